From an optimization exercise on the open Yosys and OpenROAD flow, aimed at small area; shortcuts taken in it are not production practice. RTL that was checked went through simulation tests only; none was proved equivalent to the original. The runs stand in the order in which they began. Some may have run side by side, so a run need not build on the results above it, and the first need not be the original design. Not every run is shown, and edits may drop behaviour that the tests do not exercise. For runs 3 and 12, only the layout was checked, not whether the RTL still works. The clock cells of runs 8, 9 and 11 to 13 come from the design's own scripts or RTL, not from TritonCTS. The flow treats the clock pin as an ideal source. Dropping or thinning the clock tree relies on that and would not hold on a real chip.

### design.v
module counter #(
    parameter END=15,
    parameter WIDTH=4
)(
    input clk, 
    input reset, 
    input cnt_inc, 
    output cnt_end, 
    output reg[WIDTH-1:0] cnt
);
assign cnt_end = (cnt == END);
always @(posedge clk, posedge reset) begin
	if (reset) cnt <= 0;
	else if (cnt_end) cnt <= 0;
	else if (cnt_inc) cnt <= cnt + 1;
end
endmodule
module keyboard #(
    parameter CNT_THRESHOLD=1000-1
)(
    input  wire       clk,
    input  wire       reset,
    input  wire [3:0] row,            
    output reg  [3:0] col,            
    output reg        keyboard_en,    
    output reg  [3:0] keyboard_num,   
    output reg [15:0] keyboard_led    
);
wire cnt_end;
counter #(CNT_THRESHOLD, 10) u_counter(
    .clk(clk), 
    .reset(reset), 
    .cnt_inc(1'b1),
    .cnt_end(cnt_end)
);
reg[15:0] key;
reg[15:0] key_r;
wire[15:0] key_posedge = (~key_r) & key;  
always @(posedge clk, posedge reset) begin
    if (reset == 1) begin
        keyboard_num <= 0;   
    end else if (key_posedge) begin
		if (key_posedge[0]) keyboard_num <= 'hd;
		else if (key_posedge[1]) keyboard_num <= 'hc;
		else if (key_posedge[2]) keyboard_num <= 'hb;
		else if (key_posedge[3]) keyboard_num <= 'ha;
		else if (key_posedge[4]) keyboard_num <= 'hf;
		else if (key_posedge[5]) keyboard_num <= 'h9;
		else if (key_posedge[6]) keyboard_num <= 'h6;
		else if (key_posedge[7]) keyboard_num <= 'h3;
		else if (key_posedge[8]) keyboard_num <= 'h0;
		else if (key_posedge[9]) keyboard_num <= 'h8;
		else if (key_posedge[10]) keyboard_num <= 'h5;
		else if (key_posedge[11]) keyboard_num <= 'h2;
		else if (key_posedge[12]) keyboard_num <= 'he;
		else if (key_posedge[13]) keyboard_num <= 'h7;
		else if (key_posedge[14]) keyboard_num <= 'h4;
		else if (key_posedge[15]) keyboard_num <= 'h1;
	end else begin
		keyboard_num <= 0;
	end
end
always @(posedge clk, posedge reset) begin
    if (reset == 1) begin
        keyboard_en <= 0;
    end else if (key_posedge) begin
		keyboard_en <= 1;
	end else begin
		keyboard_en <= 0;
	end
end
always @(posedge clk, posedge reset) begin
    if (reset == 1)
        keyboard_led <= 0;
    else 
        keyboard_led <= key;
end
always @(posedge clk, posedge reset) begin
    if (reset == 1)           col <= 4'b1111;
    else if (col ==  4'b1111) col <= 4'b1110;
    else if (cnt_end)         col <= {col[2:0], col[3]};
end
always @(posedge clk, posedge reset) begin
    if (reset == 1) key_r <= 0;
    else key_r <= key;
end
always @(posedge clk, posedge reset) begin
    if (reset == 1) key <= 0;
    else if (cnt_end) begin
        if (col[0] == 0) key[3:0]   <= ~row;
        if (col[1] == 0) key[7:4]   <= ~row;
        if (col[2] == 0) key[11:8]  <= ~row;
        if (col[3] == 0) key[15:12] <= ~row;
    end
end
endmodule
module state_machine(
    input wire clk,set,rst,sure,check,
    input wire[3:0] keyboard_num,
    input wire keyboard_en,
    output reg[7:0] led_en,
    output reg[6:0] led,
    output reg led0,led1,led2,led3
    );
parameter IDLE =4'b0000;
parameter s0 =4'b0001;
parameter s1 =4'b0010;
parameter s2 =4'b0011;
parameter s3 =4'b0100;
parameter s4 =4'b0101;
parameter s5 =4'b0110;
parameter s6 =4'b0111;
parameter s7 =4'b1000;
parameter s8 =4'b1001;
parameter IDLE1 =3'b000;
parameter a0 =3'b001;
parameter a1 =3'b010;
parameter a2 =3'b011;
parameter a3 =3'b100;
parameter a4 =3'b101;
wire cnt_end;
reg[3:0] current_state;
reg[3:0] next_state;
reg[2:0] current_state1;
reg[2:0] next_state1;
reg[5:0] mi;
reg[5:0] temp;
reg[1:0] n;
always @(posedge clk or posedge rst)                   
begin
if(rst) n<=2'b10;
else if(sure)n<=2'b10;
else if(((current_state==s2)|(current_state==s6)|(current_state==s4)|(current_state==s0))&keyboard_en) n<=n-2'b01;
end 
always @(posedge clk or posedge rst)
begin
if(rst) temp<=6'd0;
else if((current_state==s2)|(current_state==s6)|(current_state==s4))
     begin
     if((n==2'b10)&keyboard_en)
     begin
     case(keyboard_num)
     4'd1:temp[5:4]<=2'b01;
     4'd2:temp[5:4]<=2'b10;
     4'd3:temp[5:4]<=2'b11;
     default:temp[5:4]<=2'b00;
     endcase
     end
     else if((n==2'b01)&keyboard_en)
     begin
     case(keyboard_num)
     4'd1:temp[3:2]<=2'b01;
     4'd2:temp[3:2]<=2'b10;
     4'd3:temp[3:2]<=2'b11;
     default:temp[3:2]<=2'b00;
     endcase
     end
     else if((n==2'b00)&keyboard_en)
     begin
     case(keyboard_num)
     4'd1:temp[1:0]<=2'b01;
     4'd2:temp[1:0]<=2'b10;
     4'd3:temp[1:0]<=2'b11;
     default:temp[1:0]<=2'b00;
     endcase
     end
     end
else if(!((current_state==s2)|(current_state==s6)|(current_state==s4))) temp<=6'd0;
end
always @(*)
begin
    if(rst) next_state1=IDLE1;
    else
    begin
    case(current_state1)
    IDLE1:if(check) next_state1=a0;
            else next_state1=IDLE1;
    a0:if((temp[5:4]==mi[5:4])&&(temp[5:4]!=2'b00)) next_state1=a1;
        else if((temp[5:4]!=mi[5:4])&&(temp[5:4]!=2'b00)) next_state1=a4;
        else next_state1=a0;
    a1:if((temp[3:2]==mi[3:2])&&(temp[3:2]!=2'b00)) next_state1=a2;
        else if((temp[3:2]!=mi[3:2])&&(temp[3:2]!=2'b00))next_state1=a4;
        else next_state1=a1;
    a2:if((temp[1:0]==mi[1:0])&&(temp[1:0]!=2'b00)) next_state1=a3;
        else if((temp[1:0]!=mi[1:0])&&(temp[1:0]!=2'b00))next_state1=a4;
        else next_state1=a2;
    a3:if(sure)next_state1=IDLE1;
        else next_state1=a3;
    a4:if(sure)next_state1=IDLE1;
        else next_state1=a4;
    default:next_state1=IDLE1;
    endcase
    end
end
always @(posedge clk or posedge rst)
begin
if(rst) mi<=6'd0;
else if(current_state==s0)
     begin
     if((n==2'b10)&keyboard_en)
     begin
     case(keyboard_num)
     4'd1:mi[5:4]<=2'b01;
     4'd2:mi[5:4]<=2'b10;
     4'd3:mi[5:4]<=2'b11;
     default:mi[5:4]<=2'b00;
     endcase
     end
     else if((n==2'b01)&keyboard_en)
     begin
     case(keyboard_num)
     4'd1:mi[3:2]<=2'b01;
     4'd2:mi[3:2]<=2'b10;
     4'd3:mi[3:2]<=2'b11;
     default:mi[3:2]<=2'b00;
     endcase
     end
     else if((n==2'b00)&keyboard_en)
     begin
     case(keyboard_num)
     4'd1:mi[1:0]<=2'b01;
     4'd2:mi[1:0]<=2'b10;
     4'd3:mi[1:0]<=2'b11;
     default:mi[1:0]<=2'b00;
     endcase
     end
     end
else if(current_state==IDLE)mi<=6'd0;
end
counter #(200-1, 8) u_counter(   
    .clk(clk), 
    .reset(rst), 
    .cnt_inc(1'b1),
    .cnt_end(cnt_end)
);
always @(posedge clk or posedge rst)
begin
if(rst) current_state<=IDLE;
else current_state<=next_state;
end
always @(posedge clk or posedge rst)
begin
if(rst) current_state1<=IDLE1;
else current_state1<=next_state1;
end
always @(*)
begin
case(current_state)
    IDLE:if(set) next_state=s0;
         else next_state=IDLE;
    s0:if(sure) next_state=s1;
        else next_state=s0;
    s1:if(check)next_state=s2;
        else next_state=s1;
    s2:if(sure&(current_state1==a3)) next_state=IDLE;
        else if(sure) next_state=s3;
        else next_state=s2;
    s3:if(check)next_state=s4;
        else next_state=s3;
    s4:if(sure&(current_state1==a3)) next_state=IDLE;
        else if(sure) next_state=s5;
        else next_state=s4;
    s5:if(check)next_state=s6;
        else next_state=s5;
    s6:if(sure&(current_state1==a3)) next_state=IDLE;
        else if(sure) next_state=s7;
        else next_state=s6;
    default:next_state=s7;
endcase
end
always @(posedge clk or posedge rst)
begin
if(rst) led_en <= 8'b11111110;
else if(cnt_end) led_en<={led_en[6:0],led_en[7]};
end
always@(*)
begin
case(current_state)
    IDLE:led=7'b0000001;
    s0:case(led_en)
        8'b11011111:case(mi[1:0])
                    2'b01:led=7'b1001111;
                    2'b10:led=7'b0010010;
                    2'b11:led=7'b0000110;
                    default:led=7'b1111111;
                    endcase
        8'b10111111:case(mi[3:2])
                    2'b01:led=7'b1001111;
                    2'b10:led=7'b0010010;
                    2'b11:led=7'b0000110;
                    default:led=7'b1111111;
                    endcase
        8'b01111111:case(mi[5:4])
                    2'b01:led=7'b1001111;
                    2'b10:led=7'b0010010;
                    2'b11:led=7'b0000110;
                    default:led=7'b1111111;
                    endcase
        default:led=7'b1111111;
        endcase
    s1:led=7'b1111111;
    s5:led=7'b1111111;
    s3:led=7'b1111111;
    s7:led=7'b0111000;
    default:case(led_en)
            8'b11011111:case(temp[1:0])
                    2'b01:led=7'b1001111;
                    2'b10:led=7'b0010010;
                    2'b11:led=7'b0000110;
                    default:led=7'b1111111;
                    endcase
            8'b10111111:case(temp[3:2])
                    2'b01:led=7'b1001111;
                    2'b10:led=7'b0010010;
                    2'b11:led=7'b0000110;
                    default:led=7'b1111111;
                    endcase
            8'b01111111:case(temp[5:4])
                    2'b01:led=7'b1001111;
                    2'b10:led=7'b0010010;
                    2'b11:led=7'b0000110;
                    default:led=7'b1111111;
                    endcase
            default:led=7'b1111111;
            endcase
endcase
end
always@(posedge clk or posedge rst)
begin
if(rst) led0<=1'b0;
else if(current_state==s1) led0<=1'b1;
else if(current_state==IDLE) led0<=1'b0;
else led0<=led0;
end
always@(posedge clk or posedge rst)
begin
if(rst) led1<=1'b0;
else if(current_state==s3) led1<=1'b1;
else if(current_state==IDLE) led1<=1'b0;
else led1<=led1;
end
always@(posedge clk or posedge rst)
begin
if(rst) led2<=1'b0;
else if(current_state==s5) led2<=1'b1;
else if(current_state==IDLE) led2<=1'b0;
else led2<=led2;
end
always@(posedge clk or posedge rst)
begin
if(rst) led3<=1'b0;
else if(current_state==s7) led3<=1'b1;
else if(current_state==IDLE) led3<=1'b0;
else led3<=led3;
end
endmodule
module lock #(
    parameter CNT_THRESHOLD=1000-1
)(
    input wire clk,set1,rst,sure,check,
    input  wire [3:0] row,
    output wire  [3:0] col,
    output wire[7:0] led_en,
    output wire[6:0] led,
    output wire led0,led1,led2,led3
    );
wire[3:0] keyboard_num;
wire keyboard_en;
keyboard #(CNT_THRESHOLD
)u_keyboard(
.clk(clk),.reset(rst),.row(row),.col(col),.keyboard_num(keyboard_num),.keyboard_en(keyboard_en)
);
state_machine u_state_machine(
.clk(clk),.rst(rst),.sure(sure),.check(check),.set(set1),.keyboard_num(keyboard_num),.keyboard_en(keyboard_en),.led_en(led_en),.led(led),.led0(led0),.led1(led1),.led2(led2),.led3(led3)
);
endmodule
### run.sh
#!/bin/bash
# synth_recipe.tcl (not shown) runs the flow's synth.tcl, then flattens the netlist and writes it again
# the make line also repeats each setting of config.mk as NAME=value (left out here)
make -C /OpenROAD-flow-scripts/flow DESIGN_CONFIG=/design/flow/config.mk WORK_HOME=/design/flow/orfs CLKGATE_MAP_FILE= SYNTH_SCRIPT=/design/flow/synth_recipe.tcl finish
### config.mk
export PLATFORM = sky130hd
export DESIGN_NAME = lock
export DESIGN_NICKNAME = lock
export VERILOG_FILES = /design/flow/design.v
export SDC_FILE = /design/flow/constraint.sdc
export NUM_CORES = 4
export LEC_CHECK = 0
export CAP_MARGIN = 20
export CORE_MARGIN = 2
export CORE_UTILIZATION = 40
export SLEW_MARGIN = 20
### constraint.sdc
create_clock -name core_clock -period 10.0 [get_ports {clk}]
set_input_delay 2.0000 -clock core_clock [delete_from_list [all_inputs] [get_ports {clk}]]
set_output_delay 2.0000 -clock core_clock [all_outputs]
set_load 0.01 [all_outputs]
==> results.txt, run 1 <==
Syn Nets=469; final slew viol count=0; Max-slew headroom=0.369; layout cells sized above 1=0.0986; Netlist cell types=60; top cells by area, synth=dfrtp_1 45%, dfstp_2 7.0%, nor2_1 3.8%, nand2_1 3.6%, a21oi_1 3.3%; Seq/Total Area, Yosys=0.515; Fill cells=approximately 1100; CP max FO=11; Worst Max-Slew Pin Slew=942 ps; setup TNS=0 ps; Die Y=110 µm; element type at the critical path end=output pin; Clock Pin Slew Worst Setup and Hold Paths=~90 ps; core area=roughly 11000 µm²; maxcap violations=0; RSZ-0062 raised after global routing=no; Setup Skew=around 6.3 ps; post-cts sizing count=0; DRT iter0 DRCs=128; WS Path Type=reg2out; clock sink count=92; postcts setup bufs=0; antenna cells=0; WL per Instance=14.3 µm; hold path start=u_keyboard.key[3]; CTS tree=done; Final min period=around 4700 ps; Hold Path Class=reg2reg; Vias=between 3000 and 4000; ys flop type=dfrtp_1; Die Width=110 µm; Storage cell area=approximately 2300 µm²; status=finished clean; synthesized cell area=4500 µm²; EDFF count, synth=0; Fmax=213 MHz; ys async rst share=1.00; footprint of the multi-input gates=2020 µm²; #FFs+latches synth=92; Synth top cells by count=80 x dfrtp_1, 46 x nor2_1, 43 x nand2_1, 30 x a21oi_1, 28 x o21ai_0; hold buffers post-CTS=0; Fin. Hold Viols=0; total routed wirelength=9000 µm; WP data arrival=2700 ps; die area=12100 µm²; Rows=38; # IOs=32; CTS Buf Count=9; Root Driver=clkbuf_8; clk latency of the worst-skew pair=~360 ps; I/O Buffers=31; WP data required=8000 ps; Worst R2R Start=u_state_machine.n[1]; crit path from=u_state_machine.led_en[5]; Syn Area/Cell=between 9 and 10 µm²; starting density of the core=0.413; ANT nets after route=0; synthesized instance count=about 460; r2r setup slk=7800 ps; Area Growth Syn to Fin=14.7%; Tcrit/Tclk final=0.470; fin nets=slightly below 500; CTS HTree Levels=3; global-route wire length before repair=15400 µm; Yosys warning total=4; Synth top area share=0.445; Via density=5.43; startpoint types=register; initial antenna violation count=0; Final Setup Violations=0; Congestion Overflow GR=0; gp weighted congestion=0.919; vias in the first global route=roughly 3200; post-placement cell count=611; Finished Layout Cells=627; area leader, netlist=dfrtp_1; Detailed Place HPWL=6390 µm; GRT Total Usage=0.164; DRC=0; Initial DRT Pass Iterations=4; clk buf depth=2; most common cell in the netlist=dfrtp_1; pin count of the biggest net entering global routing=64
## per-layer routing
metal | GRT usage | vias to the layer above | routed length, µm
li1 | - | 1665 | -
met2 | 0.271 | 70 | 4360
met5 | 0 | - | 0
met3 | 0.0464 | 9 | 407
met4 | 0.0470 | 0 | 83
met1 | 0.209 | 1658 | 4150
## cells in the final DEF (no fill, tap or decap), types with 3 or more instances in the layout
master and n:
and2_1 3, nand4_1 6, nand2b_1 18, xnor2_1 6, o31ai_1 4, dfrtp_1 80
nand3_1 12, nor2b_1 12, nor3_1 8, bufinv_16 3, nand2_1 43, xor2_1 6
o22ai_1 9, a2111oi_0 5, and3_1 5, nor2_1 46, a211oi_1 7, nand3b_1 4
dfstp_2 12, o21ai_0 28, a21oi_1 30, a22o_1 5, ha_1 5, o21ai_1 4
a31oi_1 9, clkdlybuf4s50_1 31, inv_1 18, clkbuf_8 9, mux2_4 7
## through the flow
stage          utilization  area [µm²]  hold slack (ps)  worst slack [ps]
3_3_place_gp         0.451        4910              377              5720
5_1_grt              0.474        5160              420              5050
6_report             0.474        5160              398              5300
2_1_floorplan            -        4500              367              5610
3_5_place_dp         0.451        4910              383              5730
4_1_cts              0.474        5160              404              5290
## state kept, by name, summed over array words and instances (netlist names)
register and flops:
u_state_machine.current_state 4, u_state_machine.led2 1, u_state_machine.led_en 8, u_state_machine.n 2, u_keyboard.u_counter.cnt 10, u_keyboard.key_r 16, u_state_machine.led3 1, u_keyboard.keyboard_en 1
u_keyboard.key 16, u_state_machine.led1 1, u_keyboard.col 4, u_state_machine.mi 6, u_state_machine.temp 6, u_state_machine.current_state1 3, u_state_machine.led0 1, u_keyboard.keyboard_num 4
u_state_machine.u_counter.cnt 8
## logic make-up after synthesis
| group | share of synthesized area |
|---|---|
| multiplexers | 0.0331 |
| buffers and inverters | 0.0362 |
| AND/OR/NAND/NOR | 0.203 |
| flip-flops | 0.515 |
| AO/OA/AOI/OAI | 0.175 |
| XOR/XNOR | 0.0234 |
| adder cells (fa/ha/maj) | 0.0139 |
## critical path, stage by stage (launching register included)
cell and delay [ps]:
dfstp_2 630, nor2b_1 400, o21ai_0 170, a21o_1 210
a2111oi_0 300, o22ai_1 120, clkdlybuf4s50_1 510
## worst paths after layout
path,cells past startpoint,endpoint
worst max-delay path,6,led[5]
worst min-delay path,0,u_keyboard.key_r[3]
worst max register to register,5,u_state_machine.mi[1]
worst min register to register,0,u_keyboard.key_r[3]
max in group asynchronous,3,u_state_machine.mi[4]
min in group asynchronous,2,u_state_machine.current_state[0]
## cell type report
cell class              instances  area share
inverters                      20      0.0148
well taps                     140      0.0340
multi-input cells             326       0.391
repair buffers                 33      0.0631
clock inverters                 7      0.0238
flip-flops and latches         92       0.449
clock buffers                   9      0.0240
Power of run 1 is not shown: the default activity estimate is doubtful for this run.
==> run 2, diff against run 1 <==
==> design.v (replaced) <==
module keyboard(
    input  wire       clk,
    input  wire       reset,
    input  wire [3:0] row,
    output wire [3:0] col,
    output wire [7:0] led_en,
    output wire       kb_en,     
    output wire [1:0] kb_cls     
);
reg [7:0] c200;
reg [2:0] m5;
reg [2:0] dpos;
reg [1:0] cpos;
reg       ninit;
reg [15:0] key;
reg ev1, dg1, ev2, dg2;
wire disp_end = (c200 == 8'd199);
wire kb_end   = disp_end & (m5 == 3'd4);
always @(posedge clk, posedge reset) begin
    if (reset) begin
        c200 <= 0; m5 <= 0; dpos <= 0; cpos <= 0; ninit <= 0;
        ev1 <= 0; dg1 <= 0; ev2 <= 0; dg2 <= 0;
    end else begin
        ninit <= 1'b1;
        c200 <= disp_end ? 8'd0 : c200 + 8'd1;
        if (disp_end) begin
            m5 <= (m5 == 3'd4) ? 3'd0 : m5 + 3'd1;
            dpos <= dpos + 3'd1;
        end
        if (kb_end) cpos <= cpos + 2'd1;
        ev1 <= kb_end & (|p);
        dg1 <= kb_end & p[3] & ~p[2] & ~p[1] & ~p[0] & (cpos != 2'd0);
        ev2 <= ev1;
        dg2 <= dg1;
    end
end
wire [3:0] sel = (cpos == 2'd0) ? key[3:0] : (cpos == 2'd1) ? key[7:4] :
                 (cpos == 2'd2) ? key[11:8] : key[15:12];
wire [3:0] p = ~row & ~sel;
always @(posedge clk, posedge reset) begin
    if (reset) key <= 0;
    else if (kb_end) begin
        if (cpos == 2'd0) key[3:0]   <= ~row;
        if (cpos == 2'd1) key[7:4]   <= ~row;
        if (cpos == 2'd2) key[11:8]  <= ~row;
        if (cpos == 2'd3) key[15:12] <= ~row;
    end
end
assign col    = ninit ? ~(4'b0001 << cpos) : 4'b1111;
assign led_en = ~(8'b00000001 << dpos);
assign kb_en  = ev2;
assign kb_cls = {dg2 & cpos[1], dg2 & ~(cpos[1] & cpos[0])};
endmodule
module state_machine(
    input wire clk,set,rst,sure,check,
    input wire [1:0] kb_cls,
    input wire kb_en,
    input wire [7:0] led_en,
    output reg [6:0] led,
    output reg led0,led1,led2,led3
    );
localparam IDLE=4'd0, s0=4'd1, s1=4'd2, s2=4'd3, s3=4'd4, s4=4'd5, s5=4'd6, s6=4'd7, s7=4'd8;
localparam IDLE1=3'd0, a0=3'd1, a1=3'd2, a2=3'd3, a3=3'd4, a4=3'd5;
reg [3:0] st, nst;
reg [2:0] st1, nst1;
reg [5:0] mi, temp;
reg [1:0] n;
wire att = (st == s2) | (st == s4) | (st == s6);
wire wr0 = kb_en & (n == 2'b10);
wire wr1 = kb_en & (n == 2'b01);
wire wr2 = kb_en & (n == 2'b00);
always @(posedge clk or posedge rst) begin
    if (rst) n <= 2'b10;
    else if (sure) n <= 2'b10;
    else if ((att | (st == s0)) & kb_en) n <= n - 2'b01;
end
always @(posedge clk or posedge rst) begin
    if (rst) temp <= 6'd0;
    else if (att) begin
        if (wr0) temp[5:4] <= kb_cls;
        if (wr1) temp[3:2] <= kb_cls;
        if (wr2) temp[1:0] <= kb_cls;
    end else temp <= 6'd0;
end
always @(posedge clk or posedge rst) begin
    if (rst) mi <= 6'd0;
    else if (st == s0) begin
        if (wr0) mi[5:4] <= kb_cls;
        if (wr1) mi[3:2] <= kb_cls;
        if (wr2) mi[1:0] <= kb_cls;
    end else if (st == IDLE) mi <= 6'd0;
end
always @(*) begin
    case (st1)
    IDLE1: nst1 = check ? a0 : IDLE1;
    a0: nst1 = (temp[5:4] == 2'b00) ? a0 : (temp[5:4] == mi[5:4]) ? a1 : a4;
    a1: nst1 = (temp[3:2] == 2'b00) ? a1 : (temp[3:2] == mi[3:2]) ? a2 : a4;
    a2: nst1 = (temp[1:0] == 2'b00) ? a2 : (temp[1:0] == mi[1:0]) ? a3 : a4;
    a3: nst1 = sure ? IDLE1 : a3;
    a4: nst1 = sure ? IDLE1 : a4;
    default: nst1 = IDLE1;
    endcase
end
always @(*) begin
    case (st)
    IDLE: nst = set ? s0 : IDLE;
    s0: nst = sure ? s1 : s0;
    s1: nst = check ? s2 : s1;
    s2: nst = (sure & (st1 == a3)) ? IDLE : sure ? s3 : s2;
    s3: nst = check ? s4 : s3;
    s4: nst = (sure & (st1 == a3)) ? IDLE : sure ? s5 : s4;
    s5: nst = check ? s6 : s5;
    s6: nst = (sure & (st1 == a3)) ? IDLE : sure ? s7 : s6;
    default: nst = s7;
    endcase
end
always @(posedge clk or posedge rst) begin
    if (rst) begin st <= IDLE; st1 <= IDLE1; led0 <= 0; led1 <= 0; led2 <= 0; led3 <= 0; end
    else begin
        st <= nst; st1 <= nst1;
        led0 <= (st != IDLE) & (st != s0);
        led1 <= (st >= s3);
        led2 <= (st >= s5);
        led3 <= (st == s7);
    end
end
reg [1:0] dig;
always @(*) begin
    case (led_en)
    8'b11011111: dig = (st == s0) ? mi[1:0] : temp[1:0];
    8'b10111111: dig = (st == s0) ? mi[3:2] : temp[3:2];
    8'b01111111: dig = (st == s0) ? mi[5:4] : temp[5:4];
    default: dig = 2'b00;
    endcase
    case (st)
    IDLE: led = 7'b0000001;
    s1, s3, s5: led = 7'b1111111;
    s7: led = 7'b0111000;
    default: case (dig)
        2'b01: led = 7'b1001111;
        2'b10: led = 7'b0010010;
        2'b11: led = 7'b0000110;
        default: led = 7'b1111111;
        endcase
    endcase
end
endmodule
module lock(
    input wire clk,set1,rst,sure,check,
    input  wire [3:0] row,
    output wire  [3:0] col,
    output wire[7:0] led_en,
    output wire[6:0] led,
    output wire led0,led1,led2,led3
    );
wire kb_en;
wire [1:0] kb_cls;
keyboard u_keyboard(
.clk(clk),.reset(rst),.row(row),.col(col),.led_en(led_en),.kb_en(kb_en),.kb_cls(kb_cls)
);
state_machine u_state_machine(
.clk(clk),.rst(rst),.sure(sure),.check(check),.set(set1),.kb_cls(kb_cls),.kb_en(kb_en),.led_en(led_en),.led(led),.led0(led0),.led1(led1),.led2(led2),.led3(led3)
);
endmodule
==> results.txt, run 2 <==
postcts setup bufs=0; Tcrit/Tclk final=0.498; Syn Nets=approximately 380; Synth top cells by count=61 x dfrtp_1, 52 x nand2_1, 44 x nor2_1, 30 x a21oi_1; DRC=0; GRT Total Usage=0.163; Root Driver=clkbuf_8; Endpoint, Worst Hold=u_keyboard.dg2; slowest stage delay, CP=620 ps; maxcap violations=0; biggest regs=u_keyboard.key (16), u_keyboard.c200 (8); Syn Area/Cell=9.24 µm²; Via density=5.11; Congestion Overflow GR=0; Fill cells=763; CTS tree=done; clk latency of the worst-skew pair=approximately 340 ps; CP top delay family=simple AND/OR/NAND/NOR gates; final slew viol count=0; synthesized cell area=3240 µm²; post-placement cell count=475; setup TNS=0 ps; largest reg by FF count=u_keyboard.key; gp weighted congestion=0.858; CP cell instances=ha_1, ha_1, nor2_1, or4b_2, o22ai_1, o21ai_0, nand2_1, clkdlybuf4s50_1; Worst path slowest cell=or4b_2; total routed wirelength=6430 µm; Fin. Hold Viols=0; global-route wire length before repair=around 11000 µm; WP data required=8000 ps; I/O Buffers=31; Synth top area share=0.471; ANT nets after route=0; die area=8840 µm²; EDFF count, synth=0; synthesized instance count=351; Setup Skew=3.98 ps; #FFs+latches synth=62; most frequent cells in the layout=61 x dfrtp_1, 52 x nand2_1, 44 x nor2_1; WP data arrival=around 3000 ps; Rows=32; Fmax=201 MHz; fin nets=410; Worst Max-Slew Pin Slew=roughly 770 ps; Initial DRT Pass Iterations=5; CP max FO=3; Vias=~2500; r2r setup slk=7900 ps; WS Path Type=reg2out; flip-flop count of the largest register after layout=16; leading cell type in the layout, fill and taps excluded=dfrtp_1; clock sink count=62; pin count of the biggest net entering global routing=63; # IOs=32; Detailed Place HPWL=4660 µm; layout cells sized above 1=0.0771; most common cell in the netlist=dfrtp_1; DRT iter0 DRCs=117; WL per Instance=13.1 µm; Area Growth Syn to Fin=18.0%; hold buffers post-CTS=0; status=finished clean; element type at the critical path end=output pin; initial antenna violation count=0; RSZ-0062 raised after global routing=no; startpoint types=register; Seq/Total Area, Yosys=0.479; post-cts sizing count=0; vias in the first global route=2440; hold path start=u_keyboard.dg1; Netlist cell types=51; Die Width=94.0 µm; CTS Buf Count=9; Hold Path Class=reg2reg; Yosys warning total=2; Worst R2R Start=u_keyboard.c200[0]; ys async rst share=1.00; antenna cells=0; Finished Core Util=0.490; WP buf/inv=1; Clock Pin Slew Worst Setup and Hold Paths=70 ps; clk buf depth=2; starting density of the core=0.415; top cells by area, synth=dfrtp_1 47%, ha_1 6.6%, nand2_1 6.0%, nor2_1 5.1%, a21oi_1 4.6%; Final min period=4980 ps; Max-slew headroom=0.484; CTS HTree Levels=3; WHS Path Cells=0; Worst R2R Path Depth=7; cell mode on critical path=ha_1; Reg2Reg Capture Point=u_keyboard.m5[2]; Fin Hold WS=351 ps; Finished Layout Cells=between 400 and 500; Die Y=94.0 µm; ys flop type=dfrtp_1; Final Setup Violations=0; area leader, netlist=dfrtp_1; core area=approximately 7800 µm²
run 2: cell types whose count changed after synthesis, moves of 8 or more:
| cell | before | now |
|---|---|---|
| a31oi_1 | 9 | 1 |
| dfrtp_1 | 80 | 61 |
| dfstp_2 | 12 | 1 |
| ha_1 | 5 | 17 |
| mux2i_1 | 1 | 11 |
| nand2_1 | 43 | 52 |
| nand2b_1 | 18 | 4 |
run 2: routing by layer:
layer,GRT usage,up-vias,share of wire
met1,0.220,1199,0.49
met3,0.0353,10,0.034
met2,0.256,37,0.47
met5,0,-,0
li1,-,1262,-
met4,0.0616,0,0.013
run 2: kinds of logic (layout without fill, tap and decap cells):
family	count (synthesis)	after routing	synth area share
fa+ha+maj	17	17	0.0656
mux	13	13	0.0409
compound gates	75	75	0.136
xor+xnor	10	10	0.0270
flops	62	62	0.479
simple gates	139	139	0.206
buf+inv	34	72	0.0444
other cells	1	1	0.00116
run 2: how the worst max path moves through the flow:
stage / start / depth (start not counted) / end
6_report: u_keyboard.dpos[0] / 8 / led[2]
5_1_grt: u_keyboard.dpos[2] / 8 / led[2]
4_1_cts: u_keyboard.dpos[0] / 8 / led[2]
3_5_place_dp: u_keyboard.dpos[0] / 8 / led[2]
3_3_place_gp: u_keyboard.dpos[0] / 8 / led[2]
2_1_floorplan: u_keyboard.dpos[0] / 7 / led[4]
run 2: cell type report:
class                   instances  area, µm²  area share
inverters                      23       86.3      0.0226
flip-flops and latches         62       1550       0.406
clock buffers                   9        124      0.0324
well taps                     102        128      0.0334
clock inverters                 7       65.1      0.0170
multi-input cells             255       1550       0.404
repair buffers                 33        325      0.0850
run 2: metrics by stage:
stage | cell area (µm²) | setup slack (ps)
5_1_grt | 3830 | 4760
4_1_cts | 3830 | 4980
3_5_place_dp | 3640 | 5360
6_report | 3830 | 5020
3_3_place_gp | 3640 | 5400
2_1_floorplan | 3240 | 5950
Power of run 2 is not shown: the default activity estimate is doubtful for this run.
==> run 3, diff against run 2 <==
==> design.v (replaced) <==
module keyboard(
    input  wire       clk,
    input  wire       reset,
    input  wire [3:0] row,
    output wire [3:0] col,
    output wire [2:0] dpos,
    output wire       kb_en,     
    output wire [1:0] kb_cls     
);
reg [7:0] c200;
reg [2:0] m5;
reg [2:0] dp;
reg       ninit;
reg [15:0] key;      
reg ev1, ev2;
reg dg1, dg2;
wire disp_end = c200[1] & ~c200[2] & ~c200[4] & ~c200[5] & ~c200[6] & ~c200[7];
wire kb_end   = disp_end & m5[2];
wire [3:0] p  = ~row & ~key[3:0];
always @(posedge clk, posedge reset) begin
    if (reset) begin
        c200 <= 8'b00000110;
        m5 <= 0; dp <= 0; ninit <= 0; ev1 <= 0; ev2 <= 0;
        key <= 0;
    end else begin
        ninit <= 1'b1;
        c200 <= {c200[6:0], c200[7] ^ c200[5] ^ (c200[3] & ~c200[4])};
        if (disp_end) begin
            m5 <= {m5[1] & m5[0], m5[1] ^ m5[0], ~m5[0] & ~m5[2]};
            dp <= dp + 3'd1;
        end
        if (kb_end) key <= {~row, key[15:4]};
        ev1 <= kb_end & (|p);
        ev2 <= ev1;
    end
end
always @(posedge clk) begin
    dg1 <= p[3] & ~p[2] & ~p[1] & ~p[0] & (dp[1:0] != 2'd0);
    dg2 <= dg1;
end
wire [1:0] cpos = dp[1:0] - m5[1:0];
assign col    = ninit ? ~(4'b0001 << cpos) : 4'b1111;
assign dpos   = dp;
assign kb_en  = ev2;
assign kb_cls = {dg2 & dp[1], dg2 & ~(dp[1] & dp[0])};
endmodule
module state_machine(
    input wire clk,set,rst,sure,check,
    input wire [1:0] kb_cls,
    input wire kb_en,
    input wire [2:0] dpos,
    output reg [6:0] led,
    output reg led0,led1,led2,led3
    );
localparam W=2'd0, E=2'd1, ADV=2'd2, RET=2'd3;
localparam IDLE1=3'd0, a0=3'd1, a1=3'd2, a2=3'd3, a3=3'd4, a4=3'd5;
reg [1:0] ph;
reg [2:0] st1, nst1;
reg [5:0] mi, temp;
reg [1:0] n;
wire l0 = ~led0;                        
wire is_idle = (ph == RET) | ((ph == W) & l0);
wire is_s0   = (ph == E) & l0;
wire att     = (ph == E) & led0;
wire is_s7   = ((ph == W) & led3) | ((ph == ADV) & led2);
wire wr0 = kb_en & (n == 2'b10);
wire wr1 = kb_en & (n == 2'b01);
wire wr2 = kb_en & (n == 2'b00);
always @(posedge clk or posedge rst) begin
    if (rst) n <= 2'b10;
    else if (sure) n <= 2'b10;
    else if ((ph == E) & kb_en) n <= n - 2'b01;
end
always @(posedge clk or posedge rst) begin
    if (rst) temp <= 6'd0;
    else if (att) begin
        if (wr0) temp[5:4] <= kb_cls;
        if (wr1) temp[3:2] <= kb_cls;
        if (wr2) temp[1:0] <= kb_cls;
    end else temp <= 6'd0;
end
always @(posedge clk or posedge rst) begin
    if (rst) mi <= 6'd0;
    else if (is_s0) begin
        if (wr0) mi[5:4] <= kb_cls;
        if (wr1) mi[3:2] <= kb_cls;
        if (wr2) mi[1:0] <= kb_cls;
    end else if (is_idle) mi <= 6'd0;
end
always @(*) begin
    case (st1)
    IDLE1: nst1 = check ? a0 : IDLE1;
    a0: nst1 = (temp[5:4] == 2'b00) ? a0 : (temp[5:4] == mi[5:4]) ? a1 : a4;
    a1: nst1 = (temp[3:2] == 2'b00) ? a1 : (temp[3:2] == mi[3:2]) ? a2 : a4;
    a2: nst1 = (temp[1:0] == 2'b00) ? a2 : (temp[1:0] == mi[1:0]) ? a3 : a4;
    a3: nst1 = sure ? IDLE1 : a3;
    a4: nst1 = sure ? IDLE1 : a4;
    default: nst1 = IDLE1;
    endcase
end
always @(posedge clk or posedge rst) begin
    if (rst) begin
        ph <= W; st1 <= IDLE1; led0 <= 0; led1 <= 0; led2 <= 0; led3 <= 0;
    end else begin
        st1 <= nst1;
        case (ph)
        W:   if (l0 ? set : (check & ~led3)) ph <= E;
        E:   if (sure) ph <= (led0 & (st1 == a3)) ? RET : ADV;
        ADV: ph <= (check & ~led2) ? E : W;
        RET: ph <= set ? E : W;
        endcase
        if (ph == ADV) {led3, led2, led1, led0} <= {led2, led1, led0, 1'b1};
        if (ph == RET) {led3, led2, led1, led0} <= 4'b0000;
    end
end
reg [1:0] dig;
wire [5:0] x = temp | (mi & {6{is_s0}});    
always @(*) begin
    case (dpos)
    3'd5: dig = x[1:0];
    3'd6: dig = x[3:2];
    3'd7: dig = x[5:4];
    default: dig = 2'b00;
    endcase
    if (is_idle) led = 7'b0000001;
    else if (is_s7) led = 7'b0111000;
    else if (ph != E) led = 7'b1111111;
    else case (dig)
        2'b01: led = 7'b1001111;
        2'b10: led = 7'b0010010;
        2'b11: led = 7'b0000110;
        default: led = 7'b1111111;
        endcase
end
endmodule
module lock(
    input wire clk,set1,rst,sure,check,
    input  wire [3:0] row,
    output wire  [3:0] col,
    output wire[7:0] led_en,
    output wire[6:0] led,
    output wire led0,led1,led2,led3
    );
wire kb_en;
wire [1:0] kb_cls;
wire [2:0] dpos;
keyboard u_keyboard(
.clk(clk),.reset(rst),.row(row),.col(col),.dpos(dpos),.kb_en(kb_en),.kb_cls(kb_cls)
);
assign led_en = ~(8'b00000001 << dpos);
state_machine u_state_machine(
.clk(clk),.rst(rst),.sure(sure),.check(check),.set(set1),.kb_cls(kb_cls),.kb_en(kb_en),.dpos(dpos),.led(led),.led0(led0),.led1(led1),.led2(led2),.led3(led3)
);
endmodule
==> flow/run.sh (new file) <==
#!/bin/bash
# Own layout flow: the standard ORFS flow with three changes:
#  - synthesis maps with an area-oriented ABC script and leaves half/full
#    adders to ABC (no adder cell extraction); registers are untouched;
#  - ports are buffered with buf_1;
# Each step's full output goes to ORFS's own logs; make's output to make.log.
set -euo pipefail
here=$(pwd)
export MY_ABC_SCRIPT="$here/flow/area.abc"
bash standard.sh SYNTH_SCRIPT="$here/flow/synth.tcl" ADDER_MAP_FILE= \
  "BUFFER_PORTS_ARGS=-buffer_cell sky130_fd_sc_hd__buf_1" finish > "$here/make.log" 2>&1
==> flow/area.abc (new file) <==
strash
&get -n
&st
&dch
&nf -R 1000
&put
==> flow/synth.tcl (new file) <==
proc synth {args} { yosys synth -nofsm -noshare {*}$args }
proc abc {args} {
  set i [lsearch -exact $args -script]
  if {$i >= 0} { set args [lreplace $args [expr {$i+1}] [expr {$i+1}] $::env(MY_ABC_SCRIPT)] }
  yosys abc {*}$args
}
source $::env(SCRIPTS_DIR)/synth.tcl
# left out here: clear keep_hierarchy, flatten, clean up, hide names made inside functions, write 1_2_yosys.v
==> standard.sh (new file) <==
#!/bin/bash
# synth_recipe.tcl (not shown) runs the flow's synth.tcl, then flattens the netlist and writes it again
# the make line also repeats each setting of config.mk as NAME=value (left out here)
make -C /OpenROAD-flow-scripts/flow DESIGN_CONFIG=/design/flow/config.mk WORK_HOME=/design/flow/orfs CLKGATE_MAP_FILE= SYNTH_SCRIPT=/design/flow/synth_recipe.tcl "${@:-finish}"
--- a/config.mk
+++ b/config.mk
@@ -9,3 +9,5 @@
 export CORE_MARGIN = 2
 export CORE_UTILIZATION = 40
+export CTS_BUF_LIST = sky130_fd_sc_hd__clkbuf_4
+export CTS_CLUSTER_SIZE = 30
 export SLEW_MARGIN = 20
removed: run.sh
==> results.txt, run 3 <==
Initial DRT Pass Iterations=4; I/O Buffers=31; hold buffers post-CTS=0; top cells by area, synth=dfrtp_1 52%, mux2_1 7.5%, o21ai_0 4.3%, nand2_1 3.8%, dfstp_2 3.1%; synthesized cell area=2550 µm²; core area=approximately 6200 µm²; gp weighted congestion=0.873; CTS Buf Count=9; Rows=29; post-placement cell count=347; Worst path slowest cell=dfrtp_1; hold path start=u_keyboard.dg1; Yosys warning total=2; GRT Total Usage=0.151; Via density=5.16; Endpoint, Worst Hold=u_keyboard.dg2; Syn Nets=around 250; clk latency of the worst-skew pair=390 ps; maxcap violations=0; WS Path Type=reg2out; Fill cells=around 610; Tcrit/Tclk final=0.434; leading cell type in the layout, fill and taps excluded=dfrtp_1; CP max FO=10; Netlist cell types=37; Fin. Hold Viols=0; starting density of the core=0.408; post-cts sizing count=0; Synth top cells by count=53 x dfrtp_1, 26 x nand2_1, 22 x o21ai_0, 18 x nor2_1, 17 x mux2_1; WHS Path Cells=0; clk buf depth=2; Final min period=4340 ps; Reg2Reg Capture Point=u_keyboard.key[0]; ys flop type=dfrtp_1; global-route wire length before repair=8250 µm; Worst R2R Start=u_keyboard.c200[1]; ys async rst share=0.966; flip-flop count of the largest register after layout=16; Clock Pin Slew Worst Setup and Hold Paths=100 ps; r2r setup slk=about 7600 ps; Worst Max-Slew Pin Slew=829 ps; synthesized instance count=237; Synth top area share=0.521; RSZ-0062 raised after global routing=no; Die Y=83.8 µm; Detailed Place HPWL=around 3500 µm; # IOs=32; Seq/Total Area, Yosys=0.567; post-route setup slack=roughly 5700 ps; Area Growth Syn to Fin=14.1%; total routed wirelength=4930 µm; Hold Path Class=reg2reg; vias in the first global route=1821; largest reg by FF count=u_keyboard.key; CTS HTree Levels=3; #FFs+latches synth=58; WP data required=8000 ps; Fmax=230 MHz; postcts setup bufs=0; element type at the critical path end=output pin; Die Width=83.8 µm; fin nets=290; cell mode on critical path=a21oi_1; most frequent cells in the layout=53 x dfrtp_1, 31 x buf_1, 26 x nand2_1; startpoint types=register; Final Setup Violations=0; Max-slew headroom=0.446; CP cell instances=clkinv_1, nand2_1, nor2_1, a21oi_1, o22a_1, o21ai_0, a21oi_1, and2_0, buf_1; Finished Layout Cells=363; most common cell in the netlist=dfrtp_1; ANT nets after route=0; Worst R2R Path Depth=5; Congestion Overflow GR=0; Syn Area/Cell=10.7 µm²; Vias=1874; status=finished clean; CTS tree=done; die area=approximately 7000 µm²; pin count of the biggest net entering global routing=57; DRC=0; biggest regs=u_keyboard.key (16), u_keyboard.c200 (8); post-place setup slack=between 6000 and 7000 ps; EDFF count, synth=0; Root Driver=clkbuf_4; WP data arrival=2340 ps; setup TNS=0 ps; slowest stage delay, CP=between 400 and 500 ps; antenna cells=0; final slew viol count=0; DRT iter0 DRCs=103; layout cells sized above 1=0.0734; clock sink count=58; WL per Instance=approximately 14 µm; Setup Skew=10.5 ps; initial antenna violation count=0; area leader, netlist=dfrtp_1
==> run 3: changes by cell type after synthesis, sizes merged, moves of 4 or more <==
cell and change:
clkbuf -5, xor2 +4, ha -17, nand2 -26
nor2 -26, dfrtp -8, mux2 +15, a21oi -16
inv -23, clkinv +7, buf -6, mux2i -11
==> run 3: layout make-up <==
class | count | area, µm² | area share
sequential | 58 | 1450 | 0.497
inverter | 7 | 26.3 | 0.00904
clock buffer | 10 | 75.1 | 0.0258
multi-input combinational | 172 | 1080 | 0.370
clock inverter | 6 | 57.6 | 0.0198
timing repair buffer | 33 | 131 | 0.0452
tap | 77 | 96.3 | 0.0331
==> run 3: cell families (layout without fill, tap and decap cells) <==
group	count (synthesis)	count (layout)	share of synthesized area
XOR/XNOR	12	12	0.0413
multiplexers	17	17	0.0751
buffers and inverters	7	56	0.0103
flip-flops	58	58	0.567
AND/OR/NAND/NOR	87	87	0.176
AO/OA/AOI/OAI	55	55	0.129
other	1	1	0.00147
==> run 3: how the worst max path moves through the flow <==
stage | start | endpoint | slack [ps]
floorplan | u_state_machine.ph[1] | led[5] | 6310
detailed placement | u_state_machine.ph[1] | led[5] | 6050
finish | u_state_machine.ph[1] | led[5] | 5660
global route | u_state_machine.ph[1] | led[2] | 5350
CTS | u_state_machine.ph[1] | led[5] | 5620
global placement | u_state_machine.ph[1] | led[5] | 6150
==> run 3: critical path, delay by kind of cell (launching register included) <==
family / cells / cell delay (ps)
flip-flops: 1 / 430
buffers and inverters: 2 / 230
AO/OA/AOI/OAI: 4 / 570
AND/OR/NAND/NOR: 3 / 740
==> run 3: routing by layer <==
layer / track usage / up-vias / routed length, µm
met4: 0.0616 / 0 / 95
met3: 0.0673 / 6 / 212
met1: 0.177 / 889 / 2270
met2: 0.244 / 43 / 2350
li1: - / 936 / -
met5: 0 / - / 0
==> run 3: stage by stage <==
step           hold WS, ps  utilization  area [µm²]
2_1_floorplan          310            -        2550
3_3_place_gp           310        0.445        2780
3_5_place_dp           317        0.445        2780
4_1_cts                341        0.466        2910
5_1_grt                354        0.466        2910
6_report               343        0.466        2910
Power of run 3 is not shown: the default activity estimate is doubtful for this run.
==> run 4, diff against run 3 <==
--- a/design.v
+++ b/design.v
@@ -53,26 +53,36 @@
     output reg led0,led1,led2,led3
     );
-localparam W=2'd0, E=2'd1, ADV=2'd2, RET=2'd3;
+localparam W=2'b00, E=2'b01, ADV=2'b11, RET=2'b10;
 localparam IDLE1=3'd0, a0=3'd1, a1=3'd2, a2=3'd3, a3=3'd4, a4=3'd5;
+localparam N0=2'b10, N1=2'b01, N2=2'b00, N3=2'b11;
 reg [1:0] ph;
 reg [2:0] st1, nst1;
-reg [5:0] mi, temp;
-reg [1:0] n;
-wire l0 = ~led0;                        
+reg [5:0] temp;
+reg [5:0] mi;
+reg [1:0] n, nn;
+wire l0 = ~led0;
+wire is_e    = (ph == E);
 wire is_idle = (ph == RET) | ((ph == W) & l0);
-wire is_s0   = (ph == E) & l0;
-wire att     = (ph == E) & led0;
 wire is_s7   = ((ph == W) & led3) | ((ph == ADV) & led2);
-wire wr0 = kb_en & (n == 2'b10);
-wire wr1 = kb_en & (n == 2'b01);
-wire wr2 = kb_en & (n == 2'b00);
+wire cmp_off = l0 & ((ph == E) | (ph == ADV));
+wire wr0 = kb_en & (n == N0);
+wire wr1 = kb_en & (n == N1);
+wire wr2 = kb_en & (n == N2);
+always @(*) begin
+    case (n)
+    N0: nn = N1;
+    N1: nn = N2;
+    N2: nn = N3;
+    default: nn = N0;
+    endcase
+end
 always @(posedge clk or posedge rst) begin
-    if (rst) n <= 2'b10;
-    else if (sure) n <= 2'b10;
-    else if ((ph == E) & kb_en) n <= n - 2'b01;
+    if (rst) n <= N0;
+    else if (sure) n <= N0;
+    else if (is_e & kb_en) n <= nn;
 end
 always @(posedge clk or posedge rst) begin
     if (rst) temp <= 6'd0;
-    else if (att) begin
+    else if (is_e) begin
         if (wr0) temp[5:4] <= kb_cls;
         if (wr1) temp[3:2] <= kb_cls;
@@ -80,18 +90,16 @@
     end else temp <= 6'd0;
 end
-always @(posedge clk or posedge rst) begin
-    if (rst) mi <= 6'd0;
-    else if (is_s0) begin
-        if (wr0) mi[5:4] <= kb_cls;
-        if (wr1) mi[3:2] <= kb_cls;
-        if (wr2) mi[1:0] <= kb_cls;
-    end else if (is_idle) mi <= 6'd0;
+always @(posedge clk) begin
+    if ((ph == ADV) & l0) mi <= temp;
 end
+wire [1:0] t0 = cmp_off ? 2'b00 : temp[5:4];
+wire [1:0] t1 = cmp_off ? 2'b00 : temp[3:2];
+wire [1:0] t2 = cmp_off ? 2'b00 : temp[1:0];
 always @(*) begin
     case (st1)
     IDLE1: nst1 = check ? a0 : IDLE1;
-    a0: nst1 = (temp[5:4] == 2'b00) ? a0 : (temp[5:4] == mi[5:4]) ? a1 : a4;
-    a1: nst1 = (temp[3:2] == 2'b00) ? a1 : (temp[3:2] == mi[3:2]) ? a2 : a4;
-    a2: nst1 = (temp[1:0] == 2'b00) ? a2 : (temp[1:0] == mi[1:0]) ? a3 : a4;
+    a0: nst1 = (t0 == 2'b00) ? a0 : (t0 == mi[5:4]) ? a1 : a4;
+    a1: nst1 = (t1 == 2'b00) ? a1 : (t1 == mi[3:2]) ? a2 : a4;
+    a2: nst1 = (t2 == 2'b00) ? a2 : (t2 == mi[1:0]) ? a3 : a4;
     a3: nst1 = sure ? IDLE1 : a3;
     a4: nst1 = sure ? IDLE1 : a4;
@@ -115,15 +123,13 @@
 end
 reg [1:0] dig;
-wire [5:0] x = temp | (mi & {6{is_s0}});    
 always @(*) begin
-    case (dpos)
-    3'd5: dig = x[1:0];
-    3'd6: dig = x[3:2];
-    3'd7: dig = x[5:4];
+    case ({is_e, dpos})
+    4'b1101: dig = temp[1:0];
+    4'b1110: dig = temp[3:2];
+    4'b1111: dig = temp[5:4];
     default: dig = 2'b00;
     endcase
     if (is_idle) led = 7'b0000001;
     else if (is_s7) led = 7'b0111000;
-    else if (ph != E) led = 7'b1111111;
     else case (dig)
         2'b01: led = 7'b1001111;
==> results.txt, run 4 <==
WL per Instance=13.7 µm; Fin. Hold Viols=0; DRC=0; ys async rst share=0.862; setup TNS=0 ps; CTS HTree Levels=3; starting density of the core=0.417; DRT iter0 DRCs=26; Fmax=~240 MHz; initial antenna violation count=0; Root Driver=clkbuf_4; WS Path Type=reg2out; die area=6860 µm²; Syn Area/Cell=~11 µm²; WP data required=roughly 8000 ps; WP data arrival=between 2000 and 2500 ps; leading cell type in the layout, fill and taps excluded=dfrtp_1; Synth top area share=0.474; area leader, netlist=dfrtp_1; layout cells sized above 1=0.0659; biggest regs=u_keyboard.key (16), u_keyboard.c200 (8); # IOs=32; flip-flop count of the largest register after layout=16; GRT Total Usage=0.166; antenna cells=0; RSZ-0062 raised after global routing=no; Max-slew headroom=0.436; most frequent cells in the layout=47 x dfrtp_1, 33 x nand2_1, 31 x buf_1; Synth top cells by count=47 x dfrtp_1, 33 x nand2_1, 19 x nor2_1, 18 x mux2_1; Tcrit/Tclk final=0.423; Area Growth Syn to Fin=14.9%; Detailed Place HPWL=3430 µm; top cells by area, synth=dfrtp_1 47%, mux2_1 8.2%, edfxtp_1 7.3%, nand2_1 5.0%, dfstp_2 3.2%; Die Y=82.8 µm; Setup Skew=12.2 ps; CTS Buf Count=9; most common cell in the netlist=dfrtp_1; Die Width=82.8 µm; Congestion Overflow GR=0; fin nets=277; I/O Buffers=31; GRT met2 Usage=0.284; global-route wire length before repair=about 8000 µm; #FFs+latches synth=58; clock sink count=58; Via density=5.03; Clock Pin Slew Worst Setup and Hold Paths=100 ps; hold buffers post-CTS=0; vias in the first global route=1820; Vias=1752; largest reg by FF count=u_keyboard.key; synthesized cell area=between 2000 and 2500 µm²; Initial DRT Pass Iterations=4; synthesized instance count=around 230; total routed wirelength=about 4800 µm; Yosys warning total=2; Final min period=roughly 4200 ps; ANT nets after route=0; clk latency of the worst-skew pair=390 ps; startpoint types=register; clk buf depth=2; postcts setup bufs=0; Final Setup Violations=0; maxcap violations=0; element type at the critical path end=output pin; post-cts sizing count=0; core area=5960 µm²; status=finished clean; ys flop type=dfrtp_1; CP max FO=9; pin count of the biggest net entering global routing=51; CTS tree=done; busiest grt layer=met2; Rows=28; Hold Path Class=reg2reg; GRT met1 Usage=0.186; Syn Nets=234; EDFF count, synth=6; GRT met3 Usage=0.0682; Worst Max-Slew Pin Slew=between 800 and 900 ps; Seq/Total Area, Yosys=0.594; Netlist cell types=36; final slew viol count=0; gp weighted congestion=0.801
run 4: cell count changes after synthesis, sizes merged, moves of 3 or more:
cell	previous run	this run
edfxtp	0	6
a22o	3	0
nand4	4	0
nor2b	7	3
o21ai	22	12
nand2	26	33
dfrtp	53	47
run 4: path summary, 6_finish.rpt:
| check | startpoint | endpoint | slack (ps) | cells past startpoint |
|---|---|---|---|---|
| worst min register to register | u_keyboard.dg1 | u_keyboard.dg2 | 330 | 0 |
| min in group asynchronous | rst | u_keyboard.key[4] | 1720 | 2 |
| worst min-delay path | u_keyboard.dg1 | u_keyboard.dg2 | 330 | 0 |
| worst max register to register | u_keyboard.c200[1] | u_keyboard.key[3] | 7800 | 4 |
| max in group asynchronous | rst | u_state_machine.temp[0] | 7770 | 2 |
| worst max-delay path | u_state_machine.ph[1] | led[2] | 5770 | 8 |
run 4: area by class of cell:
cell class | instances | area (µm²)
inverters | 8 | 31.3
well taps | 75 | 93.8
clock inverters | 7 | 82.6
multi-input cells | 159 | 978
clock buffers | 9 | 67.6
repair buffers | 32 | 124
flip-flops and latches | 58 | 1480
fillers | 564 | 3100
run 4: kinds of logic (layout without fill, tap and decap cells):
logic type / Yosys count / after routing / share of synthesized area
AOI/OAI and AO/OA: 38 / 38 / 0.0907
xor gates and xnor gates: 12 / 12 / 0.0423
buffers and inverters: 8 / 56 / 0.0121
DFF: 58 / 58 / 0.594
muxes: 18 / 18 / 0.0816
other: 1 / 1 / 0.00151
and+or+nand+nor: 90 / 90 / 0.178
run 4: metal layers:
metal  vias to the layer above  wire length (µm)  part of all wire
met1                       840              2080              0.44
li1                        875                 -                 -
met5                         -                 0                 0
met3                         7               244             0.051
met2                        30              2370              0.50
met4                         0                66             0.014
run 4: through the flow:
step	worst slack (ps)	std cells	util	area, µm²	hold slack [ps]
2_1_floorplan	6360	225	-	2480	310
3_3_place_gp	6280	332	0.454	2700	311
3_5_place_dp	6210	332	0.454	2700	318
4_1_cts	5760	348	0.479	2850	328
5_1_grt	5570	348	0.479	2850	352
6_report	5770	348	0.479	2850	328
run 4: critical path, stage by stage, from the launching register on:
cell and delay, ps:
dfrtp_1 490, clkinv_1 160, nand2_1 210, nor2_1 100, a22oi_1 200, nand2_1 130
nor3_1 220, or2_0 160, buf_1 170
Power of run 4 is not shown: the default activity estimate is doubtful for this run.
==> run 5, diff against run 4 <==
--- a/design.v
+++ b/design.v
@@ -13,14 +13,15 @@
 reg       ninit;
 reg [15:0] key;      
+reg       first;     
 reg ev1, ev2;
 reg dg1, dg2;
 wire disp_end = c200[1] & ~c200[2] & ~c200[4] & ~c200[5] & ~c200[6] & ~c200[7];
 wire kb_end   = disp_end & m5[2];
-wire [3:0] p  = ~row & ~key[3:0];
+wire [3:0] p  = ~row & ~(key[3:0] & {4{~first}});
 always @(posedge clk, posedge reset) begin
     if (reset) begin
         c200 <= 8'b00000110;
         m5 <= 0; dp <= 0; ninit <= 0; ev1 <= 0; ev2 <= 0;
-        key <= 0;
+        first <= 1'b1;
     end else begin
         ninit <= 1'b1;
@@ -30,5 +31,5 @@
             dp <= dp + 3'd1;
         end
-        if (kb_end) key <= {~row, key[15:4]};
+        if (kb_end & dp[1] & dp[0]) first <= 1'b0;
         ev1 <= kb_end & (|p);
         ev2 <= ev1;
@@ -36,4 +37,5 @@
 end
 always @(posedge clk) begin
+    if (kb_end) key <= {~row, key[15:4]};
     dg1 <= p[3] & ~p[2] & ~p[1] & ~p[0] & (dp[1:0] != 2'd0);
     dg2 <= dg1;
@@ -82,7 +84,6 @@
     else if (is_e & kb_en) n <= nn;
 end
-always @(posedge clk or posedge rst) begin
-    if (rst) temp <= 6'd0;
-    else if (is_e) begin
+always @(posedge clk) begin
+    if (is_e) begin
         if (wr0) temp[5:4] <= kb_cls;
         if (wr1) temp[3:2] <= kb_cls;
==> flow/run.sh (replaced) <==
#!/bin/bash
# Own layout flow: the standard ORFS flow with these changes:
#  - synthesis maps with an area-oriented ABC script and leaves half/full
#    adders to ABC (no adder cell extraction); registers are untouched;
#  - ports are buffered with buf_1;
#  - clock tree synthesis inserts no dummy load cells.
# Each step's full output goes to ORFS's own logs under orfs/logs; make's
# output goes to make.log here.
set -euo pipefail
here=$(pwd)
export MY_ABC_SCRIPT="$here/flow/area.abc"
bash standard.sh SYNTH_SCRIPT="$here/flow/synth.tcl" ADDER_MAP_FILE= \
  "BUFFER_PORTS_ARGS=-buffer_cell sky130_fd_sc_hd__buf_1" \
  "CTS_ARGS=-sink_clustering_enable -repair_clock_nets -dont_use_dummy_load -buf_list sky130_fd_sc_hd__clkbuf_4" \
  finish > "$here/make.log" 2>&1
--- a/config.mk
+++ b/config.mk
@@ -10,4 +10,3 @@
 export CORE_UTILIZATION = 40
 export CTS_BUF_LIST = sky130_fd_sc_hd__clkbuf_4
-export CTS_CLUSTER_SIZE = 30
 export SLEW_MARGIN = 20
==> results.txt, run 5 <==
status=finished clean; gp weighted congestion=0.780; EDFF count, synth=22; core area=5920 µm²; most common cell in the netlist=nand2_1; most frequent cells in the layout=31 x buf_1, 30 x nand2_1, 25 x dfrtp_1; Area Growth Syn to Fin=11.6%; top cells by area, synth=edfxtp_1 27%, dfrtp_1 26%, dfxtp_1 6.5%, nand2_1 4.6%, dfstp_2 4.3%; Synth top cells by count=30 x nand2_1, 25 x dfrtp_1, 22 x edfxtp_1, 21 x nor2_1, 18 x clkinv_1; Worst R2R Path Depth=5; starting density of the core=0.414; Finished Core Util=0.462; initial antenna violation count=0; total routed wirelength=approximately 4600 µm; Clock Pin Slew Worst Setup and Hold Paths=90 ps; WHS Path Cells=0; Hold Path Class=reg2reg; ys async rst share=0.492; ys flop type=dfrtp_1; Worst Max-Slew Pin Slew=613 ps; WS Path Type=reg2out; Die Width=82.3 µm; Tcrit/Tclk final=0.418; clk buf depth=2; RSZ-0062 raised after global routing=no; Final Setup Violations=0; largest reg by FF count=u_keyboard.key; setup TNS=0 ps; Via density=5.05; die area=6770 µm²; element type at the critical path end=output pin; startpoint types=register; Synth top area share=0.269; final slew viol count=0; post-cts sizing count=0; I/O Buffers=31; CTS Buf Count=9; Max-slew headroom=0.590; r2r setup slk=7910 ps; WP data arrival=2180 ps; WL per Instance=13.5 µm; Fmax=239 MHz; DRT iter0 DRCs=111; clock sink count=59; synthesized instance count=approximately 230; Syn Nets=237; DRC=0; # IOs=32; synthesized cell area=2450 µm²; global-route wire length before repair=7500 µm; Netlist cell types=35; Rows=28; leading cell type in the layout, fill and taps excluded=buf_1; biggest regs=u_keyboard.key (16), u_keyboard.c200 (8); Fin. Hold Viols=0; clk latency of the worst-skew pair=380 ps; area leader, netlist=edfxtp_1; Seq/Total Area, Yosys=0.633; Die Y=slightly above 80 µm; post-placement cell count=335; CTS HTree Levels=3; #FFs+latches synth=59; vias in the first global route=1646; ANT nets after route=0; Root Driver=clkbuf_4; layout cells sized above 1=0.0558; Vias=1736; maxcap violations=0; Finished Layout Cells=~340; postcts setup bufs=0; GRT Total Usage=0.155; Congestion Overflow GR=0; CP max FO=9; pin count of the biggest net entering global routing=30; Final min period=4180 ps; Syn Area/Cell=10.8 µm²; Detailed Place HPWL=between 3000 and 4000 µm; Yosys warning total=2; antenna cells=0; hold buffers post-CTS=0; Initial DRT Pass Iterations=4; Setup Skew=33.5 ps; WP data required=around 8000 ps; flip-flop count of the largest register after layout=16; CTS tree=done; fin nets=280
[run 5: cell count changes after synthesis, moves of 3 or more]
cell      change
dfrtp_1      -22
a21oi_1       +5
mux2_1       -18
edfxtp_1     +16
nand2_1       -3
dfxtp_1       +6
nor3_1        +4
clkinv_1     +10
[run 5: stage by stage]
step	worst slack, ps	cell area [µm²]	hold WS [ps]
finish	5820	2740	332
global route	5590	2740	352
CTS	5790	2740	336
detailed placement	6230	2670	318
global placement	6320	2670	311
floorplan	6360	2450	310
[run 5: critical path: stages, from the launching register on]
cell and delay, ps:
dfrtp_1 480, clkinv_1 170, nand2_1 200, nor2_1 90
a22oi_1 190, nand2_1 140, nor3_1 240, or2_0 140
buf_1 150
[run 5: cell type report]
class	count	area (µm²)
Timing Repair Buffer	32	124
Multi-Input combinational cell	151	833
Sequential cell	59	1550
Inverter	18	67.6
Fill cell	580	3180
Tap cell	75	93.8
Clock buffer	9	67.6
[run 5: path summary, 6_finish.rpt]
| path | start | to |
|---|---|---|
| max | u_state_machine.ph[1] | led[2] |
| min | u_keyboard.dg1 | u_keyboard.dg2 |
| max in group asynchronous | rst | u_keyboard.ev2 |
| min reg2reg | u_keyboard.dg1 | u_keyboard.dg2 |
| max reg2reg | u_keyboard.c200[1] | u_keyboard.key[10] |
| min in group asynchronous | rst | u_keyboard.ev1 |
[run 5: routing by layer]
layer | global-route usage | up-vias | share of wire
li1 | - | 887 | -
met1 | 0.183 | 812 | 0.47
met2 | 0.259 | 33 | 0.49
met3 | 0.0359 | 4 | 0.033
met4 | 0.0850 | 0 | 0.010
met5 | 0 | - | 0
[run 5: logic make-up after synthesis]
logic type                share of synthesized area
and+or+nand+nor                               0.184
DFF                                           0.633
AOI/OAI and AO/OA                             0.112
buffers and inverters                        0.0275
other                                       0.00153
xor gates and xnor gates                     0.0429
Power of run 5 is not shown: the default activity estimate is doubtful for this run.
==> run 6, diff against run 5 <==
--- a/config.mk
+++ b/config.mk
@@ -8,5 +8,5 @@
 export CAP_MARGIN = 20
 export CORE_MARGIN = 2
-export CORE_UTILIZATION = 40
+export CORE_UTILIZATION = 65
 export CTS_BUF_LIST = sky130_fd_sc_hd__clkbuf_4
 export SLEW_MARGIN = 20
==> results.txt, run 6 <==
ys flop type=dfrtp_1; Tcrit/Tclk final=0.427; Seq/Total Area, Yosys=0.633; Final Setup Violations=0; synthesized cell area=2450 µm²; r2r setup slk=7870 ps; Fin. Hold Viols=0; element type at the critical path end=output pin; largest reg by FF count=u_keyboard.key; Final min period=4270 ps; CTS Buf Count=9; DRT iter0 DRCs=166; global-route wire length before repair=7390 µm; flip-flop count of the largest register after layout=16; Vias=1763; cell mode on critical path=nand2_1; ANT nets after route=0; RSZ-0062 raised after global routing=no; Syn Nets=roughly 240; initial antenna violation count=0; maxcap violations=0; most common cell in the netlist=nand2_1; Area Growth Syn to Fin=10.3%; Setup Skew=22.1 ps; Reg2Reg Capture Point=u_keyboard.key[7]; area leader, netlist=edfxtp_1; CTS tree=done; #FFs+latches synth=59; WL per Instance=14.4 µm; WP buf/inv=2; synthesized instance count=228; clk buf depth=2; Clock Pin Slew Worst Setup and Hold Paths=70 ps; DRC=0; startpoint types=register; setup TNS=0 ps; die area=around 4300 µm²; Synth top cells by count=30 x nand2_1, 25 x dfrtp_1, 22 x edfxtp_1, 21 x nor2_1, 18 x clkinv_1; CP max FO=9; Via density=5.56; WHS Path Cells=0; GRT Total Usage=0.240; Worst R2R Start=u_keyboard.c200[1]; Hold Path Class=reg2reg; ys async rst share=0.492; Rows=22; final slew viol count=0; Max-slew headroom=0.591; fin nets=between 200 and 300; starting density of the core=0.675; Congestion Overflow GR=0; Syn Area/Cell=10.8 µm²; WP data arrival=approximately 2300 ps; hold path start=u_keyboard.dg1; clock sink count=59; WS Path Type=reg2out; total routed wirelength=around 4600 µm; leading cell type in the layout, fill and taps excluded=buf_1; clk latency of the worst-skew pair=about 390 ps; Endpoint, Worst Hold=u_keyboard.dg2; post-cts sizing count=0; Synth top area share=0.269; Initial DRT Pass Iterations=4; CP cell instances=clkinv_1, nand2_1, nor2_1, a22oi_1, nand2_1, nor3_1, or2_0, buf_1; top cells by area, synth=edfxtp_1 27%, dfrtp_1 26%, dfxtp_1 6.5%, nand2_1 4.6%, dfstp_2 4.3%; Worst path slowest cell=dfrtp_1; Fmax=between 200 and 250 MHz; Die Y=65.4 µm; EDFF count, synth=22; Netlist cell types=35; status=finished clean; Detailed Place HPWL=3120 µm; # IOs=32; CP top delay family=simple AND/OR/NAND/NOR gates; vias in the first global route=1562; Die Width=65.4 µm; Yosys warning total=2; slowest stage delay, CP=approximately 500 ps; I/O Buffers=31; Worst Max-Slew Pin Slew=612 ps; core area=3630 µm²; Worst R2R Path Depth=5; pin count of the biggest net entering global routing=30; hold buffers post-CTS=0; biggest regs=u_keyboard.key (16), u_keyboard.c200 (8); layout cells sized above 1=0.0558; antenna cells=0; most frequent cells in the layout=31 x buf_1, 30 x nand2_1, 25 x dfrtp_1; postcts setup bufs=0; WP data required=8000 ps; CTS HTree Levels=3; gp weighted congestion=0.855; Root Driver=clkbuf_4
[run 6: cell counts after synthesis]
Identical to the previous run, type by type.
[run 6: per-layer routing]
metal | vias to the layer above | share of wire | global-route usage
met2 | 35 | 0.48 | 0.371
met3 | 9 | 0.044 | 0.0634
li1 | 880 | - | -
met4 | 0 | 0.018 | 0.125
met1 | 839 | 0.46 | 0.314
met5 | - | 0 | 0
[run 6: metrics by stage]
step	instances	hold slack, ps	worst slack, ps	area, µm²	util
6_report	317	335	5730	2700	0.744
5_1_grt	317	342	5460	2700	0.744
4_1_cts	317	334	5750	2700	0.744
3_5_place_dp	308	319	6220	2640	0.726
3_3_place_gp	308	319	6330	2640	0.726
2_1_floorplan	228	310	6360	2450	-
[run 6: worst max-delay path by stage]
stage | startpoint | endpoint | slack [ps] | cells past startpoint
2_1_floorplan | u_state_machine.ph[1] | led[2] | 6360 | 7
3_3_place_gp | u_state_machine.ph[1] | led[2] | 6330 | 8
3_5_place_dp | u_state_machine.ph[1] | led[2] | 6220 | 8
4_1_cts | u_state_machine.ph[1] | led[2] | 5750 | 8
5_1_grt | u_state_machine.ph[1] | led[2] | 5460 | 8
6_report | u_state_machine.ph[1] | led[2] | 5730 | 8
[run 6: cell families after synthesis]
| logic type | Yosys count | share of synthesized area |
|---|---|---|
| and+or+nand+nor | 92 | 0.184 |
| DFF | 59 | 0.633 |
| AOI/OAI and AO/OA | 46 | 0.112 |
| buffers and inverters | 18 | 0.0275 |
| xor gates and xnor gates | 12 | 0.0429 |
| other | 1 | 0.00153 |
[run 6: layout make-up]
class,instances,area (µm²)
Sequential cell,59,1550
Timing Repair Buffer,32,124
Clock buffer,9,67.6
Multi-Input combinational cell,151,833
Inverter,18,67.6
Fill cell,285,930
Tap cell,48,60.1
Power of run 6 is not shown: the default activity estimate is doubtful for this run.
==> run 7, diff against run 6 <==
--- a/design.v
+++ b/design.v
@@ -53,10 +53,15 @@
     input wire [2:0] dpos,
     output reg [6:0] led,
-    output reg led0,led1,led2,led3
+    output wire led0,led1,led2,led3
     );
 localparam W=2'b00, E=2'b01, ADV=2'b11, RET=2'b10;
-localparam IDLE1=3'd0, a0=3'd1, a1=3'd2, a2=3'd3, a3=3'd4, a4=3'd5;
+localparam IDLE1=3'b000, a0=3'b010, a1=3'b011, a2=3'b001, a3=3'b100, a4=3'b110;
 localparam N0=2'b10, N1=2'b01, N2=2'b00, N3=2'b11;
 reg [1:0] ph;
+reg [2:0] lv;    
+assign led0 = lv[0] | lv[2];
+assign led1 = lv[1];
+assign led2 = lv[2];
+assign led3 = lv[2] & ~lv[0];
 reg [2:0] st1, nst1;
 reg [5:0] temp;
@@ -94,13 +99,21 @@
     if ((ph == ADV) & l0) mi <= temp;
 end
-wire [1:0] t0 = cmp_off ? 2'b00 : temp[5:4];
-wire [1:0] t1 = cmp_off ? 2'b00 : temp[3:2];
-wire [1:0] t2 = cmp_off ? 2'b00 : temp[1:0];
+reg [1:0] ts, ms;
+always @(*) begin
+    case (st1)
+    a0: begin ts = temp[5:4]; ms = mi[5:4]; end
+    a1: begin ts = temp[3:2]; ms = mi[3:2]; end
+    a2: begin ts = temp[1:0]; ms = mi[1:0]; end
+    default: begin ts = 2'b00; ms = 2'b00; end
+    endcase
+end
+wire go = (|ts) & ~cmp_off;
+wire eq = (ts == ms);
 always @(*) begin
     case (st1)
     IDLE1: nst1 = check ? a0 : IDLE1;
-    a0: nst1 = (t0 == 2'b00) ? a0 : (t0 == mi[5:4]) ? a1 : a4;
-    a1: nst1 = (t1 == 2'b00) ? a1 : (t1 == mi[3:2]) ? a2 : a4;
-    a2: nst1 = (t2 == 2'b00) ? a2 : (t2 == mi[1:0]) ? a3 : a4;
+    a0: nst1 = ~go ? a0 : eq ? a1 : a4;
+    a1: nst1 = ~go ? a1 : eq ? a2 : a4;
+    a2: nst1 = ~go ? a2 : eq ? a3 : a4;
     a3: nst1 = sure ? IDLE1 : a3;
     a4: nst1 = sure ? IDLE1 : a4;
@@ -110,5 +123,5 @@
 always @(posedge clk or posedge rst) begin
     if (rst) begin
-        ph <= W; st1 <= IDLE1; led0 <= 0; led1 <= 0; led2 <= 0; led3 <= 0;
+        ph <= W; st1 <= IDLE1; lv <= 3'b000;
     end else begin
         st1 <= nst1;
@@ -119,6 +132,6 @@
         RET: ph <= set ? E : W;
         endcase
-        if (ph == ADV) {led3, led2, led1, led0} <= {led2, led1, led0, 1'b1};
-        if (ph == RET) {led3, led2, led1, led0} <= 4'b0000;
+        if (ph == ADV) lv <= {lv[1], lv[0], ~lv[2]};
+        if (ph == RET) lv <= 3'b000;
     end
 end
==> flow/run.sh (replaced) <==
#!/bin/bash
# Own layout flow: the standard ORFS flow with these changes:
#  - synthesis maps the combinational logic with several area-oriented ABC
#    scripts (flow/abc_*.script) and keeps the smallest result, and leaves
#    half/full adders to ABC (no adder cell extraction); registers are
#    untouched;
#  - ports are buffered with buf_1;
#  - clock tree synthesis inserts no dummy load cells.
# Each step's full output goes to ORFS's own logs under orfs/logs; make's
# output goes to make.log here.
set -euo pipefail
here=$(pwd)
export MY_ABC_SCRIPTS="$(ls "$here"/flow/abc_*.script | tr '\n' ' ')"
bash standard.sh SYNTH_SCRIPT="$here/flow/synth.tcl" ADDER_MAP_FILE= \
  "BUFFER_PORTS_ARGS=-buffer_cell sky130_fd_sc_hd__buf_1" \
  "CTS_ARGS=-sink_clustering_enable -repair_clock_nets -dont_use_dummy_load -buf_list sky130_fd_sc_hd__clkbuf_4" \
  finish > "$here/make.log" 2>&1
==> flow/abc_s1.script (new file) <==
strash
&get -n
&st
&dch
&nf -R 1000
&put
==> flow/abc_s10.script (new file) <==
strash
&get -n
&st
&dch
&nf -R 1000
&put
strash
&get -n
&st
&dch
&nf -R 1000
&put
==> flow/abc_s8.script (new file) <==
strash
&get -n
&st
&syn2
&dch -f
&nf -R 1000
&put
==> flow/abc_s9.script (new file) <==
strash
balance; rewrite; refactor; balance; rewrite; rewrite -z; balance; refactor -z; rewrite -z; balance
dch -f
amap
==> flow/synth.tcl (replaced) <==
proc synth {args} { yosys synth -nofsm -noshare {*}$args }
proc my_abc_area {lib} {
  set f [file join $::env(OBJECTS_DIR) my_abc_stat.txt]
  yosys tee -q -o $f stat -liberty $lib
  set fh [open $f r]; set txt [read $fh]; close $fh
  if {[regexp {Chip area for module '[^']*': ([0-9.]+)} $txt -> a]} { return $a }
  return 1e12
}
proc abc {args} {
  set i [lsearch -exact $args -script]
  set lib [lindex $args [expr {[lsearch -exact $args -liberty] + 1}]]
  yosys design -save my_pre_abc
  set best ""; set besta 1e12
  foreach s $::env(MY_ABC_SCRIPTS) {
    yosys design -load my_pre_abc
    yosys abc {*}[lreplace $args [expr {$i+1}] [expr {$i+1}] $s]
    yosys opt_clean
    set a [my_abc_area $lib]
    puts "MY_ABC: $s area $a"
    if {$a < $besta} { set besta $a; set best $s }
  }
  puts "MY_ABC: using $best (area $besta)"
  yosys design -load my_pre_abc
  yosys abc {*}[lreplace $args [expr {$i+1}] [expr {$i+1}] $best]
}
source $::env(SCRIPTS_DIR)/synth.tcl
# left out here: clear keep_hierarchy, flatten, clean up, hide names made inside functions, write 1_2_yosys.v
removed: flow/area.abc
==> results.txt, run 7 <==
Finished Core Util=0.766; WP data arrival=2430 ps; most common cell in the netlist=nor2_1; maxcap violations=0; core area=3390 µm²; Detailed Place HPWL=3250 µm; die area=approximately 4100 µm²; Storage cell area=1530 µm²; Die Width=roughly 64 µm; clock sink count=58; main combinational cell family by area after synthesis=simple AND/OR/NAND/NOR gates; fin nets=between 200 and 300; most frequent cells in the layout=41 x nor2_1, 39 x clkinv_1, 31 x buf_1; post-cts sizing count=0; Worst Max-Slew Pin Slew=569 ps; Fmax=226 MHz; DRC=0; vias in the first global route=1698; Worst R2R Path Depth=8; Rows=21; r2r setup slk=roughly 8000 ps; initial antenna violation count=0; element type at the critical path end=output pin; Hold Path Class=reg2reg; Syn Area/Cell=10.2 µm²; #FFs+latches synth=58; # IOs=32; DRT iter0 DRCs=180; Root Driver=clkbuf_4; WS Path Type=reg2out; Via density=between 5 and 6; Post-Synth XOR/XNOR Area=0; Netlist cell types=25; RSZ-0062 raised after global routing=no; largest reg by FF count=u_keyboard.key; EDFF count, synth=22; starting density of the core=0.692; antenna cells=0; CTS Buf Count=9; Synth top area share=0.282; Vias=roughly 1800; CP max FO=11; GRT Total Usage=0.249; synthesized cell area=2350 µm²; gp weighted congestion=0.869; post-placement cell count=between 300 and 400; WP data required=approximately 8000 ps; ys async rst share=0.483; pin count of the biggest net entering global routing=29; ANT nets after route=0; Worst path slowest cell=dfrtp_1; Endpoint, Worst Hold=u_keyboard.dg2; Fin Hold WS=350 ps; clk buf depth=2; Crit path depth=9; CP top delay family=simple AND/OR/NAND/NOR gates; startpoint types=register; Fill cells=roughly 220; setup TNS=0 ps; hold path start=u_keyboard.dg1; Tcrit/Tclk final=0.443; Seq/Total Area, Yosys=0.651; global-route wire length before repair=around 7500 µm; Setup Skew=about 24 ps; final slew viol count=0; Final Setup Violations=0; Die Y=~64 µm; leading cell type in the layout, fill and taps excluded=nor2_1; ys flop type=dfrtp_1; flip-flop count of the largest register after layout=16; Reg2Reg Capture Point=u_state_machine.st1[2]; CTS HTree Levels=3; Yosys warning total=2; post-synthesis simple-gate area fraction=0.150; top cells by area, synth=edfxtp_1 28%, dfrtp_1 26%, dfxtp_1 6.8%, nor2_1 6.6%, clkinv_1 6.4%; Syn Nets=238; CP cell instances=clkinv_1, nor2_1, clkinv_1, nor2_1, a22oi_1, o21ai_0, nor3_1, or2_0, buf_1; footprint of the multi-input gates=about 670 µm²; I/O Buffers=31; clk latency of the worst-skew pair=~380 ps; Fin. Hold Viols=0; Initial DRT Pass Iterations=5; Area Growth Syn to Fin=10.6%; total routed wirelength=4360 µm; biggest regs=u_keyboard.key (16), u_keyboard.c200 (8); WL per Instance=13.8 µm; hold buffers post-CTS=0; synthesized instance count=229; Worst R2R Start=u_state_machine.st1[0]; status=finished clean; Congestion Overflow GR=0; layout cells sized above 1=0.0556; multiplexer area fraction after synthesis=0; postcts setup bufs=0; Final min period=around 4400 ps; Clock Pin Slew Worst Setup and Hold Paths=approximately 90 ps; WHS Path Cells=0; WP buf/inv=3; Synth top cells by count=41 x nor2_1, 40 x clkinv_1, 24 x dfrtp_1, 22 x edfxtp_1, 17 x nand2_1; adder-cell share of the synthesized area=0; Synth Area in Compound Gates=0.134; area leader, netlist=edfxtp_1; Finished Layout Cells=316; Max-slew headroom=0.618; slowest stage delay, CP=450 ps; CTS tree=done
[run 7: cell types whose count changed in the layout (fill, tap and decap cells not counted), sizes merged, moves of 5 or more]
cell | previous run | this run
o22ai | 1 | 6
nor3 | 9 | 4
clkinv | 17 | 39
xnor2 | 8 | 0
a22oi | 3 | 8
nand2 | 30 | 17
nor2 | 21 | 41
[run 7: cell families after synthesis]
family | Yosys count
and+or+nand+nor | 81
DFF | 58
AOI/OAI and AO/OA | 49
buffers and inverters | 40
other | 1
[run 7: how the worst max path moves through the flow]
stage | start | to | slack, ps
2_1_floorplan | u_state_machine.ph[0] | led[2] | 6300
3_3_place_gp | u_state_machine.ph[0] | led[2] | 6130
3_5_place_dp | u_state_machine.ph[0] | led[2] | 5970
4_1_cts | u_state_machine.ph[0] | led[2] | 5560
5_1_grt | u_state_machine.ph[0] | led[2] | 5240
6_report | u_state_machine.ph[0] | led[2] | 5570
[run 7: area by class of cell]
| type | count | share of cell area |
|---|---|---|
| flip-flops and latches | 58 | 0.588 |
| multi-input cells | 131 | 0.258 |
| inverters | 40 | 0.0579 |
| repair buffers | 32 | 0.0477 |
| clock buffers | 9 | 0.0260 |
| well taps | 46 | 0.0222 |
[run 7: metrics by stage]
step | worst slack, ps | area (µm²)
6_report | 5570 | 2590
5_1_grt | 5240 | 2590
4_1_cts | 5560 | 2590
3_5_place_dp | 5970 | 2530
3_3_place_gp | 6130 | 2530
2_1_floorplan | 6300 | 2350
[run 7: per-layer routing]
layer	track usage	vias up	routed length, µm
met4	0.152	0	110
met5	0	-	0
met3	0.0616	15	222
met2	0.389	68	2020
met1	0.313	831	2010
li1	-	869	-
Power of run 7 is not shown: the default activity estimate is doubtful for this run.
==> run 8, diff against run 7 <==
--- a/flow/run.sh
+++ b/flow/run.sh
@@ -6,5 +6,6 @@
 #    untouched;
 #  - ports are buffered with buf_1;
-#  - clock tree synthesis inserts no dummy load cells.
+#  - the clock tree is one level of MY_CTS_K clock buffers built by
+#    flow/cts_hook.tcl in place of ORFS's H-tree.
 # Each step's full output goes to ORFS's own logs under orfs/logs; make's
 # output goes to make.log here.
@@ -12,6 +13,8 @@
 here=$(pwd)
 export MY_ABC_SCRIPTS="$(ls "$here"/flow/abc_*.script | tr '\n' ' ')"
+export MY_CTS_K=${MY_CTS_K:-2}
+export MY_CTS_BUF=${MY_CTS_BUF:-sky130_fd_sc_hd__clkbuf_16}
 bash standard.sh SYNTH_SCRIPT="$here/flow/synth.tcl" ADDER_MAP_FILE= \
   "BUFFER_PORTS_ARGS=-buffer_cell sky130_fd_sc_hd__buf_1" \
-  "CTS_ARGS=-sink_clustering_enable -repair_clock_nets -dont_use_dummy_load -buf_list sky130_fd_sc_hd__clkbuf_4" \
+  "PRE_CTS_TCL=$here/flow/cts_hook.tcl" \
   finish > "$here/make.log" 2>&1
==> flow/abc_t2.script (new file) <==
strash
dch -f
amap
==> flow/abc_t3.script (new file) <==
strash
balance; rewrite; refactor; balance; rewrite; rewrite -z; balance; refactor -z; rewrite -z; balance
balance; rewrite; refactor; balance; rewrite; rewrite -z; balance; refactor -z; rewrite -z; balance
dch -f
amap
==> flow/abc_t7.script (new file) <==
strash
balance; rewrite; refactor; balance; rewrite; rewrite -z; balance; refactor -z; rewrite -z; balance
dch -f
amap
strash
balance; rewrite; refactor; balance; rewrite; rewrite -z; balance; refactor -z; rewrite -z; balance
dch -f
amap
==> flow/abc_t8.script (new file) <==
strash
fraig
balance; rewrite; refactor; balance; rewrite; rewrite -z; balance; refactor -z; rewrite -z; balance
dch -f
amap
==> flow/cts_hook.tcl (new file) <==
# Sourced by ORFS's cts.tcl before clock tree synthesis (PRE_CTS_TCL).
# Replaces the H-tree with a one-level tree made by hand: the clock port
# drives MY_CTS_K clock buffers (MY_CTS_BUF), each driving one cluster of the
# clock sinks (k-means on the sink locations) from its cluster's centroid.
# cts.tcl legalises the buffers with its detailed placement afterwards.
proc my_manual_cts {K cbuf} {
  set block [ord::get_db_block]
  set master [[ord::get_db] findMaster $cbuf]
  set net [$block findNet clk]
  set its {}; set xs {}; set ys {}
  foreach it [$net getITerms] {
    lassign [[$it getInst] getLocation] x y
    lappend its $it; lappend xs $x; lappend ys $y
  }
  set n [llength $its]
  set order [lsort -integer -indices $xs]
  set cx {}; set cy {}
  for {set k 0} {$k < $K} {incr k} {
    set j [lindex $order [expr {int(($k + 0.5) * $n / $K)}]]
    lappend cx [lindex $xs $j]; lappend cy [lindex $ys $j]
  }
  for {set iter 0} {$iter < 50} {incr iter} {
    set asg {}
    for {set i 0} {$i < $n} {incr i} {
      set best 0; set bd 1e30
      for {set k 0} {$k < $K} {incr k} {
        set d [expr {abs([lindex $xs $i]-[lindex $cx $k]) + abs([lindex $ys $i]-[lindex $cy $k])}]
        if {$d < $bd} {set bd $d; set best $k}
      }
      lappend asg $best
    }
    set ncx {}; set ncy {}
    for {set k 0} {$k < $K} {incr k} {
      set sx 0; set sy 0; set c 0
      for {set i 0} {$i < $n} {incr i} {
        if {[lindex $asg $i] == $k} { set sx [expr {$sx+[lindex $xs $i]}]; set sy [expr {$sy+[lindex $ys $i]}]; incr c }
      }
      if {$c > 0} { lappend ncx [expr {$sx/$c}]; lappend ncy [expr {$sy/$c}] } else { lappend ncx [lindex $cx $k]; lappend ncy [lindex $cy $k] }
    }
    set cx $ncx; set cy $ncy
  }
  for {set k 0} {$k < $K} {incr k} {
    set inst [odb::dbInst_create $block $master clkbuf_leaf_$k]
    set nn [odb::dbNet_create $block clknet_leaf_$k]
    $nn setSigType CLOCK
    foreach it [$inst getITerms] {
      set mn [[$it getMTerm] getName]
      if {$mn eq "A"} { $it connect $net }
      if {$mn eq "X"} { $it connect $nn }
    }
    set c 0
    for {set i 0} {$i < $n} {incr i} {
      if {[lindex $asg $i] == $k} { set it [lindex $its $i]; $it disconnect; $it connect $nn; incr c }
    }
    $inst setLocation [lindex $cx $k] [lindex $cy $k]
    $inst setPlacementStatus PLACED
    puts "my_manual_cts: clock buffer $k ($cbuf) drives $c sinks"
  }
}
rename clock_tree_synthesis orfs_clock_tree_synthesis
proc clock_tree_synthesis {args} {
  my_manual_cts $::env(MY_CTS_K) $::env(MY_CTS_BUF)
  set_propagated_clock [all_clocks]
}
removed: flow/abc_s8.script
==> results.txt, run 8 <==
Netlist cell types=26; hold buffers post-CTS=0; # IOs=32; Seq/Total Area, Yosys=0.653; initial antenna violation count=0; Synth Area in Compound Gates=0.135; top cells by area, synth=edfxtp_1 28%, dfrtp_1 26%, nor2_1 7.1%, dfxtp_1 6.9%, clkinv_1 6.1%; Area Growth Syn to Fin=9.90%; EDFF count, synth=22; Max-slew headroom=0.606; GRT Total Usage=0.222; Rows=21; Synth top area share=0.283; die area=4090 µm²; Final min period=4190 ps; antenna cells=0; most frequent cells in the layout=44 x nor2_1, 37 x clkinv_1, 31 x buf_1; Worst R2R Path Depth=7; vias in the first global route=approximately 1700; Synth top cells by count=44 x nor2_1, 38 x clkinv_1, 24 x dfrtp_1, 22 x edfxtp_1, 15 x nand2_1; #FFs+latches synth=58; Hold Path Class=reg2reg; Congestion Overflow GR=0; synthesized cell area=~2300 µm²; fin nets=about 270; CP max FO=11; Vias=approximately 1700; Fin. Hold Viols=0; final slew viol count=0; setup TNS=0 ps; Fmax=239 MHz; CP Capture Point=led[2]; ANT nets after route=0; flip-flop count of the largest register after layout=16; DRT iter0 DRCs=154; Finished Layout Cells=between 300 and 400; area leader, netlist=edfxtp_1; postcts setup bufs=0; Tcrit/Tclk final=0.419; main combinational cell family by area after synthesis=simple AND/OR/NAND/NOR gates; most common cell in the netlist=nor2_1; r2r setup slk=7890 ps; maxcap violations=0; leading cell type in the layout, fill and taps excluded=nor2_1; Worst Max-Slew Pin Slew=approximately 590 ps; Die Width=64.0 µm; post-placement cell count=slightly above 300; core area=3390 µm²; Reg2Reg Capture Point=u_state_machine.st1[0]; post-route setup slack=5810 ps; ys async rst share=0.483; Clock Pin Slew Worst Setup and Hold Paths=110 ps; layout cells sized above 1=0.0307; status=finished clean; Syn Area/Cell=10.3 µm²; post-synthesis simple-gate area fraction=0.149; startpoint types=register; Detailed Place HPWL=~3200 µm; WL per Instance=13.8 µm; largest reg by FF count=u_keyboard.key; Die Y=64.0 µm; global-route wire length before repair=7280 µm; multiplexer area fraction after synthesis=0; total routed wirelength=about 4200 µm; Fill cells=approximately 240; footprint of the multi-input gates=about 670 µm²; crit path from=u_state_machine.ph[0]; ys flop type=dfrtp_1; DRC=0; post-place setup slack=6040 ps; Initial DRT Pass Iterations=4; pin count of the biggest net entering global routing=35; Worst R2R Start=u_state_machine.st1[2]; I/O Buffers=31; post-cts sizing count=0; Post-Synth XOR/XNOR Area=0; Final Setup Violations=0; clk latency of the worst-skew pair=170 ps; Yosys warning total=2; RSZ-0062 raised after global routing=no; synthesized instance count=227; Setup Skew=24.2 ps; gp weighted congestion=0.847; adder-cell share of the synthesized area=0; Fin Hold WS=324 ps; biggest regs=u_keyboard.key (16), u_keyboard.c200 (8); element type at the critical path end=output pin; WP data required=8000 ps; Via density=5.62; WS Path Type=reg2out; starting density of the core=0.690; Storage cell area=1530 µm²; WP data arrival=2190 ps; Syn Nets=around 240
run 8: cell count changes after synthesis, sizes merged:
cell,previous run,this run
nand4,1,0
nor2,41,44
nor3,4,3
a2111oi,0,1
nand2,17,15
o221ai,4,2
o22ai,6,7
a22o,0,1
o21ai,11,10
clkinv,40,38
nand3,9,10
run 8: worst min-delay path by stage:
stage | from | end | slack, ps | cells after the start
CTS | u_keyboard.dg1 | u_keyboard.dg2 | 330 | 0
global placement | u_keyboard.dg1 | u_keyboard.dg2 | 310 | 0
global route | u_keyboard.dg1 | u_keyboard.dg2 | 340 | 0
floorplan | u_keyboard.dg1 | u_keyboard.dg2 | 310 | 0
finish | u_keyboard.dg1 | u_keyboard.dg2 | 320 | 0
detailed placement | u_keyboard.dg1 | u_keyboard.dg2 | 330 | 0
run 8: critical path, stage by stage (launching register included):
cell and delay [ps]:
dfrtp_1 460, clkinv_1 110, nor2_1 190, clkinv_1 280, nor2_1 240, a22oi_1 110, o21ai_0 180, nor3_1 110
or2_0 210, buf_1 120
run 8: area by class of cell:
cell class / instances / share of cell area
inverter: 38 / 0.0555
tap: 46 / 0.0224
timing repair buffer: 32 / 0.0482
sequential: 58 / 0.594
multi-input combinational: 131 / 0.260
buffer: 2 / 0.0195
run 8: cells by family after synthesis:
kind of cell	Yosys count
simple gates	81
flops	58
compound gates	49
buf+inv	38
other cells	1
run 8: per-layer routing:
metal	GRT usage	vias to the layer above	share of wire
met1	0.319	809	0.47
met3	0.00704	7	0.042
li1	-	860	-
met2	0.388	49	0.47
met4	0.0353	0	0.018
met5	0	-	0
run 8: through the flow:
step / cell area, µm² / util
floorplan: 2340 / -
global placement: 2520 / 0.743
detailed placement: 2520 / 0.743
CTS: 2570 / 0.758
global route: 2570 / 0.758
finish: 2570 / 0.758
Power of run 8 is not shown: the default activity estimate is doubtful for this run.
==> run 9, diff against run 8 <==
--- a/design.v
+++ b/design.v
@@ -18,9 +18,9 @@
 wire disp_end = c200[1] & ~c200[2] & ~c200[4] & ~c200[5] & ~c200[6] & ~c200[7];
 wire kb_end   = disp_end & m5[2];
-wire [3:0] p  = ~row & ~(key[3:0] & {4{~first}});
+wire [3:0] p  = ~row & (key[3:0] | {4{first}});
 always @(posedge clk, posedge reset) begin
     if (reset) begin
         c200 <= 8'b00000110;
-        m5 <= 0; dp <= 0; ninit <= 0; ev1 <= 0; ev2 <= 0;
+        m5 <= 0; dp <= 0; ninit <= 0; ev2 <= 0;
         first <= 1'b1;
     end else begin
@@ -32,10 +32,10 @@
         end
         if (kb_end & dp[1] & dp[0]) first <= 1'b0;
-        ev1 <= kb_end & (|p);
         ev2 <= ev1;
     end
 end
 always @(posedge clk) begin
-    if (kb_end) key <= {~row, key[15:4]};
+    ev1 <= kb_end & (|p);
+    if (kb_end) key <= {row, key[15:4]};
     dg1 <= p[3] & ~p[2] & ~p[1] & ~p[0] & (dp[1:0] != 2'd0);
     dg2 <= dg1;
@@ -45,5 +45,5 @@
 assign dpos   = dp;
 assign kb_en  = ev2;
-assign kb_cls = {dg2 & dp[1], dg2 & ~(dp[1] & dp[0])};
+assign kb_cls = {dg2 & dp[1], dg2 & ~dp[0]};   
 endmodule
 module state_machine(
==> results.txt, run 9 <==
area leader, netlist=edfxtp_1; status=finished clean; die area=4040 µm²; Vias=1747; setup TNS=0 ps; GRT Total Usage=0.223; Tcrit/Tclk final=0.420; synthesized instance count=217; DRC=0; Setup Skew=7.10 ps; Rows=21; Hold Path Class=reg2reg; postcts setup bufs=0; WP buf/inv=3; layout cells sized above 1=0.0317; Seq/Total Area, Yosys=0.659; ys async rst share=0.466; footprint of the multi-input gates=659 µm²; WP data required=about 8000 ps; initial antenna violation count=0; Netlist cell types=27; ys flop type=dfrtp_1; CP max FO=12; EDFF count, synth=22; #FFs+latches synth=58; clk latency of the worst-skew pair=160 ps; final slew viol count=0; vias in the first global route=1652; global-route wire length before repair=7320 µm; largest reg by FF count=u_keyboard.key; gp weighted congestion=0.955; fin nets=263; core area=3360 µm²; slowest stage delay, CP=between 300 and 400 ps; leading cell type in the layout, fill and taps excluded=nor2_1; most frequent cells in the layout=42 x nor2_1, 34 x clkinv_1, 31 x buf_1; maxcap violations=0; Final min period=4200 ps; Fin Hold WS=334 ps; Die Y=about 64 µm; antenna cells=0; Syn Area/Cell=10.6 µm²; total routed wirelength=4270 µm; Final Setup Violations=0; biggest regs=u_keyboard.key (16), u_keyboard.c200 (8); DRT iter0 DRCs=between 150 and 200; RSZ-0062 raised after global routing=no; Area Growth Syn to Fin=11.2%; hold buffers post-CTS=0; CP top delay family=simple AND/OR/NAND/NOR gates; Fill cells=234; Fmax=~240 MHz; WL per Instance=roughly 14 µm; Worst path slowest cell=dfrtp_1; Synth top area share=0.286; Detailed Place HPWL=3210 µm; ANT nets after route=0; flip-flop count of the largest register after layout=16; Synth top cells by count=42 x nor2_1, 34 x clkinv_1, 23 x dfrtp_1, 22 x edfxtp_1; CP cell instances=clkinv_1, nor2_1, clkinv_1, nor2_1, a22oi_1, o21ai_0, nor3_1, or2_0, buf_1; Initial DRT Pass Iterations=4; # IOs=32; Yosys warning total=2; WS Path Type=reg2out; element type at the critical path end=output pin; most common cell in the netlist=nor2_1; synthesized cell area=around 2300 µm²; Max-slew headroom=0.617; startpoint types=register; Storage cell area=1520 µm²; starting density of the core=0.686; WP data arrival=2200 ps; I/O Buffers=31; pin count of the biggest net entering global routing=32; top cells by area, synth=edfxtp_1 29%, dfrtp_1 25%, dfxtp_1 7.8%, nor2_1 6.8%, clkinv_1 5.5%; Congestion Overflow GR=0; Syn Nets=roughly 230; post-cts sizing count=0; Via density=between 5 and 6; Fin. Hold Viols=0; Die Width=63.6 µm; Worst Max-Slew Pin Slew=roughly 570 ps; Clock Pin Slew Worst Setup and Hold Paths=100 ps
-- run 9: cell count changes after synthesis, moves of 2 or more --
cell / delta
a21oi_1: -8
nand2_1: -7
clkinv_1: -4
nor3_1: +3
o21a_1: +3
a22oi_1: +2
nor2_1: -2
-- run 9: worst paths after layout --
| kind | slack (ps) | from | to | cells past startpoint |
|---|---|---|---|---|
| setup / recovery | 5800 | u_state_machine.ph[0] | led[2] | 9 |
| hold / removal | 330 | u_keyboard.ev1 | u_keyboard.ev2 | 0 |
| setup reg to reg | 7570 | u_state_machine.st1[0] | u_state_machine.st1[0] | 7 |
| hold reg to reg | 330 | u_keyboard.ev1 | u_keyboard.ev2 | 0 |
| max in group asynchronous | 7850 | rst | u_state_machine.n[1] | 3 |
| min in group asynchronous | 1710 | rst | u_keyboard.c200[4] | 2 |
-- run 9: logic make-up after synthesis --
group	count (synthesis)	synth area share
other	1	0.00162
AOI/OAI and AO/OA	48	0.140
DFF	58	0.659
buffers and inverters	34	0.0553
and+or+nand+nor	76	0.144
-- run 9: final cells by class --
type                    count  share of cell area
repair buffers             33              0.0590
well taps                  46              0.0224
multi-input cells         125               0.257
plain buffers               2              0.0195
flip-flops and latches     58               0.593
inverters                  34              0.0497
-- run 9: per-stage QoR --
stage                     worst slack [ps]  utilization  area, µm²  cells
after floorplan                       6310            -       2310    217
after global placement                6190        0.740       2490    295
after detailed placement              6070        0.740       2490    295
after CTS                             5860        0.755       2540    297
after global routing                  5600        0.763       2570    298
final                                 5800        0.763       2570    298
-- run 9: per-layer routing --
layer / part of all wire / track usage / vias to the layer above
li1: - / - / 841
met1: 0.44 / 0.319 / 837
met2: 0.50 / 0.393 / 65
met3: 0.055 / 0.0143 / 4
met4: 0.0066 / 0.0217 / 0
met5: 0 / 0 / -
Power of run 9 is not shown: the default activity estimate is doubtful for this run.
==> run 10, diff against run 9 <==
==> flow/run.sh (replaced) <==
#!/bin/bash
# Own layout flow: the standard ORFS flow with these changes:
#  - synthesis maps the combinational logic with several area-oriented ABC
#    scripts (flow/abc_*.script) and keeps the smallest result, and leaves
#    half/full adders to ABC (no adder cell extraction); registers are
#    untouched;
#  - ports are buffered with buf_1;
#  - clock tree synthesis inserts no dummy load cells.
# Each step's full output goes to ORFS's own logs under orfs/logs; make's
# output goes to make.log here.
set -euo pipefail
here=$(pwd)
export MY_ABC_SCRIPTS="$(ls "$here"/flow/abc_*.script | tr '\n' ' ')"
bash standard.sh SYNTH_SCRIPT="$here/flow/synth.tcl" ADDER_MAP_FILE= \
  "BUFFER_PORTS_ARGS=-buffer_cell sky130_fd_sc_hd__buf_1" \
  "CTS_ARGS=-sink_clustering_enable -repair_clock_nets -dont_use_dummy_load -buf_list sky130_fd_sc_hd__clkbuf_4" \
  finish > "$here/make.log" 2>&1
removed: flow/cts_hook.tcl
==> results.txt, run 10 <==
vias in the first global route=1690; Initial DRT Pass Iterations=7; postcts setup bufs=0; CP cell instances=clkinv_1, nor2_1, clkinv_1, nor2_1, a22oi_1, o21ai_0, nor3_1, or2_0, buf_1; ys async rst share=0.466; metal3 WL=306 µm; gp weighted congestion=between 0.9 and 1; Detailed Place HPWL=3210 µm; WP data required=8000 ps; synthesized cell area=2310 µm²; startpoint types=register; Clock Pin Slew Worst Setup and Hold Paths=80 ps; I/O Buffers=31; GRT Total Usage=0.251; synthesized instance count=between 200 and 250; largest reg by FF count=u_keyboard.key; layout cells sized above 1=0.0543; WP data arrival=2420 ps; RSZ-0062 raised after global routing=no; total routed wirelength=4500 µm; M1 WL=1990 µm; Seq/Total Area, Yosys=0.659; clk latency of the worst-skew pair=400 ps; post-place setup slack=6070 ps; CTS tree=done; CP top delay family=simple AND/OR/NAND/NOR gates; # IOs=32; Root Driver=clkbuf_4; status=finished clean; Finished Core Util=0.760; setup TNS=0 ps; Worst R2R Path Depth=7; most common cell in the netlist=nor2_1; clock sink count=between 50 and 60; Worst path slowest cell=dfrtp_1; initial antenna violation count=0; global-route wire length before repair=7490 µm; Crit path depth=9; hold buffers post-CTS=0; Final Setup Violations=0; r2r setup slk=7540 ps; core area=3360 µm²; clk buf depth=2; starting density of the core=0.686; uppermost routed layer=met4; EDFF count, synth=22; WS Path Type=reg2out; leading cell type in the layout, fill and taps excluded=nor2_1; ANT nets after route=0; Syn Nets=226; final slew viol count=0; Via density=just under 6; Area Growth Syn to Fin=10.8%; fin nets=approximately 270; wire length on met2=2130 µm; biggest regs=u_keyboard.key (16), u_keyboard.c200 (8); DRT iter0 DRCs=192; Vias=1785; WL per Instance=14.8 µm; Synth top area share=0.286; area leader, netlist=edfxtp_1; Fin. Hold Viols=0; post-cts sizing count=0; Yosys warning total=2; Tcrit/Tclk final=0.442; Fmax=around 230 MHz; flip-flop count of the largest register after layout=16; Max-slew headroom=0.384; Synth top cells by count=42 x nor2_1, 34 x clkinv_1, 23 x dfrtp_1, 22 x edfxtp_1; Rows=21; element type at the critical path end=output pin; top cells by area, synth=edfxtp_1 29%, dfrtp_1 25%, dfxtp_1 7.8%, nor2_1 6.8%, clkinv_1 5.5%; Die Y=about 64 µm; die area=4040 µm²; WP buf/inv=3; CTS HTree Levels=3; pin count of the biggest net entering global routing=28; antenna cells=0; Final min period=4420 ps; Hold Path Class=reg2reg; Netlist cell types=27; Congestion Overflow GR=0; CP max FO=12; ys flop type=dfrtp_1; Worst Max-Slew Pin Slew=around 920 ps; #FFs+latches synth=58; Die Width=63.6 µm; CTS Buf Count=9; Syn Area/Cell=10.6 µm²; slowest stage delay, CP=between 300 and 400 ps; post-route setup slack=5580 ps; most frequent cells in the layout=42 x nor2_1, 34 x clkinv_1, 31 x buf_1; DRC=0; WHS Path Cells=0; maxcap violations=0; Setup Skew=~30 ps
==> run 10: area by class of cell <==
cell class              count  area, µm²
multi-input cells         125        659
flip-flops and latches     58       1520
repair buffers             32        124
inverters                  34        128
fillers                   244        806
clock buffers               9       67.6
well taps                  46       57.6
==> run 10: cell families after synthesis <==
| kind of cell | after synthesis | share of synthesized area |
|---|---|---|
| buffers and inverters | 34 | 0.0553 |
| AND/OR/NAND/NOR | 76 | 0.144 |
| flip-flops | 58 | 0.659 |
| AO/OA/AOI/OAI | 48 | 0.140 |
| other | 1 | 0.00162 |
==> run 10: final timing paths <==
check | start | endpoint
max | u_state_machine.ph[0] | led[2]
min | u_keyboard.ev1 | u_keyboard.ev2
max reg2reg | u_state_machine.st1[0] | u_state_machine.st1[0]
min reg2reg | u_keyboard.ev1 | u_keyboard.ev2
max in group asynchronous | rst | u_keyboard.dp[1]
min in group asynchronous | rst | u_keyboard.c200[0]
==> run 10: worst register-to-register path: cells and delay by family (launching register included) <==
family	cells	cell delay, ps
compound gates	4	1050
flops	1	420
buf+inv	1	140
simple gates	2	700
==> run 10: routing by layer <==
| metal | up-vias | GRT usage |
|---|---|---|
| li1 | 848 | - |
| met1 | 837 | 0.327 |
| met2 | 85 | 0.386 |
| met3 | 15 | 0.0625 |
| met4 | 0 | 0.141 |
| met5 | - | 0 |
==> run 10: per-stage QoR <==
step           instances  cell area, µm²  hold WS [ps]
2_1_floorplan        217            2310           310
3_3_place_gp         295            2490           311
6_report             304            2560           332
5_1_grt              304            2560           345
4_1_cts              304            2560           334
3_5_place_dp         295            2490           315
Power of run 10 is not shown: the default activity estimate is doubtful for this run.
==> run 11, diff against run 10 <==
--- a/design.v
+++ b/design.v
@@ -84,8 +84,7 @@
     endcase
 end
-always @(posedge clk or posedge rst) begin
-    if (rst) n <= N0;
-    else if (sure) n <= N0;
-    else if (is_e & kb_en) n <= nn;
+always @(posedge clk) begin
+    if (~is_e) n <= N0;
+    else if (kb_en) n <= nn;
 end
 always @(posedge clk) begin
==> flow/run.sh (replaced) <==
#!/bin/bash
# Own layout flow: the standard ORFS flow with these changes:
#  - synthesis maps the combinational logic with several area-oriented ABC
#    scripts (flow/abc_*.script) and keeps the smallest result, and leaves
#    half/full adders to ABC (no adder cell extraction); registers are
#    untouched;
#  - inv_1 and clkinv_1 are not used (inv_2 has the same area and twice the
#    drive), nor the largest buffers;
#  - ports are buffered with buf_1;
#  - the clock tree is one level of MY_CTS_K clock buffers built by
#    flow/cts_hook.tcl in place of ORFS's H-tree.
# Each step's full output goes to ORFS's own logs under orfs/logs; make's
# output goes to make.log here.
set -euo pipefail
here=$(pwd)
export MY_ABC_SCRIPTS="$(ls "$here"/flow/abc_*.script | tr '\n' ' ')"
export MY_CTS_K=${MY_CTS_K:-2}
export MY_CTS_BUF=${MY_CTS_BUF:-sky130_fd_sc_hd__clkbuf_16}
platform_dont_use="sky130_fd_sc_hd__probe_p_8 sky130_fd_sc_hd__probec_p_8 sky130_fd_sc_hd__lpflow_bleeder_1 sky130_fd_sc_hd__lpflow_clkbufkapwr_1 sky130_fd_sc_hd__lpflow_clkbufkapwr_16 sky130_fd_sc_hd__lpflow_clkbufkapwr_2 sky130_fd_sc_hd__lpflow_clkbufkapwr_4 sky130_fd_sc_hd__lpflow_clkbufkapwr_8 sky130_fd_sc_hd__lpflow_clkinvkapwr_1 sky130_fd_sc_hd__lpflow_clkinvkapwr_16 sky130_fd_sc_hd__lpflow_clkinvkapwr_2 sky130_fd_sc_hd__lpflow_clkinvkapwr_4 sky130_fd_sc_hd__lpflow_clkinvkapwr_8 sky130_fd_sc_hd__lpflow_decapkapwr_12 sky130_fd_sc_hd__lpflow_decapkapwr_3 sky130_fd_sc_hd__lpflow_decapkapwr_4 sky130_fd_sc_hd__lpflow_decapkapwr_6 sky130_fd_sc_hd__lpflow_decapkapwr_8 sky130_fd_sc_hd__lpflow_inputiso0n_1 sky130_fd_sc_hd__lpflow_inputiso0p_1 sky130_fd_sc_hd__lpflow_inputiso1n_1 sky130_fd_sc_hd__lpflow_inputiso1p_1 sky130_fd_sc_hd__lpflow_inputisolatch_1 sky130_fd_sc_hd__lpflow_isobufsrc_1 sky130_fd_sc_hd__lpflow_isobufsrc_16 sky130_fd_sc_hd__lpflow_isobufsrc_2 sky130_fd_sc_hd__lpflow_isobufsrc_4 sky130_fd_sc_hd__lpflow_isobufsrc_8 sky130_fd_sc_hd__lpflow_isobufsrckapwr_16 sky130_fd_sc_hd__lpflow_lsbuf_lh_hl_isowell_tap_1 sky130_fd_sc_hd__lpflow_lsbuf_lh_hl_isowell_tap_2 sky130_fd_sc_hd__lpflow_lsbuf_lh_hl_isowell_tap_4 sky130_fd_sc_hd__lpflow_lsbuf_lh_isowell_4 sky130_fd_sc_hd__lpflow_lsbuf_lh_isowell_tap_1 sky130_fd_sc_hd__lpflow_lsbuf_lh_isowell_tap_2 sky130_fd_sc_hd__lpflow_lsbuf_lh_isowell_tap_4 "
extra_dont_use="sky130_fd_sc_hd__inv_1 sky130_fd_sc_hd__clkinv_1 sky130_fd_sc_hd__buf_12 sky130_fd_sc_hd__buf_16 sky130_fd_sc_hd__bufinv_16 sky130_fd_sc_hd__bufbuf_16"
bash standard.sh SYNTH_SCRIPT="$here/flow/synth.tcl" ADDER_MAP_FILE= \
  "DONT_USE_CELLS=$platform_dont_use $extra_dont_use" \
  "BUFFER_PORTS_ARGS=-buffer_cell sky130_fd_sc_hd__buf_1" \
  "PRE_CTS_TCL=$here/flow/cts_hook.tcl" \
  finish > "$here/make.log" 2>&1
==> flow/cts_hook.tcl: back to that of run 8 <==
==> results.txt, run 11 <==
synthesized cell area=between 2000 and 2500 µm²; most frequent cells in the layout=34 x nor2_1, 31 x inv_2, 31 x buf_1; Die Width=63.2 µm; ys async rst share=0.431; total routed wirelength=~4200 µm; Rows=21; WP buf/inv=2; Hold Path Class=reg2reg; WP data required=approximately 8000 ps; area leader, netlist=edfxtp_1; Fmax=around 250 MHz; setup TNS=0 ps; gp weighted congestion=0.918; flip-flop count of the largest register after layout=16; CP max FO=11; Congestion Overflow GR=0; Die Y=63.2 µm; global-route wire length before repair=7180 µm; Final Setup Violations=0; CP cell instances=inv_2, nand2_1, nor2_1, a22oi_1, o21ai_0, nor3_1, or2_0, buf_1; Fin. Hold Viols=0; WL per Instance=14.5 µm; die area=~4000 µm²; postcts setup bufs=0; Synth top area share=0.290; core area=3360 µm²; EDFF count, synth=22; WP data arrival=2060 ps; Detailed Place HPWL=3210 µm; DRC=0; DRT iter0 DRCs=184; maxcap violations=0; initial antenna violation count=0; Vias=1675; Setup Skew=23.8 ps; CP top delay family=simple AND/OR/NAND/NOR gates; Worst Max-Slew Pin Slew=slightly below 700 ps; Synth top cells by count=34 x nor2_1, 31 x inv_2, 22 x dfrtp_1, 22 x edfxtp_1, 13 x a21oi_1; top cells by area, synth=edfxtp_1 29%, dfrtp_1 24%, dfxtp_1 9.7%, nor2_1 5.6%, inv_2 5.1%; Syn Nets=between 200 and 250; WS Path Type=reg2out; vias in the first global route=1563; layout cells sized above 1=0.152; Max-slew headroom=0.538; biggest regs=u_keyboard.key (16), u_keyboard.c200 (8); most common cell in the netlist=nor2_1; antenna cells=0; Netlist cell types=26; Final min period=around 4100 ps; pin count of the biggest net entering global routing=35; ys flop type=edfxtp_1; Area Growth Syn to Fin=10.0%; leading cell type in the layout, fill and taps excluded=nor2_1; I/O Buffers=31; element type at the critical path end=output pin; hold buffers post-CTS=0; synthesized instance count=210; startpoint types=register; Initial DRT Pass Iterations=5; final slew viol count=0; # IOs=32; RSZ-0062 raised after global routing=no; largest reg by FF count=u_keyboard.key; Tcrit/Tclk final=0.406; Clock Pin Slew Worst Setup and Hold Paths=110 ps; clk latency of the worst-skew pair=170 ps; GRT Total Usage=0.220; #FFs+latches synth=a little under 60; Via density=5.78; status=finished clean; Syn Area/Cell=10.8 µm²; Seq/Total Area, Yosys=0.663; post-cts sizing count=0; starting density of the core=0.677; ANT nets after route=0; slowest stage delay, CP=~450 ps; Worst path slowest cell=dfrtp_1; Yosys warning total=2; fin nets=255
[run 11: changes by cell type in the layout (fill, tap and decap cells not counted), moves of 2 or more]
| cell | previous run | this run |
|---|---|---|
| clkinv_1 | 34 | 0 |
| a22oi_1 | 10 | 3 |
| nor2_1 | 42 | 34 |
| a21oi_1 | 6 | 13 |
| clkbuf_16 | 0 | 2 |
| o21ai_0 | 11 | 9 |
| o22ai_1 | 7 | 5 |
| dfxtp_1 | 9 | 11 |
| inv_2 | 0 | 31 |
| o22a_1 | 0 | 6 |
| clkbuf_4 | 9 | 0 |
[run 11: final timing paths]
kind,start,endpoint,slack (ps),cells after the start
max in group asynchronous,rst,u_state_machine.ph[0],7790,2
worst max register to register,u_state_machine.st1[1],u_state_machine.st1[2],7750,6
min in group asynchronous,rst,u_keyboard.ninit,1830,2
worst min-delay path,u_keyboard.ev1,u_keyboard.ev2,340,0
worst min register to register,u_keyboard.ev1,u_keyboard.ev2,340,0
worst max-delay path,u_state_machine.ph[1],led[2],5940,8
[run 11: metrics by stage]
step | util | cells | worst slack (ps) | hold WS (ps) | cell area (µm²)
after global routing | 0.746 | 290 | 5680 | 339 | 2510
after global placement | 0.731 | 288 | 6270 | 318 | 2460
after CTS | 0.746 | 290 | 5950 | 336 | 2510
after floorplan | - | 210 | 6380 | 310 | 2280
final | 0.746 | 290 | 5940 | 335 | 2510
after detailed placement | 0.731 | 288 | 6160 | 315 | 2460
[run 11: metal layers]
metal / wire length, µm / track usage / part of all wire
met5: 0 / 0 / 0
met4: 68 / 0.0462 / 0.016
met3: 253 / 0.0196 / 0.060
met2: 1930 / 0.351 / 0.46
met1: 1960 / 0.336 / 0.47
[run 11: worst reg2reg max path: stages, from the launching register on]
cell	delay [ps]
dfrtp_1	430
nor3_1	600
a222oi_1	310
a22oi_1	360
nand2_1	160
o221ai_1	180
o21a_1	140
[run 11: cells by family (layout without fill, tap and decap cells)]
kind of cell / Yosys count / after routing / share of synthesized area
buf+inv: 31 / 65 / 0.0511
flops: 58 / 58 / 0.663
other cells: 1 / 1 / 0.00165
compound gates: 51 / 51 / 0.151
simple gates: 69 / 69 / 0.133
[run 11: final cells by class]
class | instances | area [µm²]
buffer | 2 | 50.0
inverter | 31 | 116
multi-input combinational | 121 | 652
fill | 246 | 856
timing repair buffer | 32 | 121
tap | 46 | 57.6
sequential | 58 | 1510
Power of run 11 is not shown: the default activity estimate is doubtful for this run.
==> run 12, diff against run 11 <==
--- a/design.v
+++ b/design.v
@@ -14,5 +14,5 @@
 reg [15:0] key;      
 reg       first;     
-reg ev1, ev2;
+reg ev1, ev2;        
 reg dg1, dg2;
 wire disp_end = c200[1] & ~c200[2] & ~c200[4] & ~c200[5] & ~c200[6] & ~c200[7];
@@ -22,5 +22,5 @@
     if (reset) begin
         c200 <= 8'b00000110;
-        m5 <= 0; dp <= 0; ninit <= 0; ev2 <= 0;
+        m5 <= 0; dp <= 0; ninit <= 0;
         first <= 1'b1;
     end else begin
@@ -32,9 +32,9 @@
         end
         if (kb_end & dp[1] & dp[0]) first <= 1'b0;
-        ev2 <= ev1;
     end
 end
 always @(posedge clk) begin
     ev1 <= kb_end & (|p);
+    ev2 <= ev1;
     if (kb_end) key <= {row, key[15:4]};
     dg1 <= p[3] & ~p[2] & ~p[1] & ~p[0] & (dp[1:0] != 2'd0);
--- a/config.mk
+++ b/config.mk
@@ -8,5 +8,5 @@
 export CAP_MARGIN = 20
 export CORE_MARGIN = 2
-export CORE_UTILIZATION = 65
+export CORE_UTILIZATION = 80
 export CTS_BUF_LIST = sky130_fd_sc_hd__clkbuf_4
 export SLEW_MARGIN = 20
==> results.txt, run 12 <==
wire length on met2=2550 µm; Setup Skew=11.1 ps; slowest stage delay, CP=460 ps; DRC=0; Fin. Hold Viols=0; Syn Area/Cell=10.8 µm²; setup TNS=0 ps; M1 WL=1920 µm; Congestion Overflow GR=0; WP data arrival=2100 ps; vias in the first global route=1711; CP max FO=11; status=finished clean; WP buf/inv=2; Rows=19; maxcap violations=0; ys flop type=edfxtp_1; Fill cells=100; Worst R2R Start=u_state_machine.st1[0]; WHS Path Cells=0; hold buffers post-CTS=0; biggest regs=u_keyboard.key (16), u_keyboard.c200 (8); postcts setup bufs=0; # IOs=32; Area Growth Syn to Fin=9.24%; Die Width=57.3 µm; element type at the critical path end=output pin; post-cts sizing count=0; most common cell in the netlist=nor2_1; #FFs+latches synth=58; WS Path Type=reg2out; clk latency of the worst-skew pair=170 ps; hold path start=u_keyboard.dg1; GRT Total Usage=0.309; startpoint types=register; EDFF count, synth=22; Syn Nets=220; Die Y=57.3 µm; layout cells sized above 1=0.155; Clock Pin Slew Worst Setup and Hold Paths=110 ps; I/O Buffers=31; Yosys warning total=2; Vias=1778; antenna cells=0; CP cell instances=inv_2, nand2_1, or2_0, o21ai_0, nor3_1, or2_0, buf_1; gp weighted congestion=1.02; synthesized instance count=211; flip-flop count of the largest register after layout=16; Worst Max-Slew Pin Slew=703 ps; leading cell type in the layout, fill and taps excluded=nor2_1; Max-slew headroom=0.528; Synth top cells by count=33 x nor2_1, 32 x inv_2, 22 x edfxtp_1, 21 x dfrtp_1, 12 x dfxtp_1; DRT iter0 DRCs=255; die area=3290 µm²; WP data required=approximately 8000 ps; Finished Core Util=0.909; uppermost routed layer=met4; pin count of the biggest net entering global routing=34; metal3 WL=about 320 µm; top cells by area, synth=edfxtp_1 29%, dfrtp_1 23%, dfxtp_1 11%, nor2_1 5.4%, inv_2 5.3%; ys async rst share=0.414; CP top delay family=simple AND/OR/NAND/NOR gates; Netlist cell types=25; starting density of the core=0.832; Initial DRT Pass Iterations=7; area leader, netlist=edfxtp_1; Hold Path Class=reg2reg; Synth top area share=0.290; Via density=6.44; Endpoint, Worst Hold=u_keyboard.dg2; post-route cell area=2490 µm²; largest reg by FF count=u_keyboard.key; Final min period=4100 ps; Final Setup Violations=0; WL per Instance=17.6 µm; Detailed Place HPWL=approximately 3600 µm; Fmax=244 MHz; Worst path slowest cell=dfrtp_1; initial antenna violation count=0; ANT nets after route=0; Tcrit/Tclk final=0.410; most frequent cells in the layout=33 x nor2_1, 32 x inv_2, 31 x buf_1; fin nets=256; total routed wirelength=4870 µm; Placed Area=2440 µm²; global-route wire length before repair=7890 µm; cell mode on critical path=or2_0; final slew viol count=0; Reg2Reg Capture Point=u_state_machine.st1[1]; core area=2730 µm²; Worst R2R Path Depth=7; synthesized cell area=2280 µm²; RSZ-0062 raised after global routing=no; Seq/Total Area, Yosys=0.661; r2r setup slk=~7600 ps
==> run 12: cell types whose count changed in the layout (fill, tap and decap cells not counted) <==
cell and delta:
nor2_1 -1, a22o_1 -1, dfrtp_1 -1, nand2_1 +2, o22ai_1 +1, o21ai_0 +1, inv_2 +1, a22oi_1 +1
dfxtp_1 +1, a21oi_1 -3
==> run 12: final cells by class <==
type | count | area, µm² | area share
Timing Repair Buffer | 32 | 121 | 0.0488
Tap cell | 31 | 38.8 | 0.0156
Sequential cell | 58 | 1510 | 0.605
Multi-Input combinational cell | 121 | 651 | 0.262
Inverter | 32 | 120 | 0.0483
Buffer | 2 | 50.0 | 0.0201
==> run 12: logic make-up after synthesis <==
kind of cell / count (synthesis) / synth area share
and+or+nand+nor: 70 / 0.135
AOI/OAI and AO/OA: 50 / 0.149
DFF: 58 / 0.661
other: 1 / 0.00165
buffers and inverters: 32 / 0.0528
==> run 12: worst reg2reg max path: cells and delay by family, from the launching register on <==
kind            cells  cell delay (ps)
flops               1              430
buf+inv             2              150
compound gates      4             1070
simple gates        1              590
==> run 12: stage by stage <==
stage / setup WS, ps / instances / hold WS (ps)
final: 5900 / 276 / 340
after global routing: 5730 / 276 / 350
after CTS: 5930 / 276 / 340
after detailed placement: 6140 / 274 / 315
after global placement: 6300 / 274 / 315
after floorplan: 6380 / 211 / 310
==> run 12: how the worst max path moves through the flow <==
stage | from | end | slack, ps | depth (start not counted)
final | u_state_machine.ph[1] | led[2] | 5900 | 7
after global routing | u_state_machine.ph[1] | led[2] | 5730 | 8
after CTS | u_state_machine.ph[1] | led[2] | 5930 | 7
after detailed placement | u_state_machine.ph[1] | led[2] | 6140 | 7
after global placement | u_state_machine.ph[1] | led[2] | 6300 | 7
after floorplan | u_state_machine.ph[1] | led[2] | 6380 | 7
==> run 12: metal layers <==
metal / vias to the layer above / GRT usage
li1: 819 / -
met2: 108 / 0.558
met5: - / 0
met4: 0 / 0.0698
met3: 8 / 0.0272
met1: 843 / 0.414
Power of run 12 is not shown: the default activity estimate is doubtful for this run.
==> run 13, diff against run 12 <==
--- a/design.v
+++ b/design.v
@@ -9,6 +9,7 @@
 );
 reg [7:0] c200;
-reg [2:0] m5;
 reg [2:0] dp;
+reg [1:0] cpos;
+reg       f4;
 reg       ninit;
 reg [15:0] key;      
@@ -17,10 +18,11 @@
 reg dg1, dg2;
 wire disp_end = c200[1] & ~c200[2] & ~c200[4] & ~c200[5] & ~c200[6] & ~c200[7];
-wire kb_end   = disp_end & m5[2];
+wire kb_end   = disp_end & f4;
+wire [1:0] r  = dp[1:0] - cpos;           
 wire [3:0] p  = ~row & (key[3:0] | {4{first}});
 always @(posedge clk, posedge reset) begin
     if (reset) begin
         c200 <= 8'b00000110;
-        m5 <= 0; dp <= 0; ninit <= 0;
+        dp <= 0; cpos <= 0; f4 <= 0; ninit <= 0;
         first <= 1'b1;
     end else begin
@@ -28,8 +30,9 @@
         c200 <= {c200[6:0], c200[7] ^ c200[5] ^ (c200[3] & ~c200[4])};
         if (disp_end) begin
-            m5 <= {m5[1] & m5[0], m5[1] ^ m5[0], ~m5[0] & ~m5[2]};
             dp <= dp + 3'd1;
+            f4 <= ~f4 & (r == 2'd3);
         end
-        if (kb_end & dp[1] & dp[0]) first <= 1'b0;
+        if (kb_end) cpos <= cpos + 2'd1;
+        if (kb_end & cpos[1] & cpos[0]) first <= 1'b0;
     end
 end
@@ -38,12 +41,11 @@
     ev2 <= ev1;
     if (kb_end) key <= {row, key[15:4]};
-    dg1 <= p[3] & ~p[2] & ~p[1] & ~p[0] & (dp[1:0] != 2'd0);
+    dg1 <= p[3] & ~p[2] & ~p[1] & ~p[0] & (cpos != 2'd0);
     dg2 <= dg1;
 end
-wire [1:0] cpos = dp[1:0] - m5[1:0];
 assign col    = ninit ? ~(4'b0001 << cpos) : 4'b1111;
 assign dpos   = dp;
 assign kb_en  = ev2;
-assign kb_cls = {dg2 & dp[1], dg2 & ~dp[0]};   
+assign kb_cls = {dg2 & cpos[1], dg2 & ~cpos[0]};
 endmodule
 module state_machine(
==> flow/abc_u3.script (new file) <==
strash
balance; rewrite; refactor; balance; rewrite; rewrite -z; balance; refactor -z; rewrite -z; balance
dc2
balance; rewrite; refactor; balance; rewrite; rewrite -z; balance; refactor -z; rewrite -z; balance
dch -f
amap
--- a/config.mk
+++ b/config.mk
@@ -8,5 +8,5 @@
 export CAP_MARGIN = 20
 export CORE_MARGIN = 2
-export CORE_UTILIZATION = 80
+export CORE_UTILIZATION = 65
 export CTS_BUF_LIST = sky130_fd_sc_hd__clkbuf_4
 export SLEW_MARGIN = 20
==> results.txt, run 13 <==
startpoint types=register; most frequent cells in the layout=44 x nor2_1, 31 x inv_2, 31 x buf_1; Clock Pin Slew Worst Setup and Hold Paths=110 ps; ys flop type=edfxtp_1; busiest grt layer=met2; slowest stage delay, CP=470 ps; WP data arrival=2060 ps; antenna cells=0; element type at the critical path end=output pin; Syn Nets=220; Area Growth Syn to Fin=10.1%; CP top delay family=simple AND/OR/NAND/NOR gates; setup TNS=0 ps; initial antenna violation count=0; total routed wirelength=roughly 4300 µm; GRT met3 Usage=0.0196; Rows=21; Post-Synth XOR/XNOR Area=0; RSZ-0062 raised after global routing=no; Fin. Hold Viols=0; final slew viol count=0; Crit path depth=8; Synth top cells by count=44 x nor2_1, 31 x inv_2, 22 x edfxtp_1, 21 x dfrtp_1, 13 x nand3_1; EDFF count, synth=22; CP max FO=12; WS Path Type=reg2out; synthesized instance count=211; ANT nets after route=0; footprint of the multi-input gates=653 µm²; postcts setup bufs=0; Initial DRT Pass Iterations=4; vias in the first global route=1584; Worst path slowest cell=dfrtp_1; Final min period=4060 ps; clk latency of the worst-skew pair=160 ps; Yosys warning total=2; WP data required=around 8000 ps; starting density of the core=0.682; Hold Path Class=reg2reg; Die Width=63.2 µm; Fill cells=248; Netlist cell types=27; global-route wire length before repair=7290 µm; multiplexer area fraction after synthesis=0; Final Setup Violations=0; WHS Path Cells=0; #FFs+latches synth=slightly below 60; core area=between 3000 and 4000 µm²; CP cell instances=nor2_1, inv_2, nor2_1, a222oi_1, inv_2, nor3_1, or2_0, buf_1; GRT met2 Usage=0.404; status=finished clean; post-place setup slack=6160 ps; leading cell type in the layout, fill and taps excluded=nor2_1; Via density=5.90; Congestion Overflow GR=0; Synth top area share=0.290; synthesized cell area=about 2300 µm²; area leader, netlist=edfxtp_1; top cells by area, synth=edfxtp_1 29%, dfrtp_1 23%, dfxtp_1 11%, nor2_1 7.3%, inv_2 5.1%; Seq/Total Area, Yosys=0.662; Worst R2R Path Depth=9; Fmax=246 MHz; I/O Buffers=31; pin count of the biggest net entering global routing=34; Worst Max-Slew Pin Slew=523 ps; Syn Area/Cell=10.8 µm²; Vias=1718; Setup Skew=14.5 ps; Detailed Place HPWL=~3300 µm; largest reg by FF count=u_keyboard.key; post-synthesis simple-gate area fraction=0.147; die area=3990 µm²; Die Y=63.2 µm; gp weighted congestion=0.957; Tcrit/Tclk final=0.406; WP buf/inv=3; # IOs=32; r2r setup slk=7830 ps; most common cell in the netlist=nor2_1; post-route setup slack=between 5000 and 6000 ps; main combinational cell family by area after synthesis=simple AND/OR/NAND/NOR gates; Storage cell area=1510 µm²; GRT met1 Usage=0.299; maxcap violations=0; layout cells sized above 1=0.151; GRT Total Usage=0.225; Synth Area in Compound Gates=0.138; fin nets=256; ys async rst share=0.414; Max-slew headroom=0.649; DRC=0; biggest regs=u_keyboard.key (16), u_keyboard.c200 (8); post-cts sizing count=0; adder-cell share of the synthesized area=0; flip-flop count of the largest register after layout=16; WL per Instance=14.9 µm; DRT iter0 DRCs=approximately 170; hold buffers post-CTS=0
==> run 13: cell types whose count changed after synthesis, moves of 4 or more <==
| cell | change |
|---|---|
| nor2_1 | +11 |
| o21ai_0 | -6 |
| o22a_1 | -6 |
| nand2_1 | -4 |
| o21a_1 | -4 |
==> run 13: metal layers <==
layer  vias up  part of all wire
met4         0            0.0097
met2        58              0.53
met5         -                 0
met3         4             0.044
li1        825                 -
met1       831              0.41
==> run 13: path summary, 6_finish.rpt <==
| kind | to | startpoint |
|---|---|---|
| setup reg to reg | u_state_machine.st1[0] | u_state_machine.st1[2] |
| hold reg to reg | u_keyboard.ev2 | u_keyboard.ev1 |
| min in group asynchronous | u_keyboard.dp[0] | rst |
| hold / removal | u_keyboard.ev2 | u_keyboard.ev1 |
| max in group asynchronous | u_keyboard.c200[1] | rst |
| setup / recovery | led[2] | u_state_machine.ph[1] |
==> run 13: final cells by class <==
| cell class | count | area share |
|---|---|---|
| sequential | 58 | 0.601 |
| multi-input combinational | 122 | 0.261 |
| timing repair buffer | 32 | 0.0485 |
| inverter | 31 | 0.0465 |
| tap | 46 | 0.0230 |
| buffer | 2 | 0.0200 |
==> run 13: through the flow <==
stage          hold slack, ps  area [µm²]  utilization  instances
2_1_floorplan             310        2270            -        211
3_3_place_gp              312        2450        0.735        289
3_5_place_dp              315        2450        0.735        289
4_1_cts                   348        2500        0.750        291
5_1_grt                   350        2500        0.750        291
6_report                  343        2500        0.750        291
==> run 13: cells by family (layout without fill, tap and decap cells) <==
family / count (synthesis) / after routing
compound gates: 44 / 44
buf+inv: 31 / 65
flops: 58 / 58
other cells: 1 / 1
simple gates: 77 / 77
==> run 13: worst register-to-register path, cell delays in order, from the launching register on <==
cell and delay [ps]:
dfrtp_1 450, inv_2 60, nand2_1 100, nor2_1 110, a222oi_1 490, inv_2 70, o221ai_1 250, nand2b_1 100
a222oi_1 390, inv_2 40
Power of run 13 is not shown: the default activity estimate is doubtful for this run.
==> run 14, diff against run 13 <==
--- a/flow/run.sh
+++ b/flow/run.sh
@@ -8,6 +8,5 @@
 #    drive), nor the largest buffers;
 #  - ports are buffered with buf_1;
-#  - the clock tree is one level of MY_CTS_K clock buffers built by
-#    flow/cts_hook.tcl in place of ORFS's H-tree.
+#  - clock tree synthesis inserts no dummy load cells.
 # Each step's full output goes to ORFS's own logs under orfs/logs; make's
 # output goes to make.log here.
@@ -15,6 +14,4 @@
 here=$(pwd)
 export MY_ABC_SCRIPTS="$(ls "$here"/flow/abc_*.script | tr '\n' ' ')"
-export MY_CTS_K=${MY_CTS_K:-2}
-export MY_CTS_BUF=${MY_CTS_BUF:-sky130_fd_sc_hd__clkbuf_16}
 platform_dont_use="sky130_fd_sc_hd__probe_p_8 sky130_fd_sc_hd__probec_p_8 sky130_fd_sc_hd__lpflow_bleeder_1 sky130_fd_sc_hd__lpflow_clkbufkapwr_1 sky130_fd_sc_hd__lpflow_clkbufkapwr_16 sky130_fd_sc_hd__lpflow_clkbufkapwr_2 sky130_fd_sc_hd__lpflow_clkbufkapwr_4 sky130_fd_sc_hd__lpflow_clkbufkapwr_8 sky130_fd_sc_hd__lpflow_clkinvkapwr_1 sky130_fd_sc_hd__lpflow_clkinvkapwr_16 sky130_fd_sc_hd__lpflow_clkinvkapwr_2 sky130_fd_sc_hd__lpflow_clkinvkapwr_4 sky130_fd_sc_hd__lpflow_clkinvkapwr_8 sky130_fd_sc_hd__lpflow_decapkapwr_12 sky130_fd_sc_hd__lpflow_decapkapwr_3 sky130_fd_sc_hd__lpflow_decapkapwr_4 sky130_fd_sc_hd__lpflow_decapkapwr_6 sky130_fd_sc_hd__lpflow_decapkapwr_8 sky130_fd_sc_hd__lpflow_inputiso0n_1 sky130_fd_sc_hd__lpflow_inputiso0p_1 sky130_fd_sc_hd__lpflow_inputiso1n_1 sky130_fd_sc_hd__lpflow_inputiso1p_1 sky130_fd_sc_hd__lpflow_inputisolatch_1 sky130_fd_sc_hd__lpflow_isobufsrc_1 sky130_fd_sc_hd__lpflow_isobufsrc_16 sky130_fd_sc_hd__lpflow_isobufsrc_2 sky130_fd_sc_hd__lpflow_isobufsrc_4 sky130_fd_sc_hd__lpflow_isobufsrc_8 sky130_fd_sc_hd__lpflow_isobufsrckapwr_16 sky130_fd_sc_hd__lpflow_lsbuf_lh_hl_isowell_tap_1 sky130_fd_sc_hd__lpflow_lsbuf_lh_hl_isowell_tap_2 sky130_fd_sc_hd__lpflow_lsbuf_lh_hl_isowell_tap_4 sky130_fd_sc_hd__lpflow_lsbuf_lh_isowell_4 sky130_fd_sc_hd__lpflow_lsbuf_lh_isowell_tap_1 sky130_fd_sc_hd__lpflow_lsbuf_lh_isowell_tap_2 sky130_fd_sc_hd__lpflow_lsbuf_lh_isowell_tap_4 "
 extra_dont_use="sky130_fd_sc_hd__inv_1 sky130_fd_sc_hd__clkinv_1 sky130_fd_sc_hd__buf_12 sky130_fd_sc_hd__buf_16 sky130_fd_sc_hd__bufinv_16 sky130_fd_sc_hd__bufbuf_16"
@@ -22,4 +19,4 @@
   "DONT_USE_CELLS=$platform_dont_use $extra_dont_use" \
   "BUFFER_PORTS_ARGS=-buffer_cell sky130_fd_sc_hd__buf_1" \
-  "PRE_CTS_TCL=$here/flow/cts_hook.tcl" \
+  "CTS_ARGS=-sink_clustering_enable -repair_clock_nets -dont_use_dummy_load -buf_list sky130_fd_sc_hd__clkbuf_4" \
   finish > "$here/make.log" 2>&1
removed: flow/cts_hook.tcl
==> results.txt, run 14 <==
status=finished clean; Detailed Place HPWL=3250 µm; WP buf/inv=3; WS Path Type=reg2out; Die Y=63.2 µm; biggest regs=u_keyboard.key (16), u_keyboard.c200 (8); Synth top cells by count=44 x nor2_1, 31 x inv_2, 22 x edfxtp_1, 21 x dfrtp_1, 13 x nand3_1; CP max FO=12; global-route wire length before repair=7510 µm; gp weighted congestion=0.957; Worst path slowest cell=dfrtp_1; flip-flop count of the largest register after layout=16; Setup Skew=33.7 ps; largest reg by FF count=u_keyboard.key; clock sink count=58; ys flop type=edfxtp_1; Die Width=63.2 µm; CP cell instances=nor2_1, inv_2, nor2_1, a222oi_1, inv_2, nor3_1, or2_0, buf_1; slowest stage delay, CP=480 ps; Clock Pin Slew Worst Setup and Hold Paths=about 90 ps; postcts setup bufs=0; vias in the first global route=1635; post-cts sizing count=0; CTS tree=done; synthesized instance count=211; WL per Instance=15.2 µm; Fin. Hold Viols=0; Yosys warning total=2; clk buf depth=2; Syn Nets=220; layout cells sized above 1=0.175; Root Driver=clkbuf_4; CTS Buf Count=9; clk latency of the worst-skew pair=between 400 and 500 ps; Via density=5.82; top cells by area, synth=edfxtp_1 29%, dfrtp_1 23%, dfxtp_1 11%, nor2_1 7.3%, inv_2 5.1%; setup TNS=0 ps; most common cell in the netlist=nor2_1; Fill cells=248; DRT iter0 DRCs=between 150 and 200; CTS HTree Levels=3; multiplexer area fraction after synthesis=0; Initial DRT Pass Iterations=5; Rows=21; Congestion Overflow GR=0; WP data arrival=2300 ps; die area=3990 µm²; Storage cell area=1510 µm²; most frequent cells in the layout=44 x nor2_1, 31 x inv_2, 31 x buf_1; Synth top area share=0.290; post-synthesis simple-gate area fraction=0.147; adder-cell share of the synthesized area=0; core area=between 3000 and 4000 µm²; element type at the critical path end=output pin; pin count of the biggest net entering global routing=25; hold buffers post-CTS=0; ANT nets after route=0; I/O Buffers=31; initial antenna violation count=0; main combinational cell family by area after synthesis=simple AND/OR/NAND/NOR gates; maxcap violations=0; Syn Area/Cell=approximately 11 µm²; Area Growth Syn to Fin=10.8%; Final Setup Violations=0; DRC=0; EDFF count, synth=22; startpoint types=register; Fmax=233 MHz; total routed wirelength=4530 µm; Worst Max-Slew Pin Slew=567 ps; Netlist cell types=27; final slew viol count=0; footprint of the multi-input gates=653 µm²; Final min period=4300 ps; Post-Synth XOR/XNOR Area=0; leading cell type in the layout, fill and taps excluded=nor2_1; ys async rst share=0.414; GRT Total Usage=0.255; #FFs+latches synth=58; synthesized cell area=2270 µm²; Hold Path Class=reg2reg; WP data required=~8000 ps; CP top delay family=simple AND/OR/NAND/NOR gates; # IOs=32; RSZ-0062 raised after global routing=no; starting density of the core=0.682; antenna cells=0; fin nets=263; Max-slew headroom=0.619; Seq/Total Area, Yosys=0.662; area leader, netlist=edfxtp_1; Tcrit/Tclk final=0.430; Vias=1735; Synth Area in Compound Gates=0.138
==> run 14: metrics by stage <==
stage                     area [µm²]  hold WS (ps)  instances  setup slack, ps   util
final                           2520           330        298             5700  0.756
after global routing            2520           338        298             5470  0.756
after CTS                       2520           330        298             5700  0.756
after detailed placement        2450           315        289             6160  0.735
after global placement          2450           312        289             6220  0.735
after floorplan                 2270           310        211             6260      -
==> run 14: area by class of cell <==
class / count / share of cell area
Clock buffer: 9 / 0.0268
Inverter: 31 / 0.0462
Multi-Input combinational cell: 122 / 0.259
Sequential cell: 58 / 0.597
Tap cell: 46 / 0.0228
Timing Repair Buffer: 32 / 0.0481
==> run 14: logic make-up (layout without fill, tap and decap cells) <==
kind of cell	Yosys count	after routing
simple gates	77	77
flops	58	58
compound gates	44	44
buf+inv	31	72
other cells	1	1
==> run 14: path summary, 6_finish.rpt <==
path / endpoint / slack, ps / depth (start not counted) / startpoint
hold / removal: u_keyboard.dg2 / 330 / 0 / u_keyboard.dg1
min in group asynchronous: u_state_machine.st1[0] / 1600 / 2 / rst
setup / recovery: led[2] / 5700 / 8 / u_state_machine.ph[1]
max in group asynchronous: u_keyboard.first / 8000 / 2 / rst
hold reg to reg: u_keyboard.dg2 / 330 / 0 / u_keyboard.dg1
setup reg to reg: u_state_machine.st1[0] / 7820 / 9 / u_state_machine.st1[2]
==> run 14: per-layer routing <==
layer | vias to the layer above | wire length [µm] | track usage
met2 | 63 | 2260 | 0.395
met5 | - | 0 | 0
met3 | 12 | 243 | 0.0732
li1 | 839 | - | -
met1 | 821 | 1920 | 0.318
met4 | 0 | 107 | 0.153
==> run 14: worst register-to-register path, cell delays in order (launching register included) <==
cell	delay, ps
dfrtp_1	470
inv_2	60
nand2_1	100
nor2_1	110
a222oi_1	500
inv_2	70
o221ai_1	250
nand2b_1	100
a222oi_1	390
inv_2	40
Power of run 14 is not shown: the default activity estimate is doubtful for this run.

-- afterwards: timing with drivers on the ports --
In the flow no input, the clock included, has a driving cell. The finished layouts below were timed again as built, in two steps.
Step 1 sets driving cells, clkbuf_16 on the clock port and buf_2 on the other inputs (assumed; they add their load-dependent delay and slew).
Step 2 moves the port delays by t, midway between the first and last clock arrival at a register: inputs arrive t later, outputs are due t later. That takes back most of the time a late clock gives input paths.
a / b / c = ideal / step 1 / step 2; a / b = the first two.
run | t, ns | setup slack, ns | worst setup path at the end | latest minus earliest clock arrival (ns)
run 1 | 0.386 | 5.301 / 5.271 / 5.657 | register to output | 0.010 / 0.010
run 2 | 0.362 | 5.015 / 4.987 / 5.349 | register to output | 0.004 / 0.004
run 3 | 0.405 | 5.658 / 5.634 / 6.039 | register to output | 0.010 / 0.011
run 4 | 0.410 | 5.773 / 5.749 / 6.159 | register to output | 0.012 / 0.012
run 5 | 0.389 | 5.822 / 5.797 / 6.186 | register to output | 0.034 / 0.034
run 6 | 0.405 | 5.730 / 5.707 / 6.112 | register to output | 0.022 / 0.022
run 7 | 0.392 | 5.567 / 5.542 / 5.934 | register to output | 0.024 / 0.024
run 8 | 0.205 | 5.809 / 5.766 / 5.971 | register to output | 0.025 / 0.024
run 9 | 0.200 | 5.802 / 5.758 / 5.958 | register to output | 0.008 / 0.008
run 10 | 0.409 | 5.581 / 5.558 / 5.968 | register to output | 0.031 / 0.031
run 11 | 0.207 | 5.938 / 5.892 / 6.099 | register to output | 0.024 / 0.024
run 12 | 0.203 | 5.898 / 5.855 / 6.058 | register to output | 0.011 / 0.012
run 13 | 0.202 | 5.937 / 5.893 / 6.095 | register to output | 0.016 / 0.016
run 14 | 0.415 | 5.700 / 5.678 / 6.093 | register to output | 0.034 / 0.034
After both steps setup and hold are still met in every run listed.
